Source: an optimization exercise on an open RTL-to-GDS flow (aim: small area and a short achievable clock period). Production flows keep margins and buffers that such runs may drop.
Only simulation tests tie the RTL to the original design; equivalence was not proved.
Runs are listed by start time; runs that overlapped did not see each other's results, and the first one shown may already differ from the original design.
The series may have gaps, and a smaller design here may also do less where the tests do not look.

$ cat flow/design.v
`timescale 1ns/10ps
module D_FF (q, d, reset, clk);
output reg q;
input d, reset, clk;
always_ff @(posedge clk)
if (reset)
q <= 0;  
else
q <= d;  
endmodule 
`timescale 1ns/10ps
module mux2to1 (data1, data2, readreg, dataout);
	input logic data1, data2;
	input logic readreg;
	output dataout;
	logic notreadreg;
	logic a, b;
	not (notreadreg, readreg);
	and (a, notreadreg, data1);
	and (b, readreg, data2);
	or (dataout, a, b);
endmodule  
`timescale 1ns/10ps
module mux4to1 (A, B, C, D, select, out);
	input logic A, B, C, D;
	input logic [1:0] select;
	output logic out;
	logic out1, out2;
	mux2to1 mux1 (A, B, select[0], out1);
	mux2to1 mux2 (C, D, select[0], out2);
	mux2to1 mux3 (out1, out2, select[1], out);
endmodule 
`timescale 1ns/10ps
module mux8to1 (data0, data1, data2, data3, data4, data5,
					 data6, data7, select, out);
	input logic data0, data1, data2, data3, data4, data5, data6, data7;
	input logic [2:0] select;
	output logic out;
	logic data10, data11, data12, data13;
	logic data20, data21;
	mux2to1 mux10 (data0, data1, select[0], data10);
	mux2to1 mux11 (data2, data3, select[0], data11);
	mux2to1 mux12 (data4, data5, select[0], data12);
	mux2to1 mux13 (data6, data7, select[0], data13);
	mux2to1 mux20 (data10, data11, select[1], data20);
	mux2to1 mux21 (data12, data13, select[1], data21);
	mux2to1 mux3 (data20, data21, select[2], out);
endmodule
`timescale 1ns/10ps
module mux32to1 (datain, dataout, regselect);
	input logic [31:0] datain;
	input logic [4:0] regselect;
	output logic dataout;
	logic [15:0] data1;
	logic [7:0] data2;
	logic [3:0] data3;
	logic [1:0] data4;
	genvar i;
	genvar j;
	generate
		for(i=0; i<32; i=i+2) begin : eachMux1
			mux2to1 mux2a (datain[i], datain[i+1], regselect[0], data1[i/2]);
		end
	endgenerate
	generate
		for(i=0; i<16; i=i+2) begin : eachMux2
			mux2to1 mux2b (data1[i], data1[i+1], regselect[1], data2[i/2]);
		end
	endgenerate
	generate
		for(i=0; i<8; i=i+2) begin : eachMux3
			mux2to1 mux2c (data2[i], data2[i+1], regselect[2], data3[i/2]);
		end
	endgenerate
	generate
		for(i=0; i<4; i=i+2) begin : eachMux4
			mux2to1 mux2d (data3[i], data3[i+1], regselect[3], data4[i/2]);
		end
	endgenerate
	mux2to1 mux2e (data4[0], data4[1], regselect[4], dataout);
endmodule  
`timescale 1ns/10ps
module decoder2to4 (regwrite, wraddr, wren);
	input logic regwrite;
	input logic [1:0] wraddr;
	output logic [3:0] wren;
	logic [1:0] nwa;
	not (nwa[0], wraddr[0]);
	not (nwa[1], wraddr[1]);
	and (wren[0], nwa[1], nwa[0], regwrite);
	and (wren[1], nwa[1], wraddr[0], regwrite);
	and (wren[2], wraddr[1], nwa[0], regwrite);
	and (wren[3], wraddr[1], wraddr[0], regwrite);
endmodule  
`timescale 1ns/10ps
module decoder3to8 (regwrite, wraddr, wren);
	input logic regwrite;
	input logic [2:0] wraddr;
	output logic [7:0] wren;
	logic [2:0] nwa;
	not (nwa[0], wraddr[0]);
	not (nwa[1], wraddr[1]);
	not (nwa[2], wraddr[2]);
	and (wren[0], nwa[2], nwa[1], nwa[0], regwrite);
	and (wren[1], nwa[2], nwa[1], wraddr[0], regwrite);
	and (wren[2], nwa[2], wraddr[1], nwa[0], regwrite);
	and (wren[3], nwa[2], wraddr[1], wraddr[0], regwrite);
	and (wren[4], wraddr[2], nwa[1], nwa[0], regwrite);
	and (wren[5], wraddr[2], nwa[1], wraddr[0], regwrite);
	and (wren[6], wraddr[2], wraddr[1], nwa[0], regwrite);
	and (wren[7], wraddr[2], wraddr[1], wraddr[0], regwrite);
endmodule  
`timescale 1ns/10ps
module Decoder (regwrite, wraddr, wren);
	input logic regwrite;
	input logic [4:0] wraddr;
	output logic [31:0] wren;
	logic [3:0] enables;
	decoder2to4 dec1 (regwrite, wraddr[4:3], enables);
	decoder3to8 findec1 (enables[0], wraddr[2:0], wren[7:0]);
	decoder3to8 findec2 (enables[1], wraddr[2:0], wren[15:8]);
	decoder3to8 findec3 (enables[2], wraddr[2:0], wren[23:16]);
	decoder3to8 findec4 (enables[3], wraddr[2:0], wren[31:24]);
endmodule  
`timescale 1ns/10ps
module Reg (clk, wren, datain, dataout);
	input logic clk;
	input logic wren;
	input logic [63:0] datain;
	output logic [63:0] dataout;
	logic nwr;
	logic [63:0] datanew, dataold, datafinal;
	not (nwr, wren);
	genvar i;
	generate 
		for(i=0; i<64; i++) begin : eachdata
			and (datanew[i], datain[i], wren);
			and (dataold[i], dataout[i], nwr);
			or (datafinal[i], datanew[i], dataold[i]);
			D_FF dff_thing (dataout[i], datafinal[i], 1'b0, clk);
		end
	endgenerate
endmodule  
`timescale 1ns/10ps
module regfile (clk, RegWrite, WriteRegister, WriteData, ReadRegister1, 
					  ReadRegister2, ReadData1, ReadData2);
	input logic clk, RegWrite;
	input logic [4:0] WriteRegister, ReadRegister1, ReadRegister2;
	input logic [63:0] WriteData;
	output logic [63:0] ReadData1, ReadData2;
	logic [31:0] WriteEnable;
	logic [31:0][63:0] DataOut;
	logic [63:0][31:0] DataBit;
	logic [63:0] ArrayData1, ArrayData2;
	Decoder decoder (RegWrite, WriteRegister, WriteEnable);
	genvar i;
	genvar l;
	generate 
		for(i=0; i<31; i++) begin : eachRegister
			Reg reg1 (clk, WriteEnable[i], WriteData, DataOut[i]);
		end
	endgenerate
	Reg reg31 (clk, 1, 64'b0, DataOut[31]);
	genvar r;
	genvar m;
	generate
		for(r=0; r<32; r++) begin : eachSwitch
			for(m=0; m<64; m++) begin :eachLoad
				assign DataBit[m][r] = DataOut[r][m];
			end
		end
	endgenerate
	genvar j;
	genvar k;
	generate
		for(j=0; j<64; j++) begin : eachMux
			mux32to1 mux1 (DataBit[j], ArrayData1[j], ReadRegister1);
			mux32to1 mux2 (DataBit[j], ArrayData2[j], ReadRegister2);
		end
	endgenerate
	assign ReadData1 = (RegWrite && (WriteRegister != 5'd31) && (WriteRegister == ReadRegister1)) ? WriteData : ArrayData1;
	assign ReadData2 = (RegWrite && (WriteRegister != 5'd31) && (WriteRegister == ReadRegister2)) ? WriteData : ArrayData2;
endmodule  
`timescale 1ns/10ps
module fullAdder (a, b, cin, cout, sum);
	input logic a, b, cin;
	output logic cout, sum;
	logic acin;
	logic bcin;
	logic ab;
	and (acin, a, cin);
	and (bcin, b, cin);
	and (ab, a, b);
	or (cout, acin, bcin, ab);
	xor (sum, a, b, cin);
endmodule 
`timescale 1ns/10ps
module overflow (cin, cout, isOverflow);
	input logic cin, cout;
	output logic isOverflow;
	xor (isOverflow, cin, cout);
endmodule 
`timescale 1ns/10ps
module addOperation (a, b, sum, overflow, cout);
	input logic [63:0] a, b;
	output logic [63:0] sum;
	output logic overflow;
	output logic cout;
	logic [63:0] currCout;
	fullAdder add0 (a[0], b[0], 0, currCout[0], sum[0]);
	genvar i;
	generate
		for(i=1; i<64; i=i+1) begin : addEachBit
			fullAdder add1 (a[i], b[i], currCout[i-1], currCout[i], sum[i]);
		end
	endgenerate
	overflow msbOverflow (currCout[62], currCout[63], overflow);
	or (cout, currCout[63], 1'b0);
endmodule
`timescale 1ns/10ps
module subOperation (a, b, sum, overflow, cout);
	input logic [63:0] a, b;
	output logic [63:0] sum;
	output logic overflow;
	output logic cout;
	logic [63:0] currCout;
	logic [63:0] bInverted;
	genvar j;
	generate 
		for(j=0; j<64; j++) begin : eachInvert
			not (bInverted[j], b[j]);
		end
	endgenerate
	fullAdder add0 (a[0], bInverted[0], 1, currCout[0], sum[0]);
	genvar i;
	generate
		for(i=1; i<64; i=i+1) begin : addEachBit
			fullAdder add1 (a[i], bInverted[i], currCout[i-1], currCout[i], sum[i]);
		end
	endgenerate
	overflow msbOverflow (currCout[62], currCout[63], overflow);
	or (cout, currCout[63], 1'b0);
endmodule 
`timescale 1ns/10ps
module andOperation (a, b, result);
	input logic [63:0] a, b;
	output logic [63:0] result;
	genvar i;
	generate
		for (i=0; i<64; i++) begin : andOp
			and (result[i], a[i], b[i]);
		end
	endgenerate
endmodule
`timescale 1ns/10ps
module orOperation (a, b, result);
	input logic [63:0] a, b;
	output logic [63:0] result;
	genvar i;
	generate
		for (i=0; i<64; i++) begin : orOp
			or (result[i], a[i], b[i]);
		end
	endgenerate
endmodule
`timescale 1ns/10ps
module xorOperation (a, b, result);
	input logic [63:0] a, b;
	output logic [63:0] result;
	genvar i;
	generate
		for (i=0; i<64; i++) begin : xorOp
			xor (result[i], a[i], b[i]);
		end
	endgenerate
endmodule 
`timescale 1ns/10ps
module zero (data, isZero);
	input logic [63:0] data;
	output logic isZero;
	logic [31:0] data1;
	logic [15:0] data2;
	logic [7:0] data3;
	logic [3:0] data4;
	logic [1:0] data5;
	logic isNotZero;
	genvar i;
	generate
		for(i=0; i<63; i=i+2) begin : eachOr1
			or (data1[i/2], data[i], data[i+1]);
		end
	endgenerate
	generate
		for(i=0; i<31; i=i+2) begin : eachOr2
			or (data2[i/2], data1[i], data1[i+1]);
		end
	endgenerate
	generate
		for(i=0; i<15; i=i+2) begin : eachOr3
			or (data3[i/2], data2[i], data2[i+1]);
		end
	endgenerate
	generate
		for(i=0; i<7; i=i+2) begin : eachOr4
			or (data4[i/2], data3[i], data3[i+1]);
		end
	endgenerate
	generate
		for(i=0; i<3; i=i+2) begin : eachOr5
			or (data5[i/2], data4[i], data4[i+1]);
		end
	endgenerate
	or (isNotZero, data5[0], data5[1]);
	not (isZero, isNotZero);
endmodule 
`timescale 1ns/10ps
module alu(A, B, cntrl, result, negative, zero, overflow, carry_out);
	input logic [63:0] A, B;
	input logic [2:0] cntrl;
	output logic [63:0] result;
	output logic negative, zero, overflow, carry_out;
	logic [63:0] addresult;
	logic [63:0] subresult;
	logic [63:0] andresult;
	logic [63:0] orresult;
	logic [63:0] xorresult;
	logic [63:0] bresult;
	logic addover, subover;
	logic addcout, subcout;
	logic x1, x2;
	addOperation add (A, B, addresult, addover, addcout);
	subOperation sub (A, B, subresult, subover, subcout);
	andOperation aNd (A, B, andresult);
	orOperation oR (A, B, orresult);
	xorOperation xOr (A, B, xorresult);
	genvar j;
	generate
		for(j=0; j<64; j++) begin : eachBuf
			buf (bresult[j], B[j]);
		end
	endgenerate
	genvar i;
	generate
		for(i=0; i<64; i++) begin : eachComp
			mux8to1 mux1 (bresult[i], x1, addresult[i], subresult[i], 
							  andresult[i], orresult[i], xorresult[i], x2, 
							  cntrl, result[i]);
		end
	endgenerate
	zero z1 (result, zero);
	assign negative = result[63];
	mux2to1 mux2 (addover, subover, cntrl[0], overflow);
	mux2to1 mux3 (addcout, subcout, cntrl[0], carry_out);
endmodule 
`timescale 1ns/10ps
module mult (
	input logic		[63:0]	A, B,
	input logic					doSigned,				 
	output logic	[63:0]	mult_low, mult_high 
	);
	logic signed	[63:0]	signedA, signedB;
	logic signed	[127:0]	signedResult;
	logic				[127:0]	unsignedResult;
	always_comb begin
		signedA = A;
		signedB = B;
		signedResult = signedA * signedB;
	end
	always_comb
		unsignedResult = A * B;
	always_comb
		if (doSigned)
			{mult_high, mult_low} = signedResult;
		else
			{mult_high, mult_low} = unsignedResult;
endmodule
`timescale 1ns/10ps
module shifter(
	input logic		[63:0]	value,
	input logic					direction,  
	input	logic		[5:0]		distance,
	output logic	[63:0]	result
	);
	always_comb begin
		if (direction == 0)
			result = value << distance;
		else
			result = value >> distance;
	end
endmodule
`timescale 1ns/10ps
module control (clk, instruction, Reg2Loc, ALUSrc, MemtoRegMem, RegWriteWr, MemWriteMem, BrTaken, UncondBr, ValSelect, ALUOpEx, ShiftSelectEx, WhichtoRegMem, DirectionEx, negative, overflow, zero, carryout, cbzZ);
	input logic clk;
	input logic [31:0] instruction;
	logic [31:0] instructionS;
	input logic negative, overflow, zero, carryout, cbzZ;
	output logic  BrTaken, UncondBr;
	output logic Reg2Loc, ValSelect, ALUSrc;
	logic MemToReg, RegWrite, MemWrite, ShiftSelect, WhichToReg, Direction;
	logic [3:0] ALUOp;
	logic newNegative, newOverflow, newZero, newCarryout;
	logic CondDelay, CondDelayD;
	logic [1:0] zeroD;
	logic [20:16] zeroRm;
	logic [5:0] shamt;
	logic [4:0] codeLT;	
	logic [5:0] opcodeB;
	logic [7:0] opcodeCB;
	logic [9:0] opcodeI;
	logic [10:0] opcodeR;
	logic [10:0] opcodeD;
	logic [10:0] opcodeRS;
	logic [5:0] shamtS;
	assign opcodeRS = instructionS[31:21];
	assign shamtS = instructionS[15:10]; 
	assign zeroD = instruction[11:10];  
	assign zeroRm = instruction[20:16];  
	assign shamt = instruction[15:10];  
	assign codeLT = instruction[4:0]; 
	assign opcodeB = instruction[31:26];
	assign opcodeCB = instruction[31:24];
	assign opcodeI = instruction[31:22];
	assign opcodeR = instruction[31:21];
	assign opcodeD = instruction[31:21];
	always_comb begin
		CondDelay = 1'b0;
		Reg2Loc = 1'b0;
		ALUSrc = 1'b0;
		MemToReg = 1'b0;
		RegWrite = 1'b0;
		MemWrite = 1'b0;
		BrTaken = 1'b0;
		UncondBr = 1'b0;
		ValSelect = 1'b0;
		ShiftSelect = 1'b0;
		WhichToReg = 1'b0;
		Direction = 1'b0;
		ALUOp = 3'b000;
		if (opcodeI == 10'b1001000100) begin
			ALUSrc = 1;
			MemToReg = 0;
			RegWrite = 1; 
			MemWrite = 0;
			BrTaken = 0;
			ValSelect = 1;
			WhichToReg = 0;
			ALUOp = 3'b010;
		end
		else if ((opcodeR == 11'b10101011000) && (shamt == 6'b000000)) begin
			CondDelay = 1;
			Reg2Loc = 1;
			ALUSrc = 0;
			MemToReg = 0;
			RegWrite = 1;
			MemWrite = 0;
			BrTaken = 0;
			WhichToReg = 0;
			ALUOp = 3'b010;
		end
		else if (opcodeB == 6'b000101) begin
			RegWrite = 0;
			MemWrite = 0;
			BrTaken = 1;
			UncondBr = 1;
			ALUOp = 3'b000;
		end
		else if ((opcodeCB == 8'b01010100) && (codeLT == 5'b01011)) begin
			Reg2Loc = 0;
			ALUSrc = 0;
			RegWrite = 0;
			MemWrite = 0;
			BrTaken = CondDelayD ? (negative != overflow) : (newNegative != newOverflow);
			UncondBr = 0;
			ALUOp = 3'b000;
		end
		else if (opcodeCB == 8'b10110100) begin
			Reg2Loc = 0;
			ALUSrc = 0;
			RegWrite = 0;
			MemWrite = 0;
			BrTaken = cbzZ;
			UncondBr = 0;
			ALUOp = 3'b000;
		end
		else if ((opcodeD == 11'b11111000010) && (zeroD == 2'b00)) begin
			ALUSrc = 1;
			MemToReg = 1;
			RegWrite = 1;
			MemWrite = 0;
			BrTaken = 0;
			ValSelect = 0;
			WhichToReg = 0;
			ALUOp = 3'b010;
		end
		else if ((opcodeR == 11'b11010011011) && (zeroRm == 5'b00000)) begin
			RegWrite = 1;
			MemWrite = 0;
			BrTaken = 0;
			ShiftSelect = 1;
			WhichToReg = 1;
			Direction = 0;
			ALUOp = 3'b000;
		end
		else if ((opcodeR == 11'b11010011010) && (zeroRm == 5'b00000)) begin
			RegWrite = 1;
			MemWrite = 0;
			BrTaken = 0;
			ShiftSelect = 1;
			WhichToReg = 1;
			Direction = 1;
			ALUOp = 3'b000;
		end
		else if ((opcodeR == 11'b10011011000) && (shamt == 6'h1F)) begin
			Reg2Loc = 1;
			RegWrite = 1;
			MemWrite = 0;
			BrTaken = 0;
			ShiftSelect = 0;
			WhichToReg = 1;
			ALUOp = 3'b000;
		end
		else if ((opcodeD == 11'b11111000000) && (zeroD == 2'b00)) begin
			Reg2Loc = 0;
			ALUSrc = 1;
			MemToReg = 1;
			RegWrite = 0;
			MemWrite = 1;
			BrTaken = 0;
			ValSelect = 0;
			WhichToReg = 0;
			ALUOp = 3'b010;
		end
		else if ((opcodeR == 11'b11101011000) && (shamt == 6'b000000)) begin
			CondDelay = 1;
			Reg2Loc = 1;
			ALUSrc = 0;
			MemToReg = 0;
			RegWrite = 1;
			MemWrite = 0;
			BrTaken = 0;
			WhichToReg = 0;
			ALUOp = 3'b011;
		end
		else begin
			CondDelay = 1'b0;
			Reg2Loc = 1'b0;
			ALUSrc = 1'b0;
			MemToReg = 1'b0;
			RegWrite = 1'b0;
			MemWrite = 1'b0;
			BrTaken = 1'b0;
			UncondBr = 1'b0;
			ValSelect = 1'b0;
		   ShiftSelect = 1'b0;
			WhichToReg = 1'b0;
			Direction = 1'b0;
			ALUOp = 3'b000;
		end
	end
	always_ff @(posedge clk) begin
		instructionS <= instruction;
	end
	always_ff @(posedge clk) begin
		CondDelayD <= CondDelay;
	end
	always_ff @(posedge clk) begin
		if (((opcodeRS == 11'b10101011000) || (opcodeRS == 11'b11101011000)) && (shamtS == 6'b000000)) begin
			newNegative <= negative;
			newOverflow <= overflow;
			newZero <= zero;
			newCarryout <= carryout;
		end
		else begin
			newNegative <= newNegative;
			newOverflow <= newOverflow;
			newZero <= newZero;
			newCarryout <= newCarryout;
		end
	end
	logic MemtoRegEx, RegWriteEx, MemWriteEx,
	WhichtoRegEx;
	output logic [3:0] ALUOpEx;
	output logic DirectionEx, ShiftSelectEx;
	always_ff @(posedge clk) begin
		MemtoRegEx <= MemToReg;
		RegWriteEx <= RegWrite;
		MemWriteEx <= MemWrite;
		ALUOpEx <= ALUOp;
		ShiftSelectEx <= ShiftSelect;
		WhichtoRegEx <= WhichToReg;
		DirectionEx <= Direction;
	end
	output logic MemtoRegMem, MemWriteMem, WhichtoRegMem;
	logic RegWriteMem;
	always_ff @(posedge clk) begin
		MemtoRegMem <= MemtoRegEx;
		RegWriteMem <= RegWriteEx;
		MemWriteMem <= MemWriteEx;
		WhichtoRegMem <= WhichtoRegEx;
	end
	output logic RegWriteWr;
	always_ff @(posedge clk) begin
		RegWriteWr <= RegWriteMem;
	end
endmodule
`timescale 1ns/10ps
module forwarding_unit (clk, instruction, Rd, Rm, Rn, Rdrf, Rmrf, Rnrf, RdE, RmE, RnE, 
							   WARrn, WARrm);
	input logic clk;
	input logic [31:0] instruction;						
	input logic [4:0] Rd, Rm, Rn, Rdrf, Rmrf, Rnrf, RdE, RmE, RnE;
	output logic [1:0] WARrm, WARrn;
	logic [31:0] instructionE;
	always_ff @(posedge clk) begin
		instructionE <= instruction;
	end
	logic [1:0] zeroD;
	logic [20:16] zeroRm;
	logic [5:0] shamt;
	logic [4:0] codeLT;	
	logic [5:0] opcodeB;
	logic [7:0] opcodeCB;
	logic [9:0] opcodeI;
	logic [10:0] opcodeR;
	logic [10:0] opcodeD;
	logic [1:0] zeroDE;
	logic [20:16] zeroRmE;
	logic [5:0] shamtE;
	logic [4:0] codeLTE;	
	logic [5:0] opcodeBE;
	logic [7:0] opcodeCBE;
	logic [9:0] opcodeIE;
	logic [10:0] opcodeRE;
	logic [10:0] opcodeDE; 
	assign zeroD = instruction[11:10];  
	assign zeroRm = instruction[20:16];  
	assign shamt = instruction[15:10];  
	assign codeLT = instruction[4:0]; 
	assign opcodeB = instruction[31:26];
	assign opcodeCB = instruction[31:24];
	assign opcodeI = instruction[31:22];
	assign opcodeR = instruction[31:21];
	assign opcodeD = instruction[31:21];
	assign zeroDE = instructionE[11:10];  
	assign zeroRmE = instructionE[20:16];  
	assign shamtE = instructionE[15:10];  
	assign codeLTE = instructionE[4:0]; 
	assign opcodeBE = instructionE[31:26];
	assign opcodeCBE = instructionE[31:24];
	assign opcodeIE = instructionE[31:22];
	assign opcodeRE = instructionE[31:21];
	assign opcodeDE = instructionE[31:21];
	always_comb begin
		if (opcodeI == 10'b1001000100) begin
			if ((Rdrf == 5'b11111 && Rn == 5'b11111) || (RdE == 5'b11111 && Rn == 5'b11111))
				WARrn = 2'b00;
			else if ((opcodeDE == 11'b11111000000) && (zeroDE == 2'b00)) begin
				if (RdE == Rn)
					WARrn = 2'b10;
				else 
					WARrn = 2'b00;
			end
			else begin
				if (Rdrf == Rn) begin
					if ((opcodeRE == 11'b11010011011) && (zeroRmE == 5'b00000) ||
						(opcodeRE == 11'b11010011010) && (zeroRmE == 5'b00000) || 
						(opcodeRE == 11'b10011011000) && (shamtE == 6'h1F)) 
						WARrn = 2'b11;
					else
						WARrn = 2'b01;
				end
				else if (RdE == Rn)
					WARrn = 2'b10;
				else
					WARrn = 2'b00;
			end
			if ((Rdrf == 5'b11111 && Rm == 5'b11111) || (RdE == 5'b11111 && Rm == 5'b11111))
				WARrm = 2'b00;
			else if ((opcodeDE == 11'b11111000000) && (zeroDE == 2'b00)) begin
				if (RdE == Rm)
					WARrm = 2'b10;
				else 
					WARrm = 2'b00;
			end
			else begin
				if (Rdrf == Rm) begin
					if ((opcodeRE == 11'b11010011011) && (zeroRmE == 5'b00000) ||
						(opcodeRE == 11'b11010011010) && (zeroRmE == 5'b00000) || 
						(opcodeRE == 11'b10011011000) && (shamtE == 6'h1F)) 
						WARrm = 2'b11;
					else
						WARrm = 2'b01;
				end
				else if (RdE == Rm)
					WARrm = 2'b10;
				else
					WARrm = 2'b00;
			end
		end
		else if ((opcodeR == 11'b10101011000) && (shamt == 6'b000000)) begin
			if ((Rdrf == 5'b11111 && Rn == 5'b11111) || (RdE == 5'b11111 && Rn == 5'b11111))
				WARrn = 2'b00;
			else if ((opcodeDE == 11'b11111000000) && (zeroDE == 2'b00)) begin
				if (RdE == Rn)
					WARrn = 2'b10;
				else 
					WARrn = 2'b00;
			end
			else begin
				if (Rdrf == Rn) begin
					if ((opcodeRE == 11'b11010011011) && (zeroRmE == 5'b00000) ||
						(opcodeRE == 11'b11010011010) && (zeroRmE == 5'b00000) || 
						(opcodeRE == 11'b10011011000) && (shamtE == 6'h1F)) 
						WARrn = 2'b11;
					else
						WARrn = 2'b01;
				end
				else if (RdE == Rn)
					WARrn = 2'b10;
				else
					WARrn = 2'b00;
			end
			if ((Rdrf == 5'b11111 && Rm == 5'b11111) || (RdE == 5'b11111 && Rm == 5'b11111))
				WARrm = 2'b00;
			else if ((opcodeDE == 11'b11111000000) && (zeroDE == 2'b00)) begin
				if (RdE == Rm)
					WARrm = 2'b10;
				else 
					WARrm = 2'b00;
			end
			else begin
				if (Rdrf == Rm) begin
					if ((opcodeRE == 11'b11010011011) && (zeroRmE == 5'b00000) ||
						(opcodeRE == 11'b11010011010) && (zeroRmE == 5'b00000) || 
						(opcodeRE == 11'b10011011000) && (shamtE == 6'h1F)) 
						WARrm = 2'b11;
					else
						WARrm = 2'b01;
				end
				else if (RdE == Rm)
					WARrm = 2'b10;
				else
					WARrm = 2'b00;
			end
		end
		else if (opcodeB == 6'b000101) begin
			WARrn = 2'b00;
			WARrm = 2'b00;
		end
		else if ((opcodeCB == 8'b01010100) && (codeLT == 5'b01011)) begin
			WARrn = 2'b00;
			WARrm = 2'b00;
		end
		else if (opcodeCB == 8'b10110100) begin
			WARrn = 2'b00;
			if ((Rdrf == 5'b11111) && (Rd == 5'b11111))
				WARrm = 2'b00;
			else if (Rdrf == Rd) begin
				   if ((opcodeRE == 11'b11010011011) && (zeroRmE == 5'b00000) ||
						(opcodeRE == 11'b11010011010) && (zeroRmE == 5'b00000) || 
						(opcodeRE == 11'b10011011000) && (shamtE == 6'h1F)) 
						WARrm = 2'b11;
					else
						WARrm = 2'b01;
			end
			else if (RdE == Rd)
				WARrm = 2'b10;
			else
				WARrm = 2'b00;
		end
		else if ((opcodeD == 11'b11111000010) && (zeroD == 2'b00)) begin
			if ((Rdrf == 5'b11111 && Rn == 5'b11111) || (RdE == 5'b11111 && Rn == 5'b11111))
				WARrn = 2'b00;
			else if ((opcodeDE == 11'b11111000000) && (zeroDE == 2'b00)) begin
				if (RdE == Rn)
					WARrn = 2'b10;
				else 
					WARrn = 2'b00;
			end
			else begin
				if (Rdrf == Rn) begin
					if ((opcodeRE == 11'b11010011011) && (zeroRmE == 5'b00000) ||
						(opcodeRE == 11'b11010011010) && (zeroRmE == 5'b00000) || 
						(opcodeRE == 11'b10011011000) && (shamtE == 6'h1F)) 
						WARrn = 2'b11;
					else
						WARrn = 2'b01;
				end
				else if (RdE == Rn)
					WARrn = 2'b10;
				else
					WARrn = 2'b00;
			end
			if ((Rdrf == 5'b11111 && Rd == 5'b11111) || (RdE == 5'b11111 && Rd == 5'b11111))
				WARrm = 2'b00;
			else if ((opcodeDE == 11'b11111000000) && (zeroDE == 2'b00)) begin
				if (RdE == Rd)
					WARrm = 2'b10;
				else 
					WARrm = 2'b00;
			end
			else begin
				if (Rdrf == Rd) begin
					if ((opcodeRE == 11'b11010011011) && (zeroRmE == 5'b00000) ||
						(opcodeRE == 11'b11010011010) && (zeroRmE == 5'b00000) || 
						(opcodeRE == 11'b10011011000) && (shamtE == 6'h1F)) 
						WARrm = 2'b11;
					else
						WARrm = 2'b01;
				end
				else if (RdE == Rd)
					WARrm = 2'b10;
				else
					WARrm = 2'b00;
			end
		end
		else if ((opcodeR == 11'b11010011011) && (zeroRm == 5'b00000)) begin
			if ((Rdrf == 5'b11111 && Rn == 5'b11111) || (RdE == 5'b11111 && Rn == 5'b11111))
				WARrn = 2'b00;
			else if ((opcodeDE == 11'b11111000000) && (zeroDE == 2'b00)) begin
				if (RdE == Rn)
					WARrn = 2'b10;
				else 
					WARrn = 2'b00;
			end
			else begin
				if (Rdrf == Rn) begin
					if ((opcodeRE == 11'b11010011011) && (zeroRmE == 5'b00000) ||
						(opcodeRE == 11'b11010011010) && (zeroRmE == 5'b00000) || 
						(opcodeRE == 11'b10011011000) && (shamtE == 6'h1F)) 
						WARrn = 2'b11;
					else
						WARrn = 2'b01;
				end
				else if (RdE == Rn)
					WARrn = 2'b10;
				else
					WARrn = 2'b00;
			end
			if ((Rdrf == 5'b11111 && Rm == 5'b11111) || (RdE == 5'b11111 && Rm == 5'b11111))
				WARrm = 2'b00;
			else if ((opcodeDE == 11'b11111000000) && (zeroDE == 2'b00)) begin
				if (RdE == Rm)
					WARrm = 2'b10;
				else 
					WARrm = 2'b00;
			end
			else begin
				if (Rdrf == Rm) begin
					if ((opcodeRE == 11'b11010011011) && (zeroRmE == 5'b00000) ||
						(opcodeRE == 11'b11010011010) && (zeroRmE == 5'b00000) || 
						(opcodeRE == 11'b10011011000) && (shamtE == 6'h1F)) 
						WARrm = 2'b11;
					else
						WARrm = 2'b01;
				end
				else if (RdE == Rm)
					WARrm = 2'b10;
				else
					WARrm = 2'b00;
			end
		end
		else if ((opcodeR == 11'b11010011010) && (zeroRm == 5'b00000)) begin
			if ((Rdrf == 5'b11111 && Rn == 5'b11111) || (RdE == 5'b11111 && Rn == 5'b11111))
				WARrn = 2'b00;
			else if ((opcodeDE == 11'b11111000000) && (zeroDE == 2'b00)) begin
				if (RdE == Rn)
					WARrn = 2'b10;
				else 
					WARrn = 2'b00;
			end
			else begin
				if (Rdrf == Rn) begin
					if ((opcodeRE == 11'b11010011011) && (zeroRmE == 5'b00000) ||
						(opcodeRE == 11'b11010011010) && (zeroRmE == 5'b00000) || 
						(opcodeRE == 11'b10011011000) && (shamtE == 6'h1F)) 
						WARrn = 2'b11;
					else
						WARrn = 2'b01;
				end
				else if (RdE == Rn)
					WARrn = 2'b10;
				else
					WARrn = 2'b00;
			end
			if ((Rdrf == 5'b11111 && Rm == 5'b11111) || (RdE == 5'b11111 && Rm == 5'b11111))
				WARrm = 2'b00;
			else if ((opcodeDE == 11'b11111000000) && (zeroDE == 2'b00)) begin
				if (RdE == Rm)
					WARrm = 2'b10;
				else 
					WARrm = 2'b00;
			end
			else begin
				if (Rdrf == Rm) begin
					if ((opcodeRE == 11'b11010011011) && (zeroRmE == 5'b00000) ||
						(opcodeRE == 11'b11010011010) && (zeroRmE == 5'b00000) || 
						(opcodeRE == 11'b10011011000) && (shamtE == 6'h1F)) 
						WARrm = 2'b11;
					else
						WARrm = 2'b01;
				end
				else if (RdE == Rm)
					WARrm = 2'b10;
				else
					WARrm = 2'b00;
			end
		end
		else if ((opcodeR == 11'b10011011000) && (shamt == 6'h1F)) begin
			if ((Rdrf == 5'b11111 && Rn == 5'b11111) || (RdE == 5'b11111 && Rn == 5'b11111))
				WARrn = 2'b00;
			else if ((opcodeDE == 11'b11111000000) && (zeroDE == 2'b00)) begin
				if (RdE == Rn)
					WARrn = 2'b10;
				else 
					WARrn = 2'b00;
			end
			else begin
				if (Rdrf == Rn) begin
					if ((opcodeRE == 11'b11010011011) && (zeroRmE == 5'b00000) ||
						(opcodeRE == 11'b11010011010) && (zeroRmE == 5'b00000) || 
						(opcodeRE == 11'b10011011000) && (shamtE == 6'h1F)) 
						WARrn = 2'b11;
					else
						WARrn = 2'b01;
				end
				else if (RdE == Rn)
					WARrn = 2'b10;
				else
					WARrn = 2'b00;
			end
			if ((Rdrf == 5'b11111 && Rm == 5'b11111) || (RdE == 5'b11111 && Rm == 5'b11111))
				WARrm = 2'b00;
			else if ((opcodeDE == 11'b11111000000) && (zeroDE == 2'b00)) begin
				if (RdE == Rm)
					WARrm = 2'b10;
				else 
					WARrm = 2'b00;
			end
			else begin
				if (Rdrf == Rm) begin
					if ((opcodeRE == 11'b11010011011) && (zeroRmE == 5'b00000) ||
						(opcodeRE == 11'b11010011010) && (zeroRmE == 5'b00000) || 
						(opcodeRE == 11'b10011011000) && (shamtE == 6'h1F)) 
						WARrm = 2'b11;
					else
						WARrm = 2'b01;
				end
				else if (RdE == Rm)
					WARrm = 2'b10;
				else
					WARrm = 2'b00;
			end
		end
		else if ((opcodeD == 11'b11111000000) && (zeroD == 2'b00)) begin
			if ((Rdrf == 5'b11111 && Rn == 5'b11111) || (RdE == 5'b11111 && Rn == 5'b11111))
				WARrn = 2'b00;
			else if ((opcodeDE == 11'b11111000000) && (zeroDE == 2'b00)) begin
				if (RdE == Rn)
					WARrn = 2'b10;
				else 
					WARrn = 2'b00;
			end
			else begin
				if (Rdrf == Rn) begin
					if ((opcodeRE == 11'b11010011011) && (zeroRmE == 5'b00000) ||
						(opcodeRE == 11'b11010011010) && (zeroRmE == 5'b00000) || 
						(opcodeRE == 11'b10011011000) && (shamtE == 6'h1F)) 
						WARrn = 2'b11;
					else
						WARrn = 2'b01;
				end
				else if (RdE == Rn)
					WARrn = 2'b10;
				else
					WARrn = 2'b00;
			end
			if ((Rdrf == 5'b11111 && Rd == 5'b11111) || (RdE == 5'b11111 && Rd == 5'b11111))
				WARrm = 2'b00;
			else if ((opcodeDE == 11'b11111000000) && (zeroDE == 2'b00)) begin
				if (RdE == Rd)
					WARrm = 2'b10;
				else 
					WARrm = 2'b00;
			end
			else begin
				if (Rdrf == Rd) begin
					if ((opcodeRE == 11'b11010011011) && (zeroRmE == 5'b00000) ||
						(opcodeRE == 11'b11010011010) && (zeroRmE == 5'b00000) || 
						(opcodeRE == 11'b10011011000) && (shamtE == 6'h1F)) 
						WARrm = 2'b11;
					else
						WARrm = 2'b01;
				end
				else if (RdE == Rd)
					WARrm = 2'b10;
				else
					WARrm = 2'b00;
			end
		end
		else if ((opcodeR == 11'b11101011000) && (shamt == 6'b000000)) begin
			if ((Rdrf == 5'b11111 && Rn == 5'b11111) || (RdE == 5'b11111 && Rn == 5'b11111))
				WARrn = 2'b00;
			else if ((opcodeDE == 11'b11111000000) && (zeroDE == 2'b00)) begin
				if (RdE == Rn)
					WARrn = 2'b10;
				else 
					WARrn = 2'b00;
			end
			else begin
				if (Rdrf == Rn) begin
					if ((opcodeRE == 11'b11010011011) && (zeroRmE == 5'b00000) ||
						(opcodeRE == 11'b11010011010) && (zeroRmE == 5'b00000) || 
						(opcodeRE == 11'b10011011000) && (shamtE == 6'h1F)) 
						WARrn = 2'b11;
					else
						WARrn = 2'b01;
				end
				else if (RdE == Rn)
					WARrn = 2'b10;
				else
					WARrn = 2'b00;
			end
			if ((Rdrf == 5'b11111 && Rm == 5'b11111) || (RdE == 5'b11111 && Rm == 5'b11111))
				WARrm = 2'b00;
			else if ((opcodeDE == 11'b11111000000) && (zeroDE == 2'b00)) begin
				if (RdE == Rm)
					WARrm = 2'b10;
				else 
					WARrm = 2'b00;
			end
			else begin
				if (Rdrf == Rm) begin
					if ((opcodeRE == 11'b11010011011) && (zeroRmE == 5'b00000) ||
						(opcodeRE == 11'b11010011010) && (zeroRmE == 5'b00000) || 
						(opcodeRE == 11'b10011011000) && (shamtE == 6'h1F)) 
						WARrm = 2'b11;
					else
						WARrm = 2'b01;
				end
				else if (RdE == Rm)
					WARrm = 2'b10;
				else
					WARrm = 2'b00;
			end
		end
		else begin
			WARrn = 2'b00;
			WARrm = 2'b00;
		end
	end
endmodule
`timescale 1ns/10ps
module cpu (clk, reset, imem_addr, imem_rdata, dmem_addr, dmem_we, dmem_wdata, dmem_rdata);
	input logic clk, reset;
	output logic [63:0] imem_addr;
	input logic [31:0] imem_rdata;
	output logic [63:0] dmem_addr;
	output logic dmem_we;
	output logic [63:0] dmem_wdata;
	input logic [63:0] dmem_rdata;
	logic RegWrite;
	logic [4:0] WriteRegister, ReadRegister1, ReadRegister2;
	logic [63:0] WriteData, ReadData1, ReadData2;
	logic [63:0] A, B;
	logic [2:0] ALUOp;
	logic [63:0] result;
	logic negative, zero, overflow, carry_out;
	logic MemWrite;
	logic [63:0] read_data;
	logic [31:0] instruction;
	logic [63:0] PC, PC1, PC2, PC3;
	logic [63:0] PCBr;
	logic dontcare1, dontcare2, dontcare3, dontcare4;
	logic [18:0] CondAddr19;
	logic [25:0] BrAddr26; 
	logic [63:0] SE19, SE26;
	logic [63:0] CondOut;
	logic [63:0] ReadData2rf;
	logic [63:0] ReadData1rf;
	logic UncondBr;
	logic BrTaken;
	logic [63:0] BranchAdd;
	logic [63:0] mulLowE;
	logic [63:0] shiftResultE;
	logic [63:0] resultE;
	logic [63:0] ReadData2E;
	logic [31:0] instructionFF;
	logic [63:0] Aout;
	logic [63:0] Bout;
	logic [63:0] Brf;
	logic [63:0] Arf;
	logic [63:0] Amul;
	logic [63:0] Bmul;
	logic [63:0] mulSelectOut;
	logic [63:0] WriteDataMem;
	logic [1:0] WARrm, WARrn;
	addOperation add (PC, 64'd4, PC1, dontcare1, dontcare2);
	assign SE19 = { {45{CondAddr19[18]}}, CondAddr19 };
	assign SE26 = { {38{BrAddr26[25]}}, BrAddr26 };
	genvar i1;
	generate
		for (i1=0; i1<64; i1++) begin : eachCondmux
			mux2to1 mux2 (SE19[i1], SE26[i1], UncondBr, CondOut[i1]);
		end
	endgenerate
	shifter sh1 (CondOut, 1'b0, 6'd2, BranchAdd);
	genvar i18;
	generate 
		for (i18=0; i18<64; i18++) begin : eachPCbranch
			D_FF PCFF (PCBr[i18], PC[i18], reset, clk);
		end
	endgenerate
	addOperation add1 (PCBr, BranchAdd, PC2, dontcare3, dontcare4);
	genvar i2;
	generate
		for (i2=0; i2<64; i2++) begin : eachBranchmux
			mux2to1 mux3 (PC1[i2], PC2[i2], BrTaken, PC3[i2]);
		end
	endgenerate
	genvar i3;
	generate
		for (i3=0; i3<64; i3++) begin : eachDff
			D_FF flipflop (PC[i3], PC3[i3], reset, clk);
		end
	endgenerate
	assign imem_addr = PC;
	assign instruction = imem_rdata;
	genvar i10;
	generate
		for (i10=0; i10<32; i10++) begin : eachInstruction
			D_FF dffI (instructionFF[i10], instruction[i10], reset, clk);
		end
	endgenerate
	logic [4:0] Rd, Rm, Rn;
	logic [4:0] RdMem;
	logic Reg2Loc;
	genvar i4;
	generate
		for (i4=0; i4<5; i4++) begin : eachAddr
			mux2to1 mux4 (Rd[i4], Rm[i4], Reg2Loc, ReadRegister2[i4]);
		end
	endgenerate
	assign WriteRegister = Rd;
	assign ReadRegister1 = Rn;
	regfile register (clk, RegWrite, RdMem, WriteDataMem, ReadRegister1, 
					  ReadRegister2, ReadData1, ReadData2);
	genvar i17;
	generate
		for (i17=0; i17<64; i17++) begin : eachRFforward
			mux4to1 mux17A (ReadData1[i17], result[i17], WriteData[i17], mulSelectOut[i17], WARrn, A[i17]);
			mux4to1 mux17B (ReadData2[i17], result[i17], WriteData[i17], mulSelectOut[i17], WARrm, B[i17]);
		end
	endgenerate
	logic cbzZ;
	zero cbzflag (B, cbzZ);
	logic [8:0] DAddr9;
	logic [11:0] Imm12;
	logic [63:0] SE9;
	logic [63:0] ZE12;
	assign SE9 = { {55{DAddr9[8]}}, DAddr9 };
	assign ZE12 = { 52'b0, Imm12};
	logic [63:0] immediate_val;
	logic ValSelect;
	genvar i5;
	generate
		for (i5=0; i5<64; i5++) begin : eachImmediate
			mux2to1 mux5 (SE9[i5], ZE12[i5], ValSelect, immediate_val[i5]);
		end
	endgenerate
	logic ALUSrc;
	genvar i6;
	generate
		for (i6=0; i6<64; i6++) begin : eachImmselect
			mux2to1 mux6 (B[i6], immediate_val[i6], ALUSrc, Bout[i6]);
		end
	endgenerate
	assign Aout = A;
	genvar i11;
	generate 
		for (i11=0; i11<64; i11++) begin : eachRegisterfetch
			D_FF dffR1 (Brf[i11], Bout[i11], reset, clk);
			D_FF dffR2 (Arf[i11], Aout[i11], reset, clk);
			D_FF dffR3 (ReadData2rf[i11], B[i11], reset, clk);
			D_FF dffR4 (ReadData1rf[i11], A[i11], reset, clk);
		end
	endgenerate
	logic [4:0] Rdrf;
	logic [4:0] Rmrf;
	logic [4:0] Rnrf;
	genvar i12;
	generate
		for (i12=0; i12<5; i12++) begin : eachRdrf
			D_FF dffRd1 (Rdrf[i12], Rd[i12], reset, clk);
			D_FF dffRm1 (Rmrf[i12], Rm[i12], reset, clk);
			D_FF dffRn1 (Rnrf[i12], Rn[i12], reset, clk);
		end
	endgenerate
	alu alu1 (Arf, Brf, ALUOp, result, negative, zero, overflow, carry_out);
	logic [63:0] mulLow, mulHigh;
	mult multiply (ReadData1rf, ReadData2rf, 0, mulLow, mulHigh);
	logic direction;
	logic [5:0] distance;
	logic [63:0] shiftResult;
	logic [5:0] distanceEx;
	genvar i19;
	generate
		for (i19=0; i19<6; i19++) begin : eachDistance
			D_FF disFF (distanceEx[i19], distance[i19], reset, clk);
		end
	endgenerate
	shifter shift (ReadData1rf, direction, distanceEx, shiftResult);
	logic ShiftSelect;
   genvar i7;
	generate 
		for (i7=0; i7<64; i7++) begin : eachMulshift
			mux2to1 mux7 (mulLow[i7], shiftResult[i7], ShiftSelect, mulSelectOut[i7]);
		end
	endgenerate
	logic [63:0] mulSelectOutE;
	genvar i13;
	generate 
		for (i13=0; i13<64; i13++) begin : eachExecute
			D_FF dffE1 (mulSelectOutE[i13], mulSelectOut[i13], reset, clk);
			D_FF dffE3 (resultE[i13], result[i13], reset, clk);
			D_FF dffE4 (ReadData2E[i13], ReadData2rf[i13], reset, clk);
		end
	endgenerate
	logic [4:0] RdE;
	logic [4:0] RmE;
	logic [4:0] RnE;
	genvar i14;
	generate 
		for (i14=0; i14<5; i14++) begin : eachRdExecute
			D_FF dffRdE (RdE[i14], Rdrf[i14], reset, clk);
			D_FF dffRmE (RmE[i14], Rmrf[i14], reset, clk);
			D_FF dffRnE (RnE[i14], Rnrf[i14], reset, clk);
		end
	endgenerate
	logic MemtoReg;
	logic [63:0] memOrALU;
	genvar i8;
	generate
		for (i8=0; i8<64; i8++) begin : eachMem
			mux2to1 mux8 (resultE[i8], read_data[i8], MemtoReg, memOrALU[i8]);
		end
	endgenerate
	logic WhichToReg;
	genvar i9;
	generate
		for (i9=0; i9<64; i9++) begin : eachALUshift
			mux2to1 mux9 (memOrALU[i9], mulSelectOutE[i9], WhichToReg, WriteData[i9]);
		end
	endgenerate
	genvar i15;
	generate
		for (i15=0; i15<64; i15++) begin : eachMemory
			D_FF dffM1 (WriteDataMem[i15], WriteData[i15], reset, clk);
		end
	endgenerate
	genvar i16;
	generate
		for (i16=0; i16<5; i16++) begin : eachRdMem 
			D_FF dffrdm (RdMem[i16], RdE[i16], reset, clk);
		end
	endgenerate
	logic negativeF, overflowF, zeroF, carry_outF;
	assign dmem_addr = resultE;
	assign dmem_we = MemWrite;
	assign dmem_wdata = ReadData2E;
	assign read_data = dmem_rdata;
	control ctrl (clk, instructionFF, Reg2Loc, ALUSrc, MemtoReg, RegWrite, MemWrite, BrTaken, 
					  UncondBr, ValSelect, ALUOp, ShiftSelect, WhichToReg, direction, 
					  negative, overflow, zero, carry_out, cbzZ);
	forwarding_unit fwd (clk, instructionFF, Rd, Rm, Rn, Rdrf, Rmrf, Rnrf, RdE, RmE, RnE, 
						  WARrn, WARrm);
	assign CondAddr19 = instructionFF[23:5];
	assign BrAddr26 = instructionFF[25:0];
	assign Rn = instructionFF[9:5];
	assign Rd = instructionFF[4:0];
	assign Rm = instructionFF[20:16];
	assign Imm12 = instructionFF[21:10];
	assign DAddr9 = instructionFF[20:12];
	assign distance = instructionFF[15:10];
endmodule 
$ cat flow/run.sh
#!/bin/bash
# synth_recipe.tcl (not shown) runs the flow's synth.tcl, then flattens the netlist and writes it again
# the make line also repeats each setting of config.mk as NAME=value (left out here)
make -C /OpenROAD-flow-scripts/flow DESIGN_CONFIG=/design/flow/config.mk WORK_HOME=/design/flow/orfs CLKGATE_MAP_FILE= SYNTH_SCRIPT=/design/flow/synth_recipe.tcl finish
$ cat flow/config.mk
export PLATFORM = sky130hd
export DESIGN_NAME = cpu
export DESIGN_NICKNAME = cpu
export VERILOG_FILES = /design/flow/design.v
export SDC_FILE = /design/flow/constraint.sdc
export NUM_CORES = 4
export LEC_CHECK = 0
export CAP_MARGIN = 20
export CORE_MARGIN = 2
export CORE_UTILIZATION = 30
export PLACE_DENSITY = 0.5
export SLEW_MARGIN = 20
$ cat flow/constraint.sdc
create_clock -name core_clock -period 32.0 [get_ports {clk}]
set_input_delay 6.4000 -clock core_clock [delete_from_list [all_inputs] [get_ports {clk}]]
set_output_delay 6.4000 -clock core_clock [all_outputs]
set_load 0.01 [all_outputs]
==> flow_summary_export.csv, run 1 <==
group,metric,value,unit
run_status,status,"finished clean",
sta,setup-violations-final,0,
routing,drt_wl_total,898800,um
finish,nets,20650,
hold_path,worstHoldPathCells,0,
setup_path,startpoint_type,"register",
clock_network,clock_tree_from_tritoncts,"done",
clock_network,max-clock-path-buffers,4,
clock_network,number_of_buffers_added_by_the_clock_tree_synthesis_step,308,
setup_path,critPathSlowestCell,"fa_1",
sta,min_period,31090,ps
setup_path,crit_path_end_kind,"register",
setup_path,worstReg2RegStart,"eachRegisterfetch[0].dffR2.q$_SDFF_PP0_",
sta,timing.setup.tns,0,ps
clock_network,clk-insertion-delay-late,1040,ps
synthesis,synth_cell_type_count,97,
synthesis,ys_top_cells_by_area,"edfxtp_1 29%, fa_1 20%, mux4_2 7.7%, dfxtp_1 6.6%, and2_1 6.3%",
place,gp_routability_congestion,0.9856,
die,fp-row-count,301,
global_routing,grt_overflow_total,0,
clock_network,htreeDepth,5,
synthesis,sequential_to_total_area_share_from_yosys_stat,35.98,%
sta,worst_slew_margin_rel,13.06,%
synthesis,synth_largest_area_cell,"edfxtp_1",
die,placeableCoreArea,672600,um^2
synthesis,ys_ff_latch,2651,
die,fp.dieH,826.1,um
setup_path,worst_path_largest_cell_delay,480,ps
hold_path,timing.hold.worst.start,"ctrl.WhichtoRegEx$_SDFF_PP0_",
run,timing.max_cap.violations,0,
synthesis,netlist_instances,18540,
sta,hold_viol,0,
sta,grt_setup_unrepaired,"no",
sta,max_freq,0.03217,GHz
finish,layout.cells.most_common_list,"2037 x and2_1, 1986 x edfxtp_1, 1976 x fa_1, 1974 x nand2_1, 1819 x inv_1",
setup_path,worst-endpoint-required,32890,ps
die,dieWidth,826.1,um
routing,antenna_left,0,
global_routing,grt_pass1_wl,1245000,um
clock_network,clockRootBuffer,"clkbuf_16",
global_routing,grt_antenna_before_repair,123,
global_routing,grt_util_all_layers,25.79,%
synthesis,synth-edff-count,1986,
setup_path,rr_endpoint,"eachDff[17].flipflop.q$_SDFF_PP0_",
finish,syn_to_final_growth,11.36,%
sta,worst-slew-pin-transition,1268,ps
synthesis,ys_dominant_reg_cell,"edfxtp_1",
synthesis,synthArstFlopShare,0,%
setup_path,arrival_time_reported_for_the_critical_path_endpoint,31980,ps
synthesis,yosysWarningCount,12,
setup_path,worstRegToRegCells,78,
die,fp.dieArea,682500,um^2
global_routing,grt_start_max_net_pins,151,
synthesis,synth_area_per_cell,10.94,um^2
clock_network,clock_sink_count,2651,
finish,layout_commonest_cell,"and2_1",
finish,drive_gt1_share,11.73,%
global_routing,grt_pass1_vias,152800,
routing,viasPerCell,5.591,
sta,post-route-period-util,97.15,%
clock_network,cts_hold_buffers,0,
setup_path,critPathKind,"register to register",
hold_path,min_delay_worst_endpoint,"ctrl.WhichtoRegMem$_DFF_P_",
routing,via_count,153200,
die,floorplan.initialDensity,30.15,%
clock_network,worst_setup_hold_path_clk_slew,70,ps
setup_path,critPathMaxFanout,18,
routing,route.detailed.drc,0,
synthesis,mappedNetlistArea,202800,um^2
setup_path,crit_path_frequent_cell,"fa_1",
synthesis,synth_largest_type_area_fraction,29.41,%
sta,drv_slew,0,
place,port_buffers,290,
routing,post_drt_wl_per_cell,32.80,um
routing,drt_iter0_markers,20850,
die,io-pin-count,291,
setup_path,regToRegSetupSlack,910,ps
sta,finClkSkew,93.13,ps
place,post-dp-hpwl,620600,um
setup_path,worstSetupStartpoint,"eachRegisterfetch[0].dffR2.q$_SDFF_PP0_",
routing,drt-pass1-iter-count,6,
hold_path,hold_path_class,"register to register",
how the worst max path moves through the flow:
stage                                              to  cells past startpoint
floorplan           eachDff[22].flipflop.q$_SDFF_PP0_                     77
global placement    eachDff[63].flipflop.q$_SDFF_PP0_                     75
detailed placement  eachDff[22].flipflop.q$_SDFF_PP0_                     75
CTS                  eachDff[7].flipflop.q$_SDFF_PP0_                     76
global route         eachDff[9].flipflop.q$_SDFF_PP0_                     76
finish              eachDff[17].flipflop.q$_SDFF_PP0_                     78
routing by layer:
metal	global-route usage [%]	part of all wire [%]
met2	40.23	45
met4	14.49	6.9
met5	0	0.030
met3	6.587	11
met1	32.65	37
repair_timing:
item,CTS,global route
pin swaps,3,1
gates cloned,1,0
resized for setup,22,26
endpoints found under the setup margin,64,64
setup buffers,2,0
hold endpoints to repair,0,0
area by class of cell:
class	count	area, um^2
repair buffers	899	8026
multi-input cells	12480	116600
diodes	57	142.6
fillers	67520	446800
clock buffers	397	8297
clock inverters	166	1582
flip-flops and latches	2651	73150
well taps	8938	11180
inverters	1822	6842
stage by stage:
step | worst slack, ps | hold WS (ps) | instances | util, % | cell area [um^2]
global placement | -615.7 | 312.2 | 26770 | 32.01 | 215300
floorplan | 535.3 | 309.6 | 18540 | - | 202800
detailed placement | -755.5 | 319.8 | 26780 | 32.04 | 215500
CTS | 28.23 | 328.8 | 27350 | 33.52 | 225500
global route | 21.96 | 340.8 | 27370 | 33.56 | 225700
finish | 910.6 | 338.0 | 27410 | 33.57 | 225800
critical path, delay by kind of cell (launching register included):
family	cells	cell delay (ps)
buf+inv	5	700
compound gates	3	530
xor+xnor	2	320
fa+ha+maj	64	28740
flops	1	350
simple gates	4	390
cells by family after synthesis:
logic type               Yosys count  synth area share [%]
XOR/XNOR                         223                0.9632
adder cells (fa/ha/maj)         2391                 22.22
buffers and inverters           3407                 6.966
AND/OR/NAND/NOR                 6149                 15.13
flip-flops                      2651                 35.98
AO/OA/AOI/OAI                   2182                 6.873
multiplexers                    1532                 11.87
cell usage after synthesis, drive strengths merged, types with 549 or more instances:
| cell type | n |
|---|---|
| a21oi | 549 |
| and2 | 2038 |
| buf | 652 |
| clkbuf | 933 |
| dfxtp | 665 |
| edfxtp | 1986 |
| fa | 2016 |
| inv | 1820 |
| mux2i | 767 |
| mux4 | 691 |
| nand2 | 1980 |
| nand3 | 561 |
| nor2 | 832 |
| o21ai | 570 |
Power of run 1 is not shown: the default activity estimate is doubtful for this run.
==> run 2, diff against run 1 <==
==> flow/design.v (replaced) <==
`timescale 1ns/10ps
module cpu (clk, reset, imem_addr, imem_rdata, dmem_addr, dmem_we, dmem_wdata, dmem_rdata);
	input  logic        clk, reset;
	output logic [63:0] imem_addr;
	input  logic [31:0] imem_rdata;
	output logic [63:0] dmem_addr;
	output logic        dmem_we;
	output logic [63:0] dmem_wdata;
	input  logic [63:0] dmem_rdata;
	logic [63:0] PC, PCBr;
	logic [31:0] IR;
	logic [63:0] Arf, Brf, RD2rf;
	logic [4:0]  Rdrf;
	logic [5:0]  distE;
	logic [63:0] resultE, mulE, RD2E;
	logic [4:0]  RdE;
	logic E_memtoreg, E_regwrite, E_memwrite, E_alu, E_sub, E_shift, E_wtr, E_dir, E_cond;
	logic M_memtoreg, M_regwrite, M_memwrite, M_wtr;
	logic flagLT;
	logic [63:0] rf [0:30];
	wire [4:0]  Rd = IR[4:0];
	wire [4:0]  Rn = IR[9:5];
	wire [4:0]  Rm = IR[20:16];
	wire [10:0] op = IR[31:21];
	wire d_addi = (IR[31:22] == 10'b1001000100);
	wire d_adds = (op == 11'b10101011000) && (IR[15:10] == 6'd0);
	wire d_subs = (op == 11'b11101011000) && (IR[15:10] == 6'd0);
	wire d_b    = (IR[31:26] == 6'b000101);
	wire d_blt  = (IR[31:24] == 8'b01010100) && (IR[4:0] == 5'b01011);
	wire d_cbz  = (IR[31:24] == 8'b10110100);
	wire d_ldur = (op == 11'b11111000010) && (IR[11:10] == 2'b00);
	wire d_stur = (op == 11'b11111000000) && (IR[11:10] == 2'b00);
	wire d_lsl  = (op == 11'b11010011011) && (IR[20:16] == 5'd0);
	wire d_lsr  = (op == 11'b11010011010) && (IR[20:16] == 5'd0);
	wire d_mul  = (op == 11'b10011011000) && (IR[15:10] == 6'h1F);
	wire Reg2Loc  = d_adds | d_subs | d_mul;
	wire ALUSrc   = d_addi | d_ldur | d_stur;
	wire d_normal = d_addi | d_adds | d_subs | d_ldur | d_stur | d_lsl | d_lsr | d_mul;
	wire [4:0]  RR2 = Reg2Loc ? Rm : Rd;
	wire [63:0] RD1 = (Rn  == 5'd31) ? 64'd0 : rf[Rn];
	wire [63:0] RD2 = (RR2 == 5'd31) ? 64'd0 : rf[RR2];
	wire [4:0] Q = (d_ldur | d_stur) ? Rd : Rm;
	logic [1:0] selA, selB;
	always_comb begin
		selA = 2'd0;
		selB = 2'd0;
		if (d_normal) begin
			if (Rn == 5'd31)           selA = 2'd0;
			else if (E_memwrite)       selA = (RdE == Rn) ? 2'd2 : 2'd0;
			else if (Rdrf == Rn)       selA = E_wtr ? 2'd3 : 2'd1;
			else if (RdE == Rn)        selA = 2'd2;
			if (Q == 5'd31)            selB = 2'd0;
			else if (E_memwrite)       selB = (RdE == Q) ? 2'd2 : 2'd0;
			else if (Rdrf == Q)        selB = E_wtr ? 2'd3 : 2'd1;
			else if (RdE == Q)         selB = 2'd2;
		end else if (d_cbz) begin
			if (Rdrf == 5'd31 && Rd == 5'd31) selB = 2'd0;
			else if (Rdrf == Rd)       selB = E_wtr ? 2'd3 : 2'd1;
			else if (RdE == Rd)        selB = 2'd2;
		end
	end
	logic [63:0] result, mulSel, WriteData;
	logic [63:0] A, B;
	always_comb begin
		case (selA)
			2'd0: A = RD1;
			2'd1: A = result;
			2'd2: A = WriteData;
			default: A = mulSel;
		endcase
		case (selB)
			2'd0: B = RD2;
			2'd1: B = result;
			2'd2: B = WriteData;
			default: B = mulSel;
		endcase
	end
	wire cbzZ = (B == 64'd0);
	wire [63:0] imm  = d_addi ? {52'd0, IR[21:10]} : {{55{IR[20]}}, IR[20:12]};
	wire [63:0] Bout = ALUSrc ? imm : B;
	wire [63:0] bb = E_sub ? ~Brf : Brf;
	wire [64:0] sum = {1'b0, Arf} + {1'b0, bb} + {64'd0, E_sub};
	assign result = E_alu ? sum[63:0] : Brf;
	wire ltE = Arf[63] ^ bb[63] ^ sum[64];
	wire ltNow = E_cond ? ltE : flagLT;
	wire [63:0] mulRes   = Arf * RD2rf;
	wire [63:0] shiftRes = E_dir ? (Arf >> distE) : (Arf << distE);
	assign mulSel = E_shift ? shiftRes : mulRes;
	assign WriteData = M_wtr ? mulE : (M_memtoreg ? dmem_rdata : resultE);
	assign dmem_addr  = resultE;
	assign dmem_we    = M_memwrite;
	assign dmem_wdata = RD2E;
	assign imem_addr  = PC;
	wire BrTaken = d_b | (d_blt & ltNow) | (d_cbz & cbzZ);
	wire [63:0] off = d_b ? {{38{IR[25]}}, IR[25:0]} : {{45{IR[23]}}, IR[23:5]};
	wire [63:0] target = PCBr + {off[61:0], 2'b00};
	wire [63:0] PCnext = BrTaken ? target : (PC + 64'd4);
	always_ff @(posedge clk) begin
		if (reset) begin
			PC <= 64'd0; PCBr <= 64'd0; IR <= 32'd0;
			Arf <= 64'd0; Brf <= 64'd0; RD2rf <= 64'd0; Rdrf <= 5'd0; distE <= 6'd0;
			resultE <= 64'd0; mulE <= 64'd0; RD2E <= 64'd0; RdE <= 5'd0;
		end else begin
			PC <= PCnext; PCBr <= PC; IR <= imem_rdata;
			Arf <= A; Brf <= Bout; RD2rf <= B; Rdrf <= Rd; distE <= IR[15:10];
			resultE <= result; mulE <= mulSel; RD2E <= RD2rf; RdE <= Rdrf;
		end
	end
	always_ff @(posedge clk) begin
		E_memtoreg <= d_ldur | d_stur;
		E_regwrite <= d_addi | d_adds | d_subs | d_ldur | d_lsl | d_lsr | d_mul;
		E_memwrite <= d_stur;
		E_alu      <= d_addi | d_adds | d_subs | d_ldur | d_stur;
		E_sub      <= d_subs;
		E_shift    <= d_lsl | d_lsr;
		E_wtr      <= d_lsl | d_lsr | d_mul;
		E_dir      <= d_lsr;
		E_cond     <= d_adds | d_subs;
		M_memtoreg <= E_memtoreg;
		M_regwrite <= E_regwrite;
		M_memwrite <= E_memwrite;
		M_wtr      <= E_wtr;
		flagLT     <= ltNow;
	end
	wire [4:0]  wa = reset ? 5'd0  : RdE;
	wire [63:0] wd = reset ? 64'd0 : WriteData;
	always_ff @(posedge clk) begin
		if (M_regwrite && wa != 5'd31)
			rf[wa] <= wd;
	end
endmodule
==> run 2 against run 1 <==
  * Final area decreased by 1.4%
  * Synthesized area decreased by 2.3%
  * Critical path depth shrank 43
  * Non-clock buffer count shrank 11
  * Worst setup slack improved by 17000 ps
  * Routed wire length down 0.89%
  * Cell count is 0.53% higher
  * Core utilization is 0.23 points higher
  * Count of clock-buffer cells in the layout increased by 21
  * Largest cell class unchanged
==> flow_summary_export.csv, run 2 <==
group,metric,value,unit
clock_network,cts_hold_buffers,0,
synthesis,yosysWarningCount,1,
run_status,status,"finished clean",
clock_network,clock_tree_from_tritoncts,"done",
clock_network,post_cts_buffers,0,
finish,largest_register_ff_count,1984,
routing,viasPerCell,5.635,
setup_path,crit_path_end_kind,"register",
routing,via_count,155300,
finish,drive_gt1_share,11.32,%
routing,antenna_left,0,
global_routing,grt_antenna_before_repair,111,
die,io-pin-count,291,
place,port_buffers,290,
sta,grt_setup_unrepaired,"no",
finish,layout_commonest_cell,"nand2_1",
clock_network,clk-insertion-delay-late,1030,ps
synthesis,synthArstFlopShare,0,%
hold_path,hold_path_class,"register to register",
synthesis,yosysMostFrequentCell,"nand2_1",
die,placeableCoreArea,658500,um^2
die,fp.dieH,816.7,um
routing,route.detailed.drc,0,
die,dieWidth,816.7,um
synthesis,synth_commonest_cells,"2835 x nand2_1, 1991 x inv_1, 1984 x edfxtp_1, 1833 x fa_1, 1009 x and2_1",
sta,post-route-period-util,44.31,%
place,post-dp-hpwl,615000,um
routing,drt_iter0_markers,19020,
setup_path,worst_path_largest_cell_delay,1030,ps
global_routing,grt_start_max_net_pins,139,
global_routing,grt_pass1_wl,1236000,um
die,floorplan.initialDensity,30.09,%
clock_network,htreeDepth,5,
synthesis,mappedNetlistArea,198100,um^2
hold_path,worstHoldPathCells,0,
routing,drt_wl_total,890900,um
setup_path,worstRegToRegCells,35,
sta,max_freq,0.07052,GHz
synthesis,synth_area_per_cell,10.61,um^2
clock_network,max-clock-path-buffers,4,
sta,finClkSkew,108.5,ps
setup_path,critPathSlowestCell,"o21ai_0",
sta,hold_viol,0,
sta,setup-violations-final,0,
setup_path,critPathMaxFanout,46,
synthesis,ys_top_cells_by_area,"edfxtp_1 30%, fa_1 19%, mux4_2 8.0%, dfxtp_1 5.8%, nand2_1 5.4%",
setup_path,worst-endpoint-required,32890,ps
global_routing,grt_util_all_layers,26.00,%
setup_path,crit_path_frequent_cell,"fa_1",
synthesis,synth_largest_area_cell,"edfxtp_1",
synthesis,ys_dominant_reg_cell,"edfxtp_1",
finish,syn_to_final_growth,12.33,%
clock_network,clockRootBuffer,"clkbuf_16",
synthesis,synth_cell_type_count,101,
global_routing,grt_overflow_total,0,
synthesis,netlist_instances,18680,
sta,drv_slew,0,
sta,min_period,14180,ps
sta,worst-slew-pin-transition,1247,ps
clock_network,ctsResizeCount,0,
run,timing.max_cap.violations,0,
finish,layout.cells.most_common_list,"2833 x nand2_1, 1988 x inv_1, 1984 x edfxtp_1, 1833 x fa_1, 992 x and2_1",
setup_path,critPathKind,"register to register",
clock_network,number_of_buffers_added_by_the_clock_tree_synthesis_step,312,
setup_path,startpoint_type,"register",
finish,nets,20880,
routing,post_drt_wl_per_cell,32.33,um
synthesis,ys_ff_latch,2558,
synthesis,sequential_to_total_area_share_from_yosys_stat,35.87,%
clock_network,clock_sink_count,2558,
synthesis,synth-edff-count,1984,
synthesis,synth_largest_type_area_fraction,30.07,%
clock_network,worst_setup_hold_path_clk_slew,60,ps
place,gp_routability_congestion,0.9859,
die,fp.dieArea,667000,um^2
finish,top_register,"rf",
die,fp-row-count,298,
sta,worst_slew_margin_rel,14.52,%
routing,drt-pass1-iter-count,7,
setup_path,arrival_time_reported_for_the_critical_path_endpoint,15070,ps
sta,timing.setup.tns,0,ps
global_routing,grt_pass1_vias,154600,
-- run 2: final timing paths --
kind,start,endpoint,slack [ps]
hold reg to reg,E_memtoreg$_DFF_P_,M_memtoreg$_DFF_P_,320
setup reg to reg,Arf[13]$_SDFF_PP0_,PC[18]$_SDFF_PP0_,17820
setup / recovery,Arf[13]$_SDFF_PP0_,PC[18]$_SDFF_PP0_,17820
hold / removal,E_memtoreg$_DFF_P_,M_memtoreg$_DFF_P_,320
-- run 2: kinds of logic after synthesis --
kind of cell | share of synthesized area (%)
and+or+nand+nor | 13.97
buffers and inverters | 6.556
DFF | 35.87
AOI/OAI and AO/OA | 8.146
adders and majority gates | 21.27
muxes | 12.31
xor gates and xnor gates | 1.887
-- run 2: per-stage QoR --
stage	instances	hold slack, ps	setup slack, ps	area [um^2]	util (%)
2_1_floorplan	18680	309.6	21380	198100	-
3_3_place_gp	26890	310.2	18040	212000	32.19
3_5_place_dp	26900	313.1	18050	212100	32.20
4_1_cts	27470	325.9	18120	222300	33.75
5_1_grt	27490	339.9	17510	222400	33.78
6_report	27550	324.3	17820	222600	33.80
-- run 2: cell type report --
cell class	instances	area, um^2
Sequential cell	2558	71240
Antenna cell	86	215.2
Fill cell	66460	435900
Timing Repair Buffer	888	7640
Tap cell	8700	10890
Clock buffer	418	8611
Multi-Input combinational cell	12760	114900
Inverter	1996	7496
Clock inverter	152	1599
-- run 2: worst max-delay path: cells and delay by family (launching register included) --
family | cells | cell delay (ps)
simple gates | 8 | 3510
fa+ha+maj | 11 | 4940
flops | 1 | 810
compound gates | 8 | 3360
buf+inv | 8 | 1350
-- run 2: routing by layer --
layer / GRT usage (%) / wire, um
met1: 32.63 / 337400
met2: 40.44 / 396100
met3: 6.549 / 90540
met4: 15.68 / 66330
met5: 0 / 422
Power of run 2 is left out: the tool's default activity adds up to more than one toggle a clock period on the data nets, which glitch-free logic cannot reach.
==> run 3: too many edits to list; what changed since run 2 <==
flow/design.v: 131 -> 5446 lines; modules unchanged: 0
  rf_aoi3: new, 3 lines
  rf_nand2: new, 3 lines
  rf_nand3: new, 3 lines
  rf_nand4: new, 3 lines
  rf_or3: new, 3 lines
  rf_bit: new, 12 lines
  regfile: new, 12 lines
  cpa64: new, 22 lines
  zprefix: new, 16 lines
  mbsel: new, 3 lines
  mbxn: new, 3 lines
  mfa: new, 4 lines
  mult: new, 5160 lines, shown in part
  booth_enc: new, 12 lines
  cpu: edited, 130 -> 182 lines
  code outside the modules changed too, not shown
==> module rf_aoi3 as of run 3 <==
module rf_aoi3 (input logic a0, a1, a2, s0, s1, s2, output logic y);
	assign y = ~((a0 & s0) | (a1 & s1) | (a2 & s2));
endmodule
==> module rf_nand2 as of run 3 <==
module rf_nand2 (input logic a, b, output logic y);
	assign y = ~(a & b);
endmodule
==> module rf_nand3 as of run 3 <==
module rf_nand3 (input logic a, b, c, output logic y);
	assign y = ~(a & b & c);
endmodule
==> module rf_nand4 as of run 3 <==
module rf_nand4 (input logic a, b, c, d, output logic y);
	assign y = ~(a & b & c & d);
endmodule
==> module rf_or3 as of run 3 <==
module rf_or3 (input logic a, b, c, output logic y);
	assign y = a | b | c;
endmodule
==> module rf_bit as of run 3 <==
module rf_bit (input logic [30:0] d, input logic [30:0] s, output logic y);
	logic [10:0] g;
	logic n0, n1, n2;
	for (genvar k = 0; k < 10; k++) begin : grp
		rf_aoi3 u (d[3*k], d[3*k+1], d[3*k+2], s[3*k], s[3*k+1], s[3*k+2], g[k]);
	end
	rf_nand2 u10 (d[30], s[30], g[10]);
	rf_nand4 m0 (g[0], g[1], g[2], g[3], n0);
	rf_nand4 m1 (g[4], g[5], g[6], g[7], n1);
	rf_nand3 m2 (g[8], g[9], g[10], n2);
	rf_or3 o (n0, n1, n2, y);
endmodule
==> module regfile as of run 3 <==
module regfile (rf, sel, q);
	input  logic [30:0][63:0] rf;
	input  logic [30:0] sel;
	output logic [63:0] q;
	for (genvar b = 0; b < 64; b++) begin : bits
		logic [30:0] d;
		for (genvar r = 0; r < 31; r++) begin : regs
			assign d[r] = rf[r][b];
		end
		rf_bit u (d, sel, q[b]);
	end
endmodule
==> module cpa64 as of run 3 <==
module cpa64 (a, b, s);
	input  logic [63:0] a, b;
	output logic [63:0] s;
	logic [63:0] G, T, Gn, Tn, h;
	always_comb begin
		G = a & b;
		T = a | b;
		h = T & ~G;
		for (int l = 0; l < 6; l++) begin
			Gn = G;
			Tn = T;
			for (int i = 0; i < 64; i++)
				if ((i >> l) & 1) begin
					Gn[i] = G[i] | (T[i] & G[((i >> l) << l) - 1]);
					Tn[i] = T[i] & T[((i >> l) << l) - 1];
				end
			G = Gn;
			T = Tn;
		end
		s = h ^ {G[62:0], 1'b0};
	end
endmodule
==> module zprefix as of run 3 <==
module zprefix (x, z);
	input  logic [63:0] x;
	output logic [64:0] z;
	logic [63:0] O, On;
	always_comb begin
		O = x;
		for (int l = 0; l < 6; l++) begin
			On = O;
			for (int i = 0; i < 64; i++)
				if ((i >> l) & 1)
					On[i] = O[i] | O[((i >> l) << l) - 1];
			O = On;
		end
		z = {~O, 1'b1};
	end
endmodule
==> module mbsel as of run 3 <==
module mbsel (input logic one, two, aj, ajm, output logic y);
  assign y = (one & aj) | (two & ajm);
endmodule
==> module mbxn as of run 3 <==
module mbxn (input logic y, neg, output logic p);
  assign p = y ^ neg;
endmodule
==> module mfa as of run 3 <==
module mfa (input logic a, b, c, output logic s, co);
  assign s = a ^ b ^ c;
  assign co = (a & b) | (a & c) | (b & c);
endmodule
==> module mult as of run 3, first 50 of 5160 lines <==
module mult (a, one, two, neg, r0, r1);
  input  logic [63:0] a;
  input  logic [31:0] one, two, neg;
  output logic [63:0] r0, r1;
  wire pp0_0 = one[0] & a[0];
  wire nc0 = neg[0] & ~pp0_0;
  wire pp0_1, y0_1;
  mbsel u0_1 (one[0], two[0], a[1], a[0], y0_1);
  mbxn x0_1 (y0_1, neg[0], pp0_1);
  wire pp0_2, y0_2;
  mbsel u0_2 (one[0], two[0], a[2], a[1], y0_2);
  mbxn x0_2 (y0_2, neg[0], pp0_2);
  wire pp0_3, y0_3;
  mbsel u0_3 (one[0], two[0], a[3], a[2], y0_3);
  mbxn x0_3 (y0_3, neg[0], pp0_3);
  wire pp0_4, y0_4;
  mbsel u0_4 (one[0], two[0], a[4], a[3], y0_4);
  mbxn x0_4 (y0_4, neg[0], pp0_4);
  wire pp0_5, y0_5;
  mbsel u0_5 (one[0], two[0], a[5], a[4], y0_5);
  mbxn x0_5 (y0_5, neg[0], pp0_5);
  wire pp0_6, y0_6;
  mbsel u0_6 (one[0], two[0], a[6], a[5], y0_6);
  mbxn x0_6 (y0_6, neg[0], pp0_6);
  wire pp0_7, y0_7;
  mbsel u0_7 (one[0], two[0], a[7], a[6], y0_7);
  mbxn x0_7 (y0_7, neg[0], pp0_7);
  wire pp0_8, y0_8;
  mbsel u0_8 (one[0], two[0], a[8], a[7], y0_8);
  mbxn x0_8 (y0_8, neg[0], pp0_8);
  wire pp0_9, y0_9;
  mbsel u0_9 (one[0], two[0], a[9], a[8], y0_9);
  mbxn x0_9 (y0_9, neg[0], pp0_9);
  wire pp0_10, y0_10;
  mbsel u0_10 (one[0], two[0], a[10], a[9], y0_10);
  mbxn x0_10 (y0_10, neg[0], pp0_10);
  wire pp0_11, y0_11;
  mbsel u0_11 (one[0], two[0], a[11], a[10], y0_11);
  mbxn x0_11 (y0_11, neg[0], pp0_11);
  wire pp0_12, y0_12;
  mbsel u0_12 (one[0], two[0], a[12], a[11], y0_12);
  mbxn x0_12 (y0_12, neg[0], pp0_12);
  wire pp0_13, y0_13;
  mbsel u0_13 (one[0], two[0], a[13], a[12], y0_13);
  mbxn x0_13 (y0_13, neg[0], pp0_13);
  wire pp0_14, y0_14;
  mbsel u0_14 (one[0], two[0], a[14], a[13], y0_14);
  mbxn x0_14 (y0_14, neg[0], pp0_14);
  wire pp0_15, y0_15;
  mbsel u0_15 (one[0], two[0], a[15], a[14], y0_15);
==> module booth_enc as of run 3 <==
module booth_enc (x, one, two, neg);
	input  logic [63:0] x;
	output logic [31:0] one, two, neg;
	for (genvar i = 0; i < 32; i++) begin : dig
		wire b1 = x[2*i+1];
		wire b0 = x[2*i];
		wire bm = (i == 0) ? 1'b0 : x[2*i-1];
		assign one[i] = b0 ^ bm;
		assign two[i] = (b1 & ~b0 & ~bm) | (~b1 & b0 & bm);
		assign neg[i] = b1;
	end
endmodule
==> module cpu as of run 3 <==
module cpu (clk, reset, imem_addr, imem_rdata, dmem_addr, dmem_we, dmem_wdata, dmem_rdata);
	input  logic        clk, reset;
	output logic [63:0] imem_addr;
	input  logic [31:0] imem_rdata;
	output logic [63:0] dmem_addr;
	output logic        dmem_we;
	output logic [63:0] dmem_wdata;
	input  logic [63:0] dmem_rdata;
	function automatic logic [63:0] rev64(input logic [63:0] x);
		for (int k = 0; k < 64; k++) rev64[k] = x[63-k];
	endfunction
	logic [63:0] PC, PCBr;
	logic [31:0] IR;
	logic [63:0] Arf, RD2rf;
	logic [31:0] bOne, bTwo, bNeg;    
	logic [11:0] immE;
	logic [4:0]  Rdrf;
	logic [63:0] XE, RD2E;
	logic        zXE;
	logic [4:0]  RdE;
	logic E_memtoreg, E_regwrite, E_memwrite, E_alu, E_sub, E_wtr, E_dir, E_cond, E_alusrc, E_valsel;
	logic M_memtoreg, M_regwrite, M_memwrite;
	logic flagLT;
	logic [30:0][63:0] rf;
	wire [4:0]  Rd = IR[4:0];
	wire [4:0]  Rn = IR[9:5];
	wire [4:0]  Rm = IR[20:16];
	wire [10:0] op = IR[31:21];
	wire d_addi = (IR[31:22] == 10'b1001000100);
	wire d_adds = (op == 11'b10101011000) && (IR[15:10] == 6'd0);
	wire d_subs = (op == 11'b11101011000) && (IR[15:10] == 6'd0);
	wire d_b    = (IR[31:26] == 6'b000101);
	wire d_blt  = (IR[31:24] == 8'b01010100) && (IR[4:0] == 5'b01011);
	wire d_cbz  = (IR[31:24] == 8'b10110100);
	wire d_ldur = (op == 11'b11111000010) && (IR[11:10] == 2'b00);
	wire d_stur = (op == 11'b11111000000) && (IR[11:10] == 2'b00);
	wire d_lsl  = (op == 11'b11010011011) && (IR[20:16] == 5'd0);
	wire d_lsr  = (op == 11'b11010011010) && (IR[20:16] == 5'd0);
	wire d_mul  = (op == 11'b10011011000) && (IR[15:10] == 6'h1F);
	wire Reg2Loc  = d_adds | d_subs | d_mul;
	wire ALUSrc   = d_addi | d_ldur | d_stur;
	wire d_normal = d_addi | d_adds | d_subs | d_ldur | d_stur | d_lsl | d_lsr | d_mul;
	wire [31:0] iw = imem_rdata;
	wire f_r2loc = ((iw[31:21] == 11'b10101011000) && (iw[15:10] == 6'd0))     
	             | ((iw[31:21] == 11'b11101011000) && (iw[15:10] == 6'd0))     
	             | ((iw[31:21] == 11'b10011011000) && (iw[15:10] == 6'h1F));   
	wire [4:0] f_rr1 = iw[9:5];
	wire [4:0] f_rr2 = f_r2loc ? iw[20:16] : iw[4:0];
	logic [30:0] sel1, sel2;
	always_ff @(posedge clk)
		for (int r = 0; r < 31; r++) begin
			sel1[r] <= reset ? (r == 0) : (f_rr1 == 5'(r));
			sel2[r] <= reset ? (r == 0) : (f_rr2 == 5'(r));
		end
	logic [63:0] RD1, RD2;
	regfile rd1 (rf, sel1, RD1);
	regfile rd2 (rf, sel2, RD2);
	wire [4:0] Q = (d_ldur | d_stur) ? Rd : Rm;
	logic [1:0] selA, selB;
	always_comb begin
		selA = 2'd0;
		selB = 2'd0;
		if (d_normal) begin
			if (Rn == 5'd31)           selA = 2'd0;
			else if (E_memwrite)       selA = (RdE == Rn) ? 2'd2 : 2'd0;
			else if (Rdrf == Rn)       selA = E_wtr ? 2'd3 : 2'd1;
			else if (RdE == Rn)        selA = 2'd2;
			if (Q == 5'd31)            selB = 2'd0;
			else if (E_memwrite)       selB = (RdE == Q) ? 2'd2 : 2'd0;
			else if (Rdrf == Q)        selB = E_wtr ? 2'd3 : 2'd1;
			else if (RdE == Q)         selB = 2'd2;
		end else if (d_cbz) begin
			if (Rdrf == 5'd31 && Rd == 5'd31) selB = 2'd0;
			else if (Rdrf == Rd)       selB = E_wtr ? 2'd3 : 2'd1;
			else if (RdE == Rd)        selB = 2'd2;
		end
	end
	logic [63:0] result, prod, mulSel, WriteData;
	logic zResult, zMul, zWD;
	logic [63:0] Aoth, Both, B;
	logic cbzZoth, cbzZ;
	always_comb begin
		case (selA)
			2'd0: Aoth = RD1;
			2'd1: Aoth = result;
			default: Aoth = WriteData;
		endcase
		case (selB)
			2'd0: begin Both = RD2;       cbzZoth = (RD2 == 64'd0); end
			2'd1: begin Both = result;    cbzZoth = zResult; end
			default: begin Both = WriteData; cbzZoth = zWD; end
		endcase
	end
	assign B    = (selB == 2'd3) ? mulSel : Both;
	assign cbzZ = (selB == 2'd3) ? zMul : cbzZoth;
	wire [63:0] Bop = E_alusrc ? (E_valsel ? {52'd0, immE} : {{55{immE[10]}}, immE[10:2]}) : RD2rf;
	wire [63:0] bb = E_sub ? ~Bop : Bop;
	wire [64:0] sum = {1'b0, Arf} + {1'b0, bb} + {64'd0, E_sub};
	assign result = E_alu ? sum[63:0] : Bop;
	assign zResult = (result == 64'd0);
	wire ltE = Arf[63] ^ bb[63] ^ sum[64];
	wire ltNow = E_cond ? ltE : flagLT;
	logic [63:0] r0, r1;
	mult mul (Arf, bOne, bTwo, bNeg, r0, r1);
	cpa64 cpa (r0, r1, prod);
	logic [64:0] za, zb;
	logic [63:0] bbits;
	always_comb
		for (int i = 0; i < 32; i++) begin
			bbits[2*i]   = bOne[i];
			bbits[2*i+1] = bNeg[i];
		end
	zprefix zpa (Arf, za);
	zprefix zpb (bbits, zb);
	always_comb begin
		zMul = 1'b0;
		for (int k = 0; k <= 64; k++)
			zMul = zMul | (za[k] & zb[64-k]);
	end
	assign mulSel = E_dir ? rev64(prod) : prod;
	wire [63:0] Anext = (selA == 2'd3) ? ((E_dir ^ d_lsr) ? rev64(prod) : prod)
	                                   : (d_lsr ? rev64(Aoth) : Aoth);
	wire d_shift = d_lsl | d_lsr;
	logic [95:0] digOth, digMul;
	booth_enc encO (d_shift ? (64'd1 << IR[15:10]) : Both, digOth[31:0], digOth[63:32], digOth[95:64]);
	booth_enc encM (mulSel, digMul[31:0], digMul[63:32], digMul[95:64]);
	wire [95:0] digNext = (selB == 2'd3 && !d_shift) ? digMul : digOth;
	wire [63:0] XEnext = E_wtr ? mulSel : result;
	wire zXEnext = E_wtr ? zMul : zResult;
	assign WriteData = M_memtoreg ? dmem_rdata : XE;
	assign zWD = M_memtoreg ? (dmem_rdata == 64'd0) : zXE;
	assign dmem_addr  = XE;
	assign dmem_we    = M_memwrite;
	assign dmem_wdata = RD2E;
	assign imem_addr  = PC;
	wire BrTaken = d_b | (d_blt & ltNow) | (d_cbz & cbzZ);
	wire [63:0] off = d_b ? {{38{IR[25]}}, IR[25:0]} : {{45{IR[23]}}, IR[23:5]};
	wire [63:0] target = PCBr + {off[61:0], 2'b00};
	wire [63:0] PCnext = BrTaken ? target : (PC + 64'd4);
	always_ff @(posedge clk) begin
		if (reset) begin
			PC <= 64'd0; IR <= 32'd0;
			Arf <= 64'd0; RD2rf <= 64'd0; bOne <= 32'd0; bTwo <= 32'd0; bNeg <= 32'd0; immE <= 12'd0; Rdrf <= 5'd0;
			XE <= 64'd0; zXE <= 1'b1; RD2E <= 64'd0; RdE <= 5'd0;
		end else begin
			PC <= PCnext; IR <= imem_rdata;
			Arf <= Anext;
			RD2rf <= B;
			{bNeg, bTwo, bOne} <= digNext;
			immE <= IR[21:10]; Rdrf <= Rd;
			XE <= XEnext; zXE <= zXEnext; RD2E <= RD2rf; RdE <= Rdrf;
		end
	end
	always_ff @(posedge clk) PCBr <= PC;
	always_ff @(posedge clk) begin
		E_memtoreg <= d_ldur | d_stur;
		E_regwrite <= d_addi | d_adds | d_subs | d_ldur | d_lsl | d_lsr | d_mul;
		E_memwrite <= d_stur;
		E_alu      <= d_addi | d_adds | d_subs | d_ldur | d_stur;
		E_alusrc   <= ALUSrc;
		E_valsel   <= d_addi;
		E_sub      <= d_subs;
		E_wtr      <= d_lsl | d_lsr | d_mul;
		E_dir      <= d_lsr;
		E_cond     <= d_adds | d_subs;
		M_memtoreg <= E_memtoreg;
		M_regwrite <= E_regwrite;
		M_memwrite <= E_memwrite;
		flagLT     <= ltNow;
	end
	logic [30:0] weOH;
	always_ff @(posedge clk)
		for (int r = 0; r < 31; r++)
			weOH[r] <= E_regwrite && ((reset ? 5'd0 : Rdrf) == 5'(r));
	always_ff @(posedge clk) begin
		if (reset ? M_regwrite : weOH[0])
			rf[0] <= reset ? 64'd0 : WriteData;
		for (int r = 1; r < 31; r++)
			if (weOH[r] && !reset)
				rf[r] <= WriteData;
	end
endmodule
removed: flow/run.sh
==> flow/flow/run.sh (new file) <==
#!/bin/bash
# The standard layout (standard.sh, with its synthesis unchanged),
# with these changes to how it is made:
# - the timing repair steps aim for a setup slack margin well above zero,
#   so that the layout is optimised for a shorter period than the clock's;
# - the port buffers are plain buffers (buf_2) rather than the flow's pick;
# - the dmem_rdata pins are placed as one group (flow/pins.tcl).
# The clock, the constraints and the design are the design's. Each ORFS
# step keeps its own log under orfs/logs/; make's output is in
# standard_flow.log.
set -euo pipefail
bash standard.sh \
  SETUP_SLACK_MARGIN=24 \
  TNS_END_PERCENT=10 \
  "BUFFER_PORTS_ARGS=-buffer_cell sky130_fd_sc_hd__buf_2" \
  "PRE_IO_PLACEMENT_TCL=$(pwd)/flow/pins.tcl" \
  finish > standard_flow.log 2>&1
==> flow/flow/pins.tcl (new file) <==
# Keep the 64 load-data input pins together on the die's edge, so that the
# logic that reads all of them at once (the zero test for CBZ) stays short.
set_io_pin_constraint -group -pin_names [get_ports {dmem_rdata*}]
==> flow/standard.sh (new file) <==
#!/bin/bash
# synth_recipe.tcl (not shown) runs the flow's synth.tcl, then flattens the netlist and writes it again
# the make line also repeats each setting of config.mk as NAME=value (left out here)
make -C /OpenROAD-flow-scripts/flow DESIGN_CONFIG=/design/flow/config.mk WORK_HOME=/design/flow/orfs CLKGATE_MAP_FILE= SYNTH_SCRIPT=/design/flow/synth_recipe.tcl "${@:-finish}"
==> flow/config.mk (replaced) <==
export PLATFORM = sky130hd
export DESIGN_NAME = cpu
export DESIGN_NICKNAME = cpu
export VERILOG_FILES = /design/flow/design.v
export SDC_FILE = /design/flow/constraint.sdc
export NUM_CORES = 4
export LEC_CHECK = 0
export CAP_MARGIN = 35
export CORE_MARGIN = 2
export CORE_UTILIZATION = 35
export CTS_BUF_LIST = sky130_fd_sc_hd__clkbuf_8
export PLACE_DENSITY = 0.5
export SLEW_MARGIN = 25
export SYNTH_HIERARCHICAL = 1
export SYNTH_MINIMUM_KEEP_SIZE = 0
==> run 3 against run 2 <==
  * Critical path type unchanged
  * Synthesized area fell by 19%
  * Still clean
  * Clock skew rose by 28 ps
  * Core utilization rose by 8.8 points
  * Worst setup slack improved by 5600 ps
  * Largest cell class unchanged
==> flow_summary_export.csv, run 3 <==
group,metric,value,unit
clock_network,clockRootBuffer,"clkbuf_8",
sta,worst_slew_margin_rel,23.88,%
synthesis,ys_ff_latch,2626,
run,timing.max_cap.violations,0,
routing,via_count,146700,
sta,hold_viol,0,
place,place_worst_setup_slack,20730,ps
synthesis,yosysMostFrequentCell,"edfxtp_1",
die,dieWidth,681.2,um
sta,finClkSkew,136.6,ps
routing,drt_wl_total,927200,um
routing,drt-pass1-iter-count,14,
setup_path,worstSetupStartpoint,"bOne[14]$_SDFF_PP0_",
synthesis,sequential_to_total_area_share_from_yosys_stat,45.12,%
synthesis,ys_dominant_reg_cell,"edfxtp_1",
die,fp.dieH,681.2,um
run_status,status,"finished clean",
global_routing,grt_pass1_vias,139000,
place,dpl_cell_area,172600,um^2
setup_path,startpoint_type,"register",
sta,setup-violations-final,0,
setup_path,path_depth,31,
synthesis,synth_cell_type_count,116,
die,io-pin-count,291,
setup_path,critPathKind,"register to register",
synthesis,synthSimpleGateAreaFrac,9.924,%
sta,worst_slack,23380,ps
routing,viasPerCell,6.936,
setup_path,worst_path_largest_cell_delay,590,ps
sta,timing.setup.tns,0,ps
finish,largest_register_ff_count,1984,
place,post-dp-hpwl,571300,um
synthesis,synth_commonest_cells,"1984 x edfxtp_1, 1337 x a222oi_1, 1226 x xor2_1, 1036 x a22o_1, 938 x fa_1",
setup_path,arrival_time_reported_for_the_critical_path_endpoint,9710,ps
place,port_buffers,290,
synthesis,netlist_instances,13250,
global_routing,grt_start_max_net_pins,95,
setup_path,rr_endpoint,"bTwo[31]$_SDFF_PP0_",
clock_network,worst_setup_hold_path_clk_slew,60,ps
synthesis,post_synth_fa_ha_maj_area_fraction,13.63,%
die,floorplan.initialDensity,35.17,%
synthesis,yosysWarningCount,9,
clock_network,clock_sink_count,2626,
hold_path,hold_path_class,"register to register",
finish,nets,15820,
finish,drive_gt1_share,19.59,%
sta,max_freq,0.1160,GHz
die,fp-row-count,248,
setup_path,critPathTopFamily,"adder cells",
setup_path,setup_crit_end,"bTwo[31]$_SDFF_PP0_",
synthesis,mappedNetlistArea,160500,um^2
die,fp.dieArea,464100,um^2
setup_path,worst-endpoint-required,33090,ps
setup_path,worstRegToRegCells,31,
routing,drt_iter0_markers,29840,
routing,route.detailed.drc,0,
global_routing,grt_pass1_wl,1221000,um
synthesis,synth-edff-count,1984,
routing,antenna_left,0,
setup_path,critPathBufInv,5,
synthesis,synth_compound_gate_area_share,19.23,%
global_routing,grt_antenna_before_repair,152,
synthesis,synth_area_per_cell,12.11,um^2
finish,layout_commonest_cell,"edfxtp_1",
synthesis,synth_largest_area_cell,"edfxtp_1",
finish,layout.cells.most_common_list,"1984 x edfxtp_1, 1337 x a222oi_1, 1156 x xor2_1, 1031 x a22o_1, 859 x nand2_1",
die,placeableCoreArea,456400,um^2
sta,worst-slew-pin-transition,1142,ps
routing,post_drt_wl_per_cell,43.84,um
sta,grt_setup_unrepaired,"yes",
setup_path,worstReg2RegStart,"bOne[14]$_SDFF_PP0_",
clock_network,number_of_buffers_added_by_the_clock_tree_synthesis_step,423,
sta,min_period,8621,ps
sta,drv_slew,0,
synthesis,ys_top_cells_by_area,"edfxtp_1 37%, fa_1 12%, a222oi_1 8.3%, dfxtp_1 8.0%, xor2_1 6.7%",
setup_path,critPathSlowestCell,"dfxtp_4",
synthesis,post_synth_mux_area_share,1.676,%
setup_path,crit_path_frequent_cell,"fa_1",
clock_network,clock_tree_from_tritoncts,"done",
finish,final_cell_area,194400,um^2
synthesis,synth_top_family_by_area,"compound AO/OA/AOI/OAI gates",
setup_path,regToRegSetupSlack,23380,ps
global_routing,grt_util_all_layers,38.48,%
sta,post-route-period-util,26.94,%
synthesis,synth_largest_type_area_fraction,37.11,%
place,gp_routability_congestion,1.006,
setup_path,crit_path_end_kind,"register",
clock_network,clk-insertion-delay-late,1240,ps
clock_network,max-clock-path-buffers,4,
clock_network,htreeDepth,5,
synthesis,post_synth_xor_area_fraction,7.866,%
finish,top_register,"rf",
setup_path,critPathMaxFanout,17,
finish,syn_to_final_growth,21.10,%
global_routing,grt_overflow_total,0,
synthesis,synthArstFlopShare,0,%
## run 3: routing by layer
layer	global-route usage [%]	part of all wire, %
met3	16.87	14
met2	55.57	42
met1	42.96	33
met4	33.90	11
met5	0.7498	0.16
## run 3: through the flow
stage | hold slack, ps | instances | util, %
floorplan | 309.6 | 13280 | -
global placement | 328.7 | 19640 | 37.59
detailed placement | 319.7 | 19700 | 37.81
CTS | 335.3 | 20890 | 41.91
global route | 336.3 | 21060 | 42.54
finish | 338.2 | 21150 | 42.59
## run 3: cell families after synthesis
logic type / Yosys count
AO/OA/AOI/OAI: 3703
other: 3
adder cells (fa/ha/maj): 1186
flip-flops: 2626
multiplexers: 253
AND/OR/NAND/NOR: 3171
buffers and inverters: 870
XOR/XNOR: 1440
## run 3: area by class of cell
type | instances | area [um^2]
multi-input cells | 9801 | 87830
clock buffers | 448 | 6166
flip-flops and latches | 2626 | 73060
diodes | 143 | 357.8
inverters | 310 | 1181
clock inverters | 321 | 2019
well taps | 6125 | 7664
repair buffers | 1376 | 16140
fillers | 43010 | 262000
## run 3: timing repair
item	in CTS	in global routing
pin swaps	191	176
gates resized for setup	1035	318
endpoints found under the setup margin	1278	762
cloned	102	12
hold buffers	0	0
setup buffers	317	85
## run 3: Yosys stat by module, one instance, submodules excluded, a selection
module | times used | cell area, um^2
rf_nand2 | 128 | 3.754
mbxn | 1024 | 8.758
mbsel | 1024 | 8.758
cpu | 1 | 98200
rf_nand4 | 256 | 6.256
cpa64 | 1 | 3910
rf_aoi3 | 1280 | 10.01
mult | 1 | 1921
booth_enc | 2 | 1105
rf_nand3 | 128 | 5.005
rf_or3 | 128 | 6.256
mfa | 930 | 20.02
zprefix | 2 | 696.9
## run 3: how the worst min path moves through the flow
stage	slack, ps	start	depth (start not counted)	endpoint
after floorplan	310	E_memtoreg$_DFF_P_	0	M_memtoreg$_DFF_P_
after CTS	340	E_memtoreg$_DFF_P_	0	M_memtoreg$_DFF_P_
final	340	E_memtoreg$_DFF_P_	0	M_memtoreg$_DFF_P_
after detailed placement	320	E_memtoreg$_DFF_P_	0	M_memtoreg$_DFF_P_
after global placement	330	E_memtoreg$_DFF_P_	0	M_memtoreg$_DFF_P_
after global routing	340	E_memtoreg$_DFF_P_	0	M_memtoreg$_DFF_P_
## run 3: worst reg2reg max path: cells and delay by family (launching register included)
kind	cells	cell delay [ps]
AND/OR/NAND/NOR	6	1280
flip-flops	1	590
adder cells (fa/ha/maj)	9	3790
multiplexers	1	300
AO/OA/AOI/OAI	8	1330
XOR/XNOR	2	210
buffers and inverters	5	970
Power of run 3 is left out for the same reason.
==> run 4, diff against run 3 <==
==> flow/run.sh (new file) <==
#!/bin/bash
# synth_recipe.tcl (not shown) runs the flow's synth.tcl, then flattens the netlist and writes it again
# the make line also repeats each setting of config.mk as NAME=value (left out here)
make -C /OpenROAD-flow-scripts/flow DESIGN_CONFIG=/design/flow/config.mk WORK_HOME=/design/flow/orfs CLKGATE_MAP_FILE= SYNTH_SCRIPT=/design/flow/synth_recipe.tcl finish
--- a/flow/config.mk
+++ b/flow/config.mk
@@ -7,9 +7,9 @@
 export LEC_CHECK = 0
 export CAP_MARGIN = 35
 export CORE_MARGIN = 2
-export CORE_UTILIZATION = 35
-export CTS_BUF_LIST = sky130_fd_sc_hd__clkbuf_8
+export CORE_UTILIZATION = 30
 export PLACE_DENSITY = 0.5
+export SETUP_SLACK_MARGIN = 5
 export SLEW_MARGIN = 25
 export SYNTH_HIERARCHICAL = 1
 export SYNTH_MINIMUM_KEEP_SIZE = 0
removed: flow/flow/run.sh
removed: flow/flow/pins.tcl
removed: flow/standard.sh
==> run 4 against run 3 <==
  * Still clean
  * First-iteration DRC count is 14% lower
  * Worst setup slack worse by 2100 ps
  * Maximum frequency is 20% lower
  * Via count is 7.7% lower
  * Count of clock-buffer cells in the layout is 97 lower
  * Die area is 17% higher
  * Routed wire length is 13% lower
  * Synthesized cell count stayed put
  * Synthesized area stayed put
==> flow_summary_export.csv, run 4 <==
group,metric,value,unit
die,dieWidth,735.5,um
setup_path,critPathTopFamily,"adder cells",
setup_path,critPathBufInv,2,
routing,via_count,135500,
sta,worst-slew-pin-transition,1116,ps
clock_network,clockRootBuffer,"clkbuf_16",
routing,viasPerCell,6.408,
setup_path,crit_path_end_kind,"register",
synthesis,synth-edff-count,1984,
sta,min_period,10740,ps
sta,post-route-period-util,33.56,%
run,timing.max_cap.violations,0,
setup_path,startpoint_type,"register",
synthesis,ys_top_cells_by_area,"edfxtp_1 37%, fa_1 12%, a222oi_1 8.3%, dfxtp_1 8.0%, xor2_1 6.7%",
place,post-dp-hpwl,541300,um
setup_path,arrival_time_reported_for_the_critical_path_endpoint,11540,ps
sta,hold_viol,0,
global_routing,grt_util_all_layers,28.64,%
finish,layout_commonest_cell,"edfxtp_1",
clock_network,worst_setup_hold_path_clk_slew,60,ps
place,gp_routability_congestion,1.057,
sta,setup-violations-final,0,
setup_path,critPathSlowestCell,"dfxtp_2",
clock_network,htreeDepth,5,
clock_network,clk-insertion-delay-late,970,ps
die,floorplan.initialDensity,30.13,%
finish,drive_gt1_share,10.02,%
setup_path,critPathMaxFanout,29,
global_routing,grt_overflow_total,0,
die,placeableCoreArea,532800,um^2
die,fp-row-count,268,
run_status,status,"finished clean",
die,io-pin-count,291,
routing,drt-pass1-iter-count,14,
clock_network,clock_tree_from_tritoncts,"done",
setup_path,crit_path_frequent_cell,"fa_1",
place,port_buffers,290,
clock_network,number_of_buffers_added_by_the_clock_tree_synthesis_step,281,
sta,max_freq,0.09313,GHz
clock_network,post_cts_buffers,0,
sta,timing.setup.tns,0,ps
finish,top_register,"rf",
routing,post_drt_wl_per_cell,38.23,um
synthesis,synth_cell_type_count,116,
synthesis,ys_dominant_reg_cell,"edfxtp_1",
global_routing,grt_pass1_vias,132500,
synthesis,netlist_instances,13250,
clock_network,ctsResizeCount,0,
synthesis,sequential_to_total_area_share_from_yosys_stat,45.12,%
synthesis,ys_ff_latch,2626,
synthesis,synth_largest_area_cell,"edfxtp_1",
clock_network,cts_hold_buffers,0,
setup_path,worst-endpoint-required,32800,ps
finish,layout.cells.most_common_list,"1984 x edfxtp_1, 1337 x a222oi_1, 1222 x xor2_1, 1036 x a22o_1, 938 x fa_1",
die,fp.dieH,735.5,um
setup_path,worst_path_largest_cell_delay,880,ps
finish,largest_register_ff_count,1984,
clock_network,max-clock-path-buffers,4,
routing,drt_wl_total,808300,um
global_routing,grt_antenna_before_repair,70,
synthesis,synth_commonest_cells,"1984 x edfxtp_1, 1337 x a222oi_1, 1226 x xor2_1, 1036 x a22o_1, 938 x fa_1",
routing,route.detailed.drc,0,
synthesis,synthArstFlopShare,0,%
global_routing,grt_start_max_net_pins,130,
hold_path,hold_path_class,"register to register",
sta,worst_slew_margin_rel,25.59,%
synthesis,synth_area_per_cell,12.11,um^2
clock_network,clock_sink_count,2626,
synthesis,yosysWarningCount,9,
sta,drv_slew,0,
sta,finClkSkew,108.9,ps
routing,drt_iter0_markers,25710,
synthesis,synth_largest_type_area_fraction,37.11,%
die,fp.dieArea,541000,um^2
synthesis,mappedNetlistArea,160500,um^2
routing,antenna_left,0,
sta,grt_setup_unrepaired,"no",
finish,nets,15140,
finish,syn_to_final_growth,14.85,%
global_routing,grt_pass1_wl,1092000,um
synthesis,yosysMostFrequentCell,"edfxtp_1",
setup_path,critPathKind,"register to register",
[run 4: cell count changes in the layout (fill, tap and decap cells not counted), moves of 94 or more]
cell             before  now
fa_2                154    0
buf_2               288    8
clkdlybuf4s50_1       0  289
buf_12              178   16
fa_1                784  938
buf_4               604  506
inv_1               399  305
clkbuf_16            12  285
clkbuf_8            450    9
[run 4: cells by family after synthesis]
kind of cell / Yosys count / synth area share, %
AOI/OAI and AO/OA: 3703 / 19.23
and+or+nand+nor: 3171 / 9.924
DFF: 2626 / 45.12
xor gates and xnor gates: 1440 / 7.866
adders and majority gates: 1186 / 13.63
buffers and inverters: 870 / 2.551
muxes: 253 / 1.676
other: 3 / 0.007014
[run 4: per-module statistics from Yosys, one instance, submodules excluded, a selection]
module	cells	area [um^2]
mfa	1	20.02
cpu	7019	98200
mbxn	1	8.758
rf_or3	1	6.256
rf_nand3	1	5.005
cpa64	529	3910
booth_enc	158	1105
rf_nand4	1	6.256
[run 4: worst paths after layout]
check	from	endpoint	slack [ps]	cells past startpoint
worst min-delay path	E_memtoreg$_DFF_P_	M_memtoreg$_DFF_P_	330	0
worst min register to register	E_memtoreg$_DFF_P_	M_memtoreg$_DFF_P_	330	0
worst max-delay path	bOne[10]$_SDFF_PP0_	bTwo[28]$_SDFF_PP0_	21260	28
worst max register to register	bOne[10]$_SDFF_PP0_	bTwo[28]$_SDFF_PP0_	21260	28
[run 4: layer usage]
layer	up-vias	wire length, um	global-route usage, %
met1	68780	290800	34.29
li1	54170	-	-
met5	-	271	0
met4	42	59730	18.18
met2	10090	359100	44.55
met3	2401	98410	9.083
[run 4: final cells by class]
cell class                 count  area [um^2]
sequential                  2626        72820
tap                         7020         8783
fill                       52740       348500
clock buffer                 351         7470
multi-input combinational   9787        84760
antenna                       55        137.6
inverter                     310         1166
timing repair buffer         846         7462
clock inverter               148         1767
[run 4: worst register-to-register path, delay by kind of cell, from the launching register on]
| kind | cells | cell delay (ps) |
|---|---|---|
| AO/OA/AOI/OAI | 7 | 2050 |
| XOR/XNOR | 2 | 930 |
| flip-flops | 1 | 880 |
| adder cells (fa/ha/maj) | 9 | 4020 |
| AND/OR/NAND/NOR | 7 | 1410 |
| buffers and inverters | 2 | 770 |
| multiplexers | 1 | 520 |
[run 4: through the flow]
| step | instance area, um^2 | hold WS (ps) | util [%] | instances | setup WS (ps) |
|---|---|---|---|---|---|
| after floorplan | 160600 | 309.6 | - | 13280 | 21730 |
| after global placement | 174100 | 320.5 | 32.67 | 20520 | 20260 |
| after detailed placement | 174600 | 315.3 | 32.78 | 20570 | 21130 |
| after CTS | 183900 | 329.7 | 34.51 | 21070 | 21270 |
| after global routing | 184300 | 337.5 | 34.58 | 21100 | 21130 |
| final | 184400 | 326.8 | 34.60 | 21140 | 21260 |
Power of run 4 is left out for the same reason.

-- re-timing with driven ports --
Ports are ideal in the flow. The routed layouts listed here were re-timed in OpenROAD. Step 1: set_driving_cell puts a clkbuf_16 on clk and a buf_2 on each other input, an assumption about the parent block. Step 2 adds t to the input delays and takes it off the output delays; t is the mean of the earliest and latest rising clock arrival at the registers after step 1. Input paths then give back, and output paths get back, about the clock's delay inside the block. Slacks: no drivers / after step 1 / after step 2; pairs: no drivers / after step 1.
run | t (ns) | setup WS [ns] | hold slack, ns | worst register clock-pin slew, ns
run 1 | 1.089 | 0.911 / 0.911 / 0.911 | 0.338 / 0.338 / 0.338 | 0.07 / 0.07
run 2 | 1.105 | 17.820 / 17.820 / 17.281 | 0.324 / 0.324 / 0.324 | 0.07 / 0.07
run 3 | 1.276 | 23.379 / 23.357 / 22.248 | 0.338 / 0.338 / 0.338 | 0.08 / 0.08
run 4 | 1.014 | 21.262 / 21.262 / 20.907 | 0.327 / 0.327 / 0.327 | 0.08 / 0.08
After both steps setup and hold are still met in every run listed. For run 3, which loses most, drivers alone change the setup slack by -0.022 ns; drivers and shift together by -1.131 ns.
